This design comes from an exercise in tuning for small area on the open sky130 flow, not from production work. The RTL was checked by simulation tests, not by an equivalence proof against the original design. Order is by start time. A run may have started before the one above it ended, and the first run may already hold edits. Not every run is shown, and edits may drop behaviour that the tests do not exercise. Power figures rest on the tool's default switching activity, not on a simulated workload.

--- design.v ---
module top_module (
  in_clk,
  in_restart,
  in_inserted_5,
  in_inserted_1,
  in_inserted_05,
  in_inserted_025,
  in_sel_a,
  in_sel_b,
  in_sel_c,
  in_sel_d,
  in_next,
  in_finish,
  out_change,
  out_stock_a,
  out_stock_b,
  out_stock_c,
  out_stock_d,
  out_csel_a,
  out_csel_b,
  out_csel_c,
  out_csel_d,
  out_change_1,
  out_change_05,
  out_change_025,
  out_spit_a,
  out_spit_b,
  out_spit_c,
  out_spit_d,
  out_state,
  out_sol_ok
);
wire [1:0] cmd;
input wire in_clk;
input wire in_restart;
input wire in_inserted_5;
input wire in_inserted_1;
input wire in_inserted_05;
input wire in_inserted_025;
input wire in_sel_a;
input wire in_sel_b;
input wire in_sel_c;
input wire in_sel_d;
input wire in_next;
input wire in_finish;
output wire signed [15:0] out_change;
output wire out_stock_a;
output wire out_stock_b;
output wire out_stock_c;
output wire out_stock_d;
output wire out_csel_a;
output wire out_csel_b;
output wire out_csel_c;
output wire out_csel_d;
output wire [7:0] out_change_1;
output wire out_change_05;
output wire out_change_025;
output wire out_spit_a;
output wire out_spit_b;
output wire out_spit_c;
output wire out_spit_d;
output wire [1:0] out_state;
output wire out_sol_ok;
main_FSM main_FSM_dut (
  .in_clk (in_clk ),
  .in_restart (in_restart ),
  .in_next ( in_next ),
  .in_finish ( in_finish ),
  .out_state (out_state ),
  .out_cmd  ( cmd)
);
dp dp_dut (
  .in_clk (in_clk ),
  .in_restart ( in_restart ),
  .in_cmd (cmd ),
  .in_inserted_5 (in_inserted_5 ),
  .in_inserted_1 (in_inserted_1 ),
  .in_inserted_05 (in_inserted_05 ),
  .in_inserted_025 (in_inserted_025 ),
  .in_sel_a (in_sel_a ),
  .in_sel_b (in_sel_b ),
  .in_sel_c (in_sel_c ),
  .in_sel_d (in_sel_d ),
  .out_change (out_change ),
  .out_stock_a (out_stock_a ),
  .out_stock_b (out_stock_b ),
  .out_stock_c (out_stock_c ),
  .out_stock_d (out_stock_d ),
  .out_csel_a (out_csel_a ),
  .out_csel_b (out_csel_b ),
  .out_csel_c (out_csel_c ),
  .out_csel_d (out_csel_d ),
  .out_change_1 (out_change_1 ),
  .out_change_05 (out_change_05 ),
  .out_change_025 (out_change_025 ),
  .out_spit_a (out_spit_a ),
  .out_spit_b (out_spit_b ),
  .out_spit_c (out_spit_c ),
  .out_spit_d (out_spit_d),
  .out_sol_ok (out_sol_ok)
);
endmodule  
module main_FSM (in_clk, in_restart, in_next, in_finish, out_state, out_cmd);
  parameter SIZE = 2;
  parameter IDLE = 2'b00, START = 2'b01, SITEM = 2'b10, SMONEY = 2'b11;
  parameter SITEM_CMD = 2'b00, SMONEY_CMD = 2'b01, CLEAR_CMD = 2'b10, START_CMD = 2'b11;
  input wire in_clk, in_next, in_finish, in_restart;
  output wire [SIZE-1:0] out_state;
  output reg [1:0] out_cmd;
  wire [SIZE-1:0] temp_out_state;
  reg [SIZE-1:0] next_out_state;
  assign temp_out_state = fsm_function(out_state, in_next);
  function [SIZE-1:0] fsm_function;
  input  [SIZE-1:0] out_state;
  input in_next;
  case(out_state)
    IDLE: begin
      fsm_function = START;
    end
    START: begin
      if(in_next) begin
        fsm_function = SITEM;
      end else if (in_finish) begin
        fsm_function = SMONEY;
      end else begin
        fsm_function = START;
      end
    end
    SITEM: begin
        fsm_function = START;
    end
    SMONEY: begin
        fsm_function = START;
    end
    default: fsm_function = IDLE;
    endcase
  endfunction
  always @ (posedge in_clk)
  begin : FSM_SEQ
    if (in_restart) begin
      next_out_state <= IDLE;
    end else begin
      next_out_state <= temp_out_state;
    end
  end
  assign out_state = next_out_state;
  always @ (*)
  begin : OUTPUT_LOGIC
    case(next_out_state)
    IDLE:    out_cmd = CLEAR_CMD;
    START:   out_cmd = START_CMD;
    SITEM:   out_cmd = SITEM_CMD;
    SMONEY:  out_cmd = SMONEY_CMD;
    default: out_cmd = CLEAR_CMD;
    endcase
  end  
endmodule   
module dp (
in_clk,        in_restart,    in_cmd, 
in_sel_a,      in_sel_b,      in_sel_c,      in_sel_d,
in_inserted_5, in_inserted_1, in_inserted_05, in_inserted_025,
out_stock_a,   out_stock_b,   out_stock_c,   out_stock_d, 
out_csel_a,    out_csel_b,    out_csel_c,    out_csel_d,
out_spit_a,    out_spit_b,    out_spit_c,    out_spit_d,
out_change,
out_change_1, out_change_05, out_change_025, out_sol_ok
);
parameter SITEM_CMD = 2'b00, SMONEY_CMD = 2'b01, CLEAR_CMD = 2'b10, START_CMD = 2'b11;
parameter ITEM_PRICE_A = 16'b1110, ITEM_PRICE_B = 16'b1100, ITEM_PRICE_C = 16'b1010, ITEM_PRICE_D = 16'b1000;
parameter DOLLAR_1_NUM = 8'b10, DOLLAR_05_NUM = 8'b10, DOLLAR_025_NUM = 8'b00;
input wire in_clk, in_restart;
input wire [1:0] in_cmd;
input wire in_inserted_5;
input wire in_inserted_1;
input wire in_inserted_05;
input wire in_inserted_025;
input wire in_sel_a;
input wire in_sel_b;
input wire in_sel_c;
input wire in_sel_d;
output wire signed [15:0] out_change;
output wire out_stock_a;
output wire out_stock_b;
output wire out_stock_c;
output wire out_stock_d;
output reg out_csel_a;
output reg out_csel_b;
output reg out_csel_c;
output reg out_csel_d;
output reg [7:0] out_change_1;
output reg out_change_05;
output reg out_change_025;
output reg out_spit_a;
output reg out_spit_b;
output reg out_spit_c;
output reg out_spit_d;
output wire out_sol_ok;
reg [7:0] item_a_num;
reg [7:0] item_b_num;
reg [7:0] item_c_num;
reg [7:0] item_d_num;
wire  [15:0] total_price;
reg  [15:0] inserted_money;
reg [7:0] dollar_1_num;
reg [7:0] dollar_05_num;
reg [7:0] dollar_025_num;
wire [7:0] out_change_1_sol1;
wire out_change_05_sol1;
wire out_change_025_sol1;
assign out_stock_a = (item_a_num == 0) ? 0 : 1;
assign out_stock_b = (item_b_num == 0) ? 0 : 1;
assign out_stock_c = (item_c_num == 0) ? 0 : 1;
assign out_stock_d = (item_d_num == 0) ? 0 : 1;
assign total_price = (in_cmd == CLEAR_CMD)?0:((out_csel_a ? ITEM_PRICE_A:0)+(out_csel_b ? ITEM_PRICE_B:0)+(out_csel_c ? ITEM_PRICE_C:0)+(out_csel_d ? ITEM_PRICE_D:0));
assign out_change = (in_cmd == CLEAR_CMD)?0:(inserted_money - total_price);
assign out_change_1_sol1 = out_change[15] ? 0:out_change[15:3];
assign out_change_05_sol1 = out_change[15] ? 0:out_change[2];
assign out_change_025_sol1 = out_change[15] ? 0:out_change[1];
assign out_sol_ok = (dollar_1_num>=out_change_1_sol1)&&(dollar_05_num>=out_change_05_sol1)&&(dollar_025_num>=out_change_025_sol1);
always @ (posedge in_clk)
begin
   if (in_restart) begin
   end else if (in_cmd == CLEAR_CMD) begin
      out_csel_a <= 0;
      out_csel_b <= 0;
      out_csel_c <= 0;
      out_csel_d <= 0;
      item_a_num <= 1;
      item_b_num <= 4;
      item_c_num <= 4;
      item_d_num <= 4;
      out_spit_a <= 0;
      out_spit_b <= 0;
      out_spit_c <= 0;
      out_spit_d <= 0;
      inserted_money <= 0;
      dollar_1_num <= DOLLAR_1_NUM;
      dollar_05_num <= DOLLAR_05_NUM;
      dollar_025_num <= DOLLAR_025_NUM;
   end else if (in_cmd == START_CMD) begin
      if (in_sel_a)
         out_csel_a <= (!out_stock_a) ? 0 : !out_csel_a;
      else
         out_csel_a <= out_csel_a;   
      if (in_sel_b)
         out_csel_b <= (!out_stock_b) ? 0 : !out_csel_b;
      else
         out_csel_b <= out_csel_b;  
      if (in_sel_c)
         out_csel_c <= (!out_stock_c) ? 0 : !out_csel_c;
      else
         out_csel_c <= out_csel_c;  
      if (in_sel_d)
         out_csel_d <= (!out_stock_d) ? 0 : !out_csel_d;
      else
         out_csel_d <= out_csel_d; 
      inserted_money <= inserted_money + (in_inserted_5 << 3) + (in_inserted_5<<5) + 
                        (in_inserted_1<<3) + 
                        (in_inserted_05<<2) + 
                        (in_inserted_025<<1);
      dollar_1_num <= dollar_1_num + in_inserted_1;
      dollar_05_num <= dollar_05_num + in_inserted_05;
      dollar_025_num <= dollar_025_num + in_inserted_025;
      out_change_1 <= 0;
      out_change_05 <= 0;
      out_change_025 <= 0;
      out_spit_a <= 0;
      out_spit_b <= 0;
      out_spit_c <= 0;
      out_spit_d <= 0;
   end else if (in_cmd == SITEM_CMD) begin
      if((inserted_money>=total_price)&&(out_sol_ok)) begin
         inserted_money <= inserted_money - total_price;
         out_spit_a <= out_csel_a;
         out_spit_b <= out_csel_b;
         out_spit_c <= out_csel_c;
         out_spit_d <= out_csel_d;
         out_csel_a <= 0;
         out_csel_b <= 0;
         out_csel_c <= 0;
         out_csel_d <= 0;
         item_a_num <= item_a_num - out_csel_a;
         item_b_num <= item_b_num - out_csel_b;
         item_c_num <= item_c_num - out_csel_c;
         item_d_num <= item_d_num - out_csel_d;
      end
   end else if (in_cmd == SMONEY_CMD) begin
      if((inserted_money>=total_price)&&(out_sol_ok)) begin
         inserted_money <= 0;
         out_spit_a <= out_csel_a;
         out_spit_b <= out_csel_b;
         out_spit_c <= out_csel_c;
         out_spit_d <= out_csel_d;
         out_csel_a <= 0;
         out_csel_b <= 0;
         out_csel_c <= 0;
         out_csel_d <= 0;
         item_a_num <= item_a_num - out_csel_a;
         item_b_num <= item_b_num - out_csel_b;
         item_c_num <= item_c_num - out_csel_c;
         item_d_num <= item_d_num - out_csel_d;
         out_change_1 <= out_sol_ok?out_change_1_sol1:inserted_money[15:3];
         out_change_05 <= out_sol_ok?out_change_05_sol1:inserted_money[2];
         out_change_025 <= out_sol_ok?out_change_025_sol1:inserted_money[1];
         dollar_1_num <= dollar_1_num - (out_sol_ok?out_change_1_sol1:inserted_money[15:3]);
         dollar_05_num <= dollar_05_num - (out_sol_ok?out_change_05_sol1:inserted_money[2]);
         dollar_025_num <= dollar_025_num - (out_sol_ok?out_change_025_sol1:inserted_money[1]);
      end
      else begin
         inserted_money <= 0;
         out_csel_a <= 0;
         out_csel_b <= 0;
         out_csel_c <= 0;
         out_csel_d <= 0;
         out_change_1 <= inserted_money[15:3];
         out_change_05 <= inserted_money[2];
         out_change_025 <= inserted_money[1];
         dollar_1_num <= dollar_1_num - inserted_money[15:3];
         dollar_05_num <= dollar_05_num - inserted_money[2];
         dollar_025_num <= dollar_025_num -   inserted_money[1];
      end
   end
   end
endmodule  
--- constraint.sdc ---
create_clock -name core_clock -period 10.0 [get_ports {in_clk}]
set_input_delay 2.0000 -clock core_clock [delete_from_list [all_inputs] [get_ports {in_clk}]]
set_output_delay 2.0000 -clock core_clock [all_outputs]
set_load 0.01 [all_outputs]
--- config.mk ---
export PLATFORM = sky130hd
export DESIGN_NAME = top_module
export DESIGN_NICKNAME = top_module
export VERILOG_FILES = /design/flow/design.v
export SDC_FILE = /design/flow/constraint.sdc
export NUM_CORES = 4
export LEC_CHECK = 0
export CAP_MARGIN = 20
export CORE_MARGIN = 2
export CORE_UTILIZATION = 40
export SLEW_MARGIN = 20
--- run.sh ---
#!/bin/bash
# synth_recipe.tcl (not shown) runs the flow's synth.tcl, then flattens the netlist and writes it again
# the make line also repeats each setting of config.mk as NAME=value (left out here)
make -C /OpenROAD-flow-scripts/flow DESIGN_CONFIG=/design/flow/config.mk WORK_HOME=/design/flow/orfs CLKGATE_MAP_FILE= SYNTH_SCRIPT=/design/flow/synth_recipe.tcl finish
==> flow_metrics.tcl, run 1 <==
set metrics [dict create \
    routed-via-count 4973 \
    ys_ff_latch 92 \
    io_pins 53 \
    cts_sinks 92 \
    pwr-share-comb_pct 53.7 \
    htreeDepth 3 \
    syn_to_final_growth_pct 15.1 \
    path_clk_slew_ns 0.07 \
    power.switching_mw 0.837 \
    grt.total_usage_pct 18.5 \
    whs_ns 0.623 \
    fmax_ghz 0.116 \
    fin_skew_ns 0.00844 \
    critPathMaxStageDelay_ns 0.74 \
    clock_path_buffers 2 \
    gp_congestion 0.846 \
    crit_type "reg2reg" \
    die_height_um 132 \
    seq_area_sq_um 2740 \
    fin_util_pct 47.3 \
    swShare_pct 41.4 \
    p_seq_share_pct 30.1 \
    crit_top_cell "ha_1" \
    initial_utilization_pct 41.1 \
    grt_max_degree 43 \
    numCtsBuffers 9 \
    numPortBuffers 52 \
    clockPowerShare_pct 16.2 \
    synth_warnings 2 \
    cp-start-kind "flop" \
    maxCapViolations 0 \
    rows 46 \
    period_share_pct 86.5 \
    fp.dieArea_sq_um 17500 \
    ir_drop_mv 0.117 \
    detail-route-antenna-nets 0 \
    synth_edf_count 90 \
    internal_power_mw 1.18 \
    place_hpwl_mm 11.4 \
    grt_first_pass_wirelength_mm 25.6 \
    post_cts_buffers 0 \
    synthCells 655 \
    detail_route.vias_per_cell 5.41 \
    dpl_cell_area_sq_um 7290 \
    antenna_found_initial 0 \
    first_global_vias 4985 \
    setup_viol_count_final 0 \
    stdcell_count 920 \
    power_density_nw_per_um2 267 \
    hp-class "reg2reg" \
    worst-path-buf-inv 2 \
    design_area_sq_um 7560 \
    nets 777 \
    synthArstFlopShare_pct 0 \
    yosysTopAreaCellShare_pct 41.1 \
    core_sq_um 16000 \
    cp_data_required_time_ns 10.11 \
    cts_root_buf "clkbuf_16" \
    yosys-top-cells-count "nor2_1 (112), edfxtp_1 (90), ha_1 (57)" \
    slew_headroom_pct 41.8 \
    rsz0062_at_grt "false" \
    nFillCells 1506 \
    end_kind "flop" \
    multi_input_area_sq_um 3610 \
    syn_nets 732 \
    drive_gt1_share_pct 7.53 \
    drt-wirelength-per-cell_um 17.0 \
    critPathTopFamily "compound AO/OA/AOI/OAI gates" \
    antenna_cells 0 \
    postCtsHoldBufs 0 \
    synth_flop_cell "edfxtp_1" \
    synth.most_common_cell "nor2_1" \
    die_w_um 132 \
    finalSetupTns_ns 0 \
    final.setup.worst_slack_ns 1.35 \
    yosysTopAreaCell "edfxtp_1" \
    p_leak_nw 2.95 \
    cts-resized-gates 0 \
    hold_violations 0 \
    drc 0 \
    synth_cell_type_count 64 \
    placed_cells 905 \
    synthTopCellsByArea "edfxtp_1 (41%), ha_1 (11%), nor2_1 (6.4%), xnor2_1 (4.9%), xor2_1 (4.1%)" \
    status "no timing/DRC/antenna violations" \
    drt_wl_total_mm 15.7 \
    yosysSeqAreaShare_pct 41.7 \
    tightest_slew_ns 0.862 \
    p_total_mw 2.02 \
    syn_area_sq_um 6570 \
    worstPathMaxFanout 34 \
    drt_iter0_markers 339 \
    dp_slack_ns 1.36 \
    slowest_stage "a311o_2" \
    cts_tree "done" \
    clock_latency_ns 0.36 \
    syn_area_per_cell_sq_um 10.0 \
    finalMaxSlewViolations 0 \
    worst_ep_arrival_time_ns 8.76 \
    overflow 0 \
    first_pass_iters 4 \
    post-route-min-period_ns 8.65 \
]
==> cell usage in the layout (no fill, tap or decap), types with 9 or more instances in the layout <==
cell type | netlist | layout
and2_1 | 9 | 9
o21ai_0 | 11 | 11
nand3_1 | 11 | 11
xnor2_1 | 37 | 37
nor2_1 | 112 | 109
nand2_1 | 45 | 45
xor2_1 | 31 | 31
ha_1 | 57 | 57
nor3_1 | 25 | 25
o22ai_1 | 9 | 9
a21o_1 | 21 | 21
a21oi_1 | 23 | 23
inv_1 | 24 | 24
clkdlybuf4s50_1 | 0 | 52
clkbuf_16 | 0 | 9
edfxtp_1 | 90 | 90
==> power by group through the flow <==
stage               Sequential (mW)  Clock (mW)  Combinational [mW]
floorplan                     0.592           0               0.853
global placement              0.613           0                1.05
detailed placement            0.615           0                1.08
CTS                           0.608       0.340                1.09
global route                  0.619       0.353                1.22
finish                        0.608       0.328                1.09
==> metal layers <==
| metal | part of all wire (%) | up-vias | global-route usage (%) | wire (um) |
|---|---|---|---|---|
| li1 | - | 2424 | - | - |
| met4 | 2.0 | 0 | 5.91 | 320 |
| met2 | 46 | 116 | 29.3 | 7220 |
| met5 | 0 | - | 0 | 0 |
| met3 | 5.2 | 22 | 4.73 | 816 |
| met1 | 47 | 2411 | 24.9 | 7300 |
==> worst paths after layout <==
path | start | end | slack, ns | depth (start not counted)
min | dp_dut.item_b_num[5]$_SDFFCE_PP0P_ | dp_dut.item_b_num[5]$_SDFFCE_PP0P_ | 0.62 | 2
max reg2reg | dp_dut.out_csel_b$_SDFFCE_PP0P_ | dp_dut.dollar_1_num[7]$_SDFFCE_PP0P_ | 1.35 | 31
min reg2reg | dp_dut.item_b_num[5]$_SDFFCE_PP0P_ | dp_dut.item_b_num[5]$_SDFFCE_PP0P_ | 0.62 | 2
max | dp_dut.out_csel_b$_SDFFCE_PP0P_ | dp_dut.dollar_1_num[7]$_SDFFCE_PP0P_ | 1.35 | 31
==> layout make-up <==
cell class / count / share of cell area, %
inverter: 24 / 1.19
sequential: 92 / 36.3
multi-input combinational: 513 / 47.7
tap: 216 / 3.57
clock buffer: 9 / 2.98
timing repair buffer: 60 / 7.67
clock inverter: 6 / 0.612
==> sequential cells by signal (all words and copies together) (netlist names) <==
register and flops:
dp_dut.out_csel_b 1, dp_dut.item_c_num 8, dp_dut.out_csel_c 1, dp_dut.out_change_05 1, dp_dut.out_spit_b 1, main_FSM_dut.next_out_state 2
dp_dut.out_spit_c 1, dp_dut.item_d_num 8, dp_dut.item_a_num 8, dp_dut.dollar_025_num 8, dp_dut.out_csel_a 1, dp_dut.out_change_1 8
dp_dut.dollar_1_num 8, dp_dut.out_spit_a 1, dp_dut.out_csel_d 1, dp_dut.inserted_money 16, dp_dut.item_b_num 8, dp_dut.out_change_025 1
dp_dut.out_spit_d 1, dp_dut.dollar_05_num 8
==> worst reg2reg max path: cells and delay by family (launching register included) <==
| family | cells | cell delay, ns |
|---|---|---|
| AO/OA/AOI/OAI | 9 | 2.91 |
| XOR/XNOR | 3 | 0.49 |
| adder cells (fa/ha/maj) | 8 | 2.88 |
| buffers and inverters | 2 | 0.09 |
| flip-flops | 1 | 0.50 |
| multiplexers | 1 | 0.43 |
| AND/OR/NAND/NOR | 8 | 1.09 |
==> cells by family (layout without fill, tap and decap cells) <==
family                   count (synthesis)  count (layout)  synth area share [%]
AND/OR/NAND/NOR                        259             259                  18.9
flip-flops                              92              92                  41.7
XOR/XNOR                                69              69                  9.31
buffers and inverters                   50              99                  3.58
adder cells (fa/ha/maj)                 65              65                  13.3
AO/OA/AOI/OAI                          116             116                  12.4
multiplexers                             4               4                 0.800
==> run 2: changes to the inputs <==
==> design.v (replaced) <==
module top_module (
  in_clk, in_restart,
  in_inserted_5, in_inserted_1, in_inserted_05, in_inserted_025,
  in_sel_a, in_sel_b, in_sel_c, in_sel_d,
  in_next, in_finish,
  out_change,
  out_stock_a, out_stock_b, out_stock_c, out_stock_d,
  out_csel_a, out_csel_b, out_csel_c, out_csel_d,
  out_change_1, out_change_05, out_change_025,
  out_spit_a, out_spit_b, out_spit_c, out_spit_d,
  out_state, out_sol_ok
);
input wire in_clk;
input wire in_restart;
input wire in_inserted_5;
input wire in_inserted_1;
input wire in_inserted_05;
input wire in_inserted_025;
input wire in_sel_a;
input wire in_sel_b;
input wire in_sel_c;
input wire in_sel_d;
input wire in_next;
input wire in_finish;
output wire signed [15:0] out_change;
output wire out_stock_a;
output wire out_stock_b;
output wire out_stock_c;
output wire out_stock_d;
output wire out_csel_a;
output wire out_csel_b;
output wire out_csel_c;
output wire out_csel_d;
output wire [7:0] out_change_1;
output wire out_change_05;
output wire out_change_025;
output wire out_spit_a;
output wire out_spit_b;
output wire out_spit_c;
output wire out_spit_d;
output wire [1:0] out_state;
output wire out_sol_ok;
main_FSM main_FSM_dut (
  .in_clk (in_clk),
  .in_restart (in_restart),
  .in_next (in_next),
  .in_finish (in_finish),
  .out_state (out_state)
);
dp dp_dut (
  .in_clk (in_clk),
  .in_restart (in_restart),
  .in_state (out_state),
  .in_inserted_5 (in_inserted_5),
  .in_inserted_1 (in_inserted_1),
  .in_inserted_05 (in_inserted_05),
  .in_inserted_025 (in_inserted_025),
  .in_sel_a (in_sel_a),
  .in_sel_b (in_sel_b),
  .in_sel_c (in_sel_c),
  .in_sel_d (in_sel_d),
  .out_change (out_change),
  .out_stock_a (out_stock_a),
  .out_stock_b (out_stock_b),
  .out_stock_c (out_stock_c),
  .out_stock_d (out_stock_d),
  .out_csel_a (out_csel_a),
  .out_csel_b (out_csel_b),
  .out_csel_c (out_csel_c),
  .out_csel_d (out_csel_d),
  .out_change_1 (out_change_1),
  .out_change_05 (out_change_05),
  .out_change_025 (out_change_025),
  .out_spit_a (out_spit_a),
  .out_spit_b (out_spit_b),
  .out_spit_c (out_spit_c),
  .out_spit_d (out_spit_d),
  .out_sol_ok (out_sol_ok)
);
endmodule
module main_FSM (in_clk, in_restart, in_next, in_finish, out_state);
  input wire in_clk, in_restart, in_next, in_finish;
  output reg [1:0] out_state;
  wire st_start = ~out_state[1] & out_state[0];
  always @(posedge in_clk) begin
    out_state[0] <= ~(in_restart | (st_start & in_next));
    out_state[1] <= ~in_restart & st_start & (in_next | in_finish);
  end
endmodule
module dp (
  in_clk, in_restart, in_state,
  in_sel_a, in_sel_b, in_sel_c, in_sel_d,
  in_inserted_5, in_inserted_1, in_inserted_05, in_inserted_025,
  out_stock_a, out_stock_b, out_stock_c, out_stock_d,
  out_csel_a, out_csel_b, out_csel_c, out_csel_d,
  out_spit_a, out_spit_b, out_spit_c, out_spit_d,
  out_change, out_change_1, out_change_05, out_change_025, out_sol_ok
);
  input wire in_clk, in_restart;
  input wire [1:0] in_state;
  input wire in_sel_a, in_sel_b, in_sel_c, in_sel_d;
  input wire in_inserted_5, in_inserted_1, in_inserted_05, in_inserted_025;
  output wire out_stock_a, out_stock_b, out_stock_c, out_stock_d;
  output reg out_csel_a, out_csel_b, out_csel_c, out_csel_d;
  output reg out_spit_a, out_spit_b, out_spit_c, out_spit_d;
  output wire signed [15:0] out_change;
  output reg [7:0] out_change_1;
  output reg out_change_05, out_change_025;
  output wire out_sol_ok;
  wire idle   = ~in_state[1] & ~in_state[0];
  wire start  = ~in_state[1] &  in_state[0];
  wire sitem  =  in_state[1] & ~in_state[0];
  wire smoney =  in_state[1] &  in_state[0];
  reg       item_a;
  reg [2:0] item_b, item_c, item_d;
  reg [14:0] money;
  reg [7:0] dollar_1_num, dollar_05_num, dollar_025_num;
  assign out_stock_a = item_a;
  assign out_stock_b = item_b[2];
  assign out_stock_c = item_c[2];
  assign out_stock_d = item_d[2];
  wire [4:0] price = (out_csel_a ? 5'd7 : 5'd0) + (out_csel_b ? 5'd6 : 5'd0) +
                     (out_csel_c ? 5'd5 : 5'd0) + (out_csel_d ? 5'd4 : 5'd0);
  wire        borrow;
  wire [14:0] change;
  assign {borrow, change} = {1'b0, money} - {11'd0, price};
  assign out_change = {change, 1'b0};
  assign out_sol_ok = change[14] |
                      ((dollar_1_num >= change[9:2]) &
                       ((|dollar_05_num) | ~change[1]) &
                       ((|dollar_025_num) | ~change[0]));
  wire buy = in_state[1] & ~borrow & out_sol_ok;
  wire [9:0] pay = ~smoney ? 10'd0 :
                   buy ? (change[14] ? 10'd0 : change[9:0]) : money[9:0];
  wire [4:0] coins = {in_inserted_5, 1'b0, in_inserted_5, 2'b00} +
                     {2'b00, in_inserted_1, in_inserted_05, in_inserted_025};
  wire [4:0] coins_g = start ? coins : 5'd0;
  always @(posedge in_clk) begin
    if (in_restart)
      money <= {10'd0, price};
    else if (idle | smoney)
      money <= 15'd0;
    else if (sitem & buy)
      money <= change;
    else
      money <= money + {10'd0, coins_g};
    if (idle) begin
      dollar_1_num   <= 8'd2;
      dollar_05_num  <= 8'd2;
      dollar_025_num <= 8'd0;
    end else begin
      dollar_1_num   <= dollar_1_num + (start ? {7'd0, in_inserted_1} : ~{pay[9:2]}) + {7'd0, ~start};
      dollar_05_num  <= dollar_05_num + {{7{pay[1]}}, pay[1] | (start & in_inserted_05)};
      dollar_025_num <= dollar_025_num + {{7{pay[0]}}, pay[0] | (start & in_inserted_025)};
    end
    if (~in_restart) begin
      if (idle | smoney | buy) begin
        out_csel_a <= 1'b0; out_csel_b <= 1'b0; out_csel_c <= 1'b0; out_csel_d <= 1'b0;
      end else if (start) begin
        if (in_sel_a) out_csel_a <= out_stock_a & ~out_csel_a;
        if (in_sel_b) out_csel_b <= out_stock_b & ~out_csel_b;
        if (in_sel_c) out_csel_c <= out_stock_c & ~out_csel_c;
        if (in_sel_d) out_csel_d <= out_stock_d & ~out_csel_d;
      end
      out_spit_a <= buy & out_csel_a;
      out_spit_b <= buy & out_csel_b;
      out_spit_c <= buy & out_csel_c;
      out_spit_d <= buy & out_csel_d;
      if (idle) begin
        item_a <= 1'b1; item_b <= 3'b101; item_c <= 3'b101; item_d <= 3'b101;
      end else if (buy) begin
        if (out_csel_a) item_a <= 1'b0;
        if (out_csel_b) item_b <= {item_b[1] | item_b[0], item_b[0], item_b[0] & ~item_b[1]};
        if (out_csel_c) item_c <= {item_c[1] | item_c[0], item_c[0], item_c[0] & ~item_c[1]};
        if (out_csel_d) item_d <= {item_d[1] | item_d[0], item_d[0], item_d[0] & ~item_d[1]};
      end
      if (in_state[0])
        {out_change_1, out_change_05, out_change_025} <= pay;
    end
  end
endmodule
==> run 2 against run 1 <==
  * Cell count shrank 20%
  * Register-to-register slack gained 0.82 ns
  * Core utilization increased by 1.5 points
  * Still clean
  * Non-clock buffer count down 7
  * Worst hold slack worse by 0.085 ns
  * Fmax is 8.3% higher
  * Flip-flop and latch count down 23
  * Critical path depth down 9
  * Power shrank 26%
  * Global-route usage rose by 0.74 points
  * Wire length decreased by 23%
==> flow_metrics.tcl, run 2 <==
set metrics [dict create \
    end_kind "output pin" \
    cts_root_buf "clkbuf_16" \
    whs_ns 0.537 \
    clock_path_buffers 2 \
    synth_fa_ha_area_share_pct 15.0 \
    drc 0 \
    cp_data_required_time_ns 8.00 \
    regMostFlops "dp_dut.money" \
    synth_compound_area_share_pct 17.9 \
    first_global_vias 3826 \
    overflow 0 \
    maxCapViolations 0 \
    fin_skew_ns 0.0101 \
    antenna_cells 0 \
    gp_congestion 0.871 \
    synthCells 517 \
    nets 629 \
    slowest_stage "fa_1" \
    fp.dieArea_sq_um 13300 \
    yosysSeqAreaShare_pct 33.6 \
    synth_warnings 2 \
    first_pass_iters 4 \
    finalMaxSlewViolations 0 \
    synth.most_common_cell "ha_1" \
    detail_route.vias_per_cell 5.30 \
    numPortBuffers 51 \
    syn_to_final_growth_pct 18.9 \
    finalSetupTns_ns 0 \
    synthMuxAreaShare_pct 1.62 \
    postCtsHoldBufs 0 \
    drive_gt1_share_pct 10.4 \
    hp-class "reg2reg" \
    grt_first_pass_wirelength_mm 19.6 \
    yosysTopAreaCell "edfxtp_1" \
    post-route-min-period_ns 7.99 \
    mostFrequentLayoutCells "clkdlybuf4s50_1 (51), ha_1 (45), nor2_1 (44)" \
    synth_cell_type_count 80 \
    syn_area_per_cell_sq_um 9.56 \
    synth_xor_area_share_pct 6.50 \
    synth_flop_cell "dfxtp_1" \
    ir_drop_mv 0.0880 \
    place_hpwl_mm 9.20 \
    path_clk_slew_ns 0.06 \
    tightest_slew_ns 1.06 \
    die_height_um 115 \
    cp-start-kind "flop" \
    synth_edf_count 28 \
    routed-via-count 3901 \
    crit_path_cell_trace "inv_1, fa_1, inv_1, fa_1, ha_1, inv_1, fa_1, ha_1, a21o_1, nand2_1, nand2_1, nor2_1, xor2_1, inv_1, ha_1, nand2_1, o21ai_0, and2_1, a221oi_4, a21o_2, nand2_1, clkdlybuf4s50_1" \
    synth_top_family_by_area "simple AND/OR/NAND/NOR gates" \
    p_leak_nw 2.43 \
    drt_iter0_markers 256 \
    worst_ep_arrival_time_ns 5.99 \
    rsz0062_at_grt "false" \
    fmax_ghz 0.125 \
    period_share_pct 79.9 \
    cts-resized-gates 0 \
    critPathMaxStageDelay_ns 0.54 \
    worst-path-buf-inv 5 \
    synthArstFlopShare_pct 0 \
    rows 40 \
    antenna_found_initial 0 \
    hold_violations 0 \
    status "no timing/DRC/antenna violations" \
    cts_sinks 69 \
    drt-wirelength-per-cell_um 16.4 \
    synthTopCellsByArea "edfxtp_1 (17%), dfxtp_1 (17%), ha_1 (11%), fa_1 (3.6%), xnor2_1 (3.5%)" \
    yosys-top-cells-count "ha_1 (45), nor2_1 (44), dfxtp_1 (41)" \
    synthSimpleGateAreaFrac_pct 20.2 \
    post_cts_buffers 0 \
    crit_type "reg2out" \
    critPathTopFamily "adder cells" \
    slew_headroom_pct 28.8 \
    syn_area_sq_um 4940 \
    grt_max_degree 47 \
    clock_latency_ns 0.35 \
    drt_wl_total_mm 12.0 \
    detail-route-antenna-nets 0 \
    cts_tree "done" \
    final_common_cell "clkdlybuf4s50_1" \
    largest_register_ffs 15 \
    yosysTopAreaCellShare_pct 17.0 \
    numCtsBuffers 9 \
    grt.total_usage_pct 19.2 \
    power_density_nw_per_um2 256 \
    setup_viol_count_final 0 \
    worstPathMaxFanout 6 \
    io_pins 53 \
    ys_ff_latch 69 \
    initial_utilization_pct 41.0 \
    core_sq_um 12100 \
    syn_nets 583 \
    htreeDepth 3 \
    die_w_um 115 \
]
run 2: changes by cell type in the layout (fill, tap and decap cells not counted), moves of 9 or more:
cell,previous run,this run
nor2b_1,5,14
inv_1,24,36
nand2_1,45,25
xnor2_1,37,20
dfxtp_1,2,41
edfxtp_1,90,28
xor2_1,31,13
ha_1,57,45
nor2_1,109,44
run 2: worst paths after layout:
| kind | endpoint | depth (start not counted) | slack, ns | start |
|---|---|---|---|---|
| worst max register to register | dp_dut.dollar_05_num[7]$_SDFF_PP0_ | 33 | 2.17 | dp_dut.out_csel_b$_SDFFCE_PP0P_ |
| worst min register to register | dp_dut.item_b[2]$_SDFFCE_PP1P_ | 1 | 0.54 | dp_dut.item_b[1]$_SDFFCE_PP0P_ |
| worst max-delay path | out_sol_ok | 22 | 2.01 | dp_dut.out_csel_b$_SDFFCE_PP0P_ |
| worst min-delay path | dp_dut.item_b[2]$_SDFFCE_PP1P_ | 1 | 0.54 | dp_dut.item_b[1]$_SDFFCE_PP0P_ |
run 2: cell families after synthesis:
kind of cell             count (synthesis)
AND/OR/NAND/NOR                        177
buffers and inverters                   56
adder cells (fa/ha/maj)                 54
multiplexers                             8
AO/OA/AOI/OAI                          117
XOR/XNOR                                35
flip-flops                              69
other                                    1
run 2: power by group:
part / total [mW] / leakage, nW / internal [mW] / switching [mW]
sequential: 0.361 / 0.602 / 0.329 / 0.0325
combinational: 0.817 / 1.68 / 0.365 / 0.452
clock: 0.327 / 0.146 / 0.194 / 0.134
run 2: layout make-up:
type	instances	area [sq um]
Clock buffer	9	225
Clock inverter	7	73.8
Fill cell	1147	6180
Inverter	38	148
Multi-Input combinational cell	392	3030
Sequential cell	69	1660
Tap cell	168	210
Timing Repair Buffer	53	526
run 2: routing by layer:
metal  vias up  track usage, %  part of all wire, %  routed length [um]
met5         -               0                    0                   0
met4         0            7.87                  1.7                 202
met3        13            3.74                  5.4                 646
met2        89            29.7                   46                5550
met1      1869            26.4                   47                5640
li1       1930               -                    -                   -
run 2: metrics by stage:
stage          util [%]  std cells  worst slack, ns  cell area [sq um]  power (mW)
6_report           48.7        736             2.01               5880        1.51
3_3_place_gp       46.3        720             2.43               5580        1.17
4_1_cts            48.7        736             1.97               5880        1.52
5_1_grt            48.7        736             1.56               5880        1.62
3_5_place_dp       46.3        720             2.15               5580        1.18
2_1_floorplan         -        517             2.84               4940       0.900
==> run 3: changes to the inputs <==
--- a/config.mk
+++ b/config.mk
@@ -8,4 +8,7 @@
 export CAP_MARGIN = 20
 export CORE_MARGIN = 2
 export CORE_UTILIZATION = 40
+export CTS_BUF_LIST = sky130_fd_sc_hd__clkbuf_8
+export CTS_CLUSTER_DIAMETER = 500
+export CTS_CLUSTER_SIZE = 100
 export SLEW_MARGIN = 20
==> run 3 against run 2 <==
  * Worst hold slack improved by 0.0073 ns
  * Critical path type unchanged
  * Clock-buffer cell count did not move
  * Sequential power is essentially flat
  * Core utilization shrank 0.84 points
  * Largest power group unchanged
  * Highest routed layer unchanged
==> flow_metrics.tcl, run 3 <==
set metrics [dict create \
    status "no timing/DRC/antenna violations" \
    drc 0 \
    period_share_pct 80.1 \
    die_w_um 115 \
    fp.dieArea_sq_um 13300 \
    synth_edf_count 28 \
    gp_congestion 0.871 \
    synthArstFlopShare_pct 0 \
    synth_warnings 2 \
    cts_tree "done" \
    clock_latency_ns 0.37 \
    whs_ns 0.545 \
    place_hpwl_mm 9.20 \
    synth_cell_type_count 80 \
    initial_utilization_pct 41.0 \
    drt-wirelength-per-cell_um 16.3 \
    yosysTopAreaCellShare_pct 17.0 \
    syn_to_final_growth_pct 16.8 \
    fin_skew_ns 0.0109 \
    rows 40 \
    core_sq_um 12100 \
    first_pass_iters 4 \
    cts-resized-gates 0 \
    synthCells 517 \
    postCtsHoldBufs 0 \
    io_pins 53 \
    setup_viol_count_final 0 \
    design_area_sq_um 5780 \
    synth_flop_cell "dfxtp_1" \
    antenna_cells 0 \
    cts_sinks 69 \
    power_density_nw_per_um2 245 \
    hold_violations 0 \
    tightest_slew_ns 1.06 \
    drt_wl_total_mm 12.0 \
    die_height_um 115 \
    grt_first_pass_wirelength_mm 19.6 \
    hp-class "reg2reg" \
    regMostFlops "dp_dut.money" \
    crit_type "reg2out" \
    antenna_found_initial 0 \
    grt.total_usage_pct 19.1 \
    rsz0062_at_grt "false" \
    syn_nets 583 \
    synth.most_common_cell "ha_1" \
    path_clk_slew_ns 0.08 \
    ir_drop_mv 0.0886 \
    drive_gt1_share_pct 10.4 \
    largest_register_ffs 15 \
    htreeDepth 3 \
    maxCapViolations 0 \
    worst_ep_arrival_time_ns 6.01 \
    yosys-top-cells-count "ha_1 (45), nor2_1 (44), dfxtp_1 (41)" \
    stdcell_count 736 \
    cp-start-kind "flop" \
    routed-via-count 3891 \
    syn_area_per_cell_sq_um 9.56 \
    ys_ff_latch 69 \
    clock_path_buffers 2 \
    numCtsBuffers 9 \
    synthTopCellsByArea "edfxtp_1 (17%), dfxtp_1 (17%), ha_1 (11%), fa_1 (3.6%), xnor2_1 (3.5%)" \
    p_leak_nw 2.38 \
    end_kind "output pin" \
    syn_area_sq_um 4940 \
    post_cts_buffers 0 \
    detail-route-antenna-nets 0 \
    finalSetupTns_ns 0 \
    yosysSeqAreaShare_pct 33.6 \
    dpl_cell_area_sq_um 5580 \
    final_common_cell "clkdlybuf4s50_1" \
    finalMaxSlewViolations 0 \
    first_global_vias 3831 \
    nets 629 \
    post-route-min-period_ns 8.01 \
    slew_headroom_pct 29.2 \
    grt_max_degree 47 \
    placed_cells 720 \
    numPortBuffers 51 \
    drt_iter0_markers 224 \
    yosysTopAreaCell "edfxtp_1" \
    fmax_ghz 0.125 \
    cts_root_buf "clkbuf_8" \
    mostFrequentLayoutCells "clkdlybuf4s50_1 (51), ha_1 (45), nor2_1 (44)" \
    cp_data_required_time_ns 8.00 \
    worstPathMaxFanout 6 \
    overflow 0 \
    detail_route.vias_per_cell 5.29 \
]
[run 3: cell counts after synthesis]
No cell type changed its count.
[run 3: per-stage QoR]
stage	total power, mW	setup slack [ns]	utilization (%)
finish	1.42	1.99	47.9
detailed placement	1.18	2.15	46.3
global placement	1.17	2.43	46.3
global route	1.52	1.55	47.9
floorplan	0.900	2.84	-
CTS	1.43	1.93	47.9
[run 3: report_power, final]
| part | total, mW | switching (mW) | internal, mW |
|---|---|---|---|
| combinational | 0.817 | 0.452 | 0.365 |
| clock | 0.237 | 0.121 | 0.116 |
| sequential | 0.361 | 0.0327 | 0.328 |
[run 3: cells by family after synthesis]
group	Yosys count	share of synthesized area [%]
buffers and inverters	56	5.04
and+or+nand+nor	177	20.2
adders and majority gates	54	15.0
muxes	8	1.62
AOI/OAI and AO/OA	117	17.9
DFF	69	33.6
other	1	0.0758
xor gates and xnor gates	35	6.50
[run 3: routing by layer]
| metal | share of wire [%] | up-vias | track usage (%) |
|---|---|---|---|
| met4 | 1.8 | 0 | 8.43 |
| met2 | 46 | 73 | 29.8 |
| met5 | 0 | - | 0 |
| li1 | - | 1932 | - |
| met1 | 49 | 1872 | 26.3 |
| met3 | 3.8 | 14 | 2.79 |
[run 3: area by class of cell]
type / count / area [sq um]
Clock inverter: 7 / 73.8
Sequential cell: 69 / 1660
Multi-Input combinational cell: 392 / 3030
Tap cell: 168 / 210
Timing Repair Buffer: 53 / 526
Inverter: 38 / 148
Clock buffer: 9 / 124
Fill cell: 1162 / 6280
[run 3: worst paths after layout]
kind                                   startpoint                            endpoint  slack, ns  cells after the start
hold reg to reg    dp_dut.item_b[1]$_SDFFCE_PP0P_      dp_dut.item_b[2]$_SDFFCE_PP1P_       0.54                      1
setup reg to reg  dp_dut.out_csel_b$_SDFFCE_PP0P_  dp_dut.dollar_05_num[7]$_SDFF_PP0_       2.19                     33
setup / recovery  dp_dut.out_csel_b$_SDFFCE_PP0P_                          out_sol_ok       1.99                     22
hold / removal     dp_dut.item_b[1]$_SDFFCE_PP0P_      dp_dut.item_b[2]$_SDFFCE_PP1P_       0.54                      1
[run 3: critical path, stage by stage, from the launching register on]
cell	delay [ns]
edfxtp_1	0.40
inv_1	0.09
fa_1	0.54
inv_1	0.05
fa_1	0.51
ha_1	0.14
inv_1	0.04
fa_1	0.48
ha_1	0.36
a21o_1	0.19
nand2_1	0.14
nand2_1	0.13
nor2_1	0.15
xor2_1	0.34
inv_1	0.11
ha_1	0.28
nand2_1	0.06
o21ai_0	0.11
and2_1	0.21
a221oi_4	0.42
a21o_2	0.26
nand2_1	0.10
clkdlybuf4s50_1	0.51
==> run 4: changes to the inputs <==
--- a/config.mk
+++ b/config.mk
@@ -7,8 +7,8 @@
 export LEC_CHECK = 0
 export CAP_MARGIN = 20
 export CORE_MARGIN = 2
-export CORE_UTILIZATION = 40
-export CTS_BUF_LIST = sky130_fd_sc_hd__clkbuf_8
+export CORE_UTILIZATION = 60
+export CTS_BUF_LIST = sky130_fd_sc_hd__clkbuf_16
 export CTS_CLUSTER_DIAMETER = 500
 export CTS_CLUSTER_SIZE = 100
 export SLEW_MARGIN = 20
==> run 4 against run 3 <==
  * Combinational power fell by 0.5%
  * Clock power rose by 43%
  * Power rose by 7.0%
  * Global-route usage rose by 8.1 points
  * Sequential share of layout area fell by 0.16 points
  * Worst hold slack got worse by 0.014 ns
  * Synthesized area did not move
  * Cell count fell by 8.7%
  * Still clean
  * Final area rose by 0.56%
  * Clock skew fell by 0.0053 ns
  * Non-clock buffer count fell by 1
  * Fmax rose by 0.80%
==> flow_metrics.tcl, run 4 <==
set metrics [dict create \
    worst_ep_arrival_time_ns 5.94 \
    cts-resized-gates 0 \
    initial_utilization_pct 61.1 \
    whs_ns 0.531 \
    postCtsHoldBufs 0 \
    crit_type "reg2out" \
    period_share_pct 79.4 \
    synth.most_common_cell "ha_1" \
    io_pins 53 \
    numPortBuffers 51 \
    yosysTopAreaCellShare_pct 17.0 \
    drive_gt1_share_pct 9.88 \
    place_hpwl_mm 8.84 \
    min_from "dp_dut.item_c[1]$_SDFFCE_PP0P_" \
    min_to "dp_dut.item_c[2]$_SDFFCE_PP1P_" \
    regMostFlops "dp_dut.money" \
    worstPathMaxFanout 6 \
    cts_root_buf "clkbuf_16" \
    finalSetupTns_ns 0 \
    ys_ff_latch 69 \
    design_area_sq_um 5810 \
    fp.dieArea_sq_um 8980 \
    tightest_slew_ns 1.08 \
    cts_sinks 69 \
    cp-start-kind "flop" \
    gp_congestion 0.925 \
    reg2reg_depth 31 \
    routed-via-count 3923 \
    nets 628 \
    fin_skew_ns 0.00562 \
    synthTopCellsByArea "edfxtp_1 (17%), dfxtp_1 (17%), ha_1 (11%), fa_1 (3.6%), xnor2_1 (3.5%)" \
    post-route-min-period_ns 7.94 \
    p_leak_nw 2.43 \
    fmax_ghz 0.126 \
    drt_wl_total_mm 11.6 \
    synth_flop_cell "dfxtp_1" \
    ir_drop_mv 0.136 \
    die_height_um 94.8 \
    synth_warnings 2 \
    antenna_found_initial 0 \
    path_clk_slew_ns 0.06 \
    final_common_cell "clkdlybuf4s50_1" \
    clock_path_buffers 2 \
    maxCapViolations 0 \
    post_cts_buffers 0 \
    stdcell_count 672 \
    slew_headroom_pct 27.8 \
    syn_to_final_growth_pct 17.5 \
    overflow 0 \
    yosysSeqAreaShare_pct 33.6 \
    first_global_vias 3709 \
    r2r_setup_slack_ns 2.17 \
    mostFrequentLayoutCells "clkdlybuf4s50_1 (51), ha_1 (45), nor2_1 (44)" \
    synthCells 517 \
    detail-route-antenna-nets 0 \
    end_kind "output pin" \
    drt-wirelength-per-cell_um 17.2 \
    drt_iter0_markers 239 \
    numCtsBuffers 9 \
    setup_viol_count_final 0 \
    first_pass_iters 4 \
    core_sq_um 8090 \
    cp_data_required_time_ns 8.00 \
    htreeDepth 3 \
    hold_violations 0 \
    grt_first_pass_wirelength_mm 18.7 \
    finalMaxSlewViolations 0 \
    largest_register_ffs 15 \
    yosysTopAreaCell "edfxtp_1" \
    antenna_cells 0 \
    placed_cells 656 \
    drc 0 \
    power_density_nw_per_um2 261 \
    syn_nets 583 \
    r2r-end "dp_dut.dollar_05_num[7]$_SDFF_PP0_" \
    synthArstFlopShare_pct 0 \
    detail_route.vias_per_cell 5.84 \
    syn_area_per_cell_sq_um 9.56 \
    cts_tree "done" \
    dpl_cell_area_sq_um 5490 \
    syn_area_sq_um 4940 \
    min_delay_path_depth 1 \
    synth_edf_count 28 \
    rows 33 \
    rsz0062_at_grt "false" \
    hp-class "reg2reg" \
    worst_r2r_startpoint "dp_dut.out_csel_b$_SDFFCE_PP0P_" \
    grt_max_degree 47 \
    nFillCells 646 \
    p_total_mw 1.51 \
    clock_latency_ns 0.33 \
    status "no timing/DRC/antenna violations" \
    synth_cell_type_count 80 \
    yosys-top-cells-count "ha_1 (45), nor2_1 (44), dfxtp_1 (41)" \
    die_w_um 94.8 \
    grt.total_usage_pct 27.2 \
]
==> run 4: cell counts after synthesis <==
Identical to the previous run, type by type.
==> run 4: per-stage QoR <==
stage | util, % | setup WS [ns]
final | 71.8 | 2.06
after global routing | 71.8 | 1.67
after CTS | 71.8 | 2.06
after detailed placement | 67.9 | 2.30
after global placement | 67.9 | 2.47
after floorplan | - | 2.84
==> run 4: worst max-delay path, cell delays in order, from the launching register on <==
cell	delay [ns]
edfxtp_1	0.38
inv_1	0.09
fa_1	0.54
inv_1	0.05
fa_1	0.51
ha_1	0.14
inv_1	0.04
fa_1	0.46
ha_1	0.35
a21oi_1	0.30
nor2_1	0.13
nor3_1	0.24
xnor2_1	0.30
ha_1	0.34
a21oi_1	0.13
o21ai_0	0.13
and2_1	0.21
a221oi_4	0.42
a21o_2	0.26
nand2_1	0.09
clkdlybuf4s50_1	0.51
==> run 4: layout make-up <==
cell class              instances  area [sq um]  share of cell area, %
clock buffers                   9           225                   3.88
clock inverters                 7          91.3                   1.57
inverters                      38           148                   2.54
multi-input cells             392          3030                   52.2
flip-flops and latches         69          1660                   28.6
well taps                     105           131                   2.26
repair buffers                 52           518                   8.92
==> run 4: how the worst max path moves through the flow <==
stage	startpoint	to	slack, ns	depth (start not counted)
floorplan	dp_dut.out_csel_b$_SDFFCE_PP0P_	dp_dut.dollar_05_num[7]$_SDFF_PP0_	2.84	33
global placement	dp_dut.out_csel_b$_SDFFCE_PP0P_	dp_dut.dollar_05_num[7]$_SDFF_PP0_	2.47	33
detailed placement	dp_dut.out_csel_c$_SDFFCE_PP0P_	dp_dut.dollar_05_num[7]$_SDFF_PP0_	2.30	33
CTS	dp_dut.out_csel_b$_SDFFCE_PP0P_	out_sol_ok	2.06	20
global route	dp_dut.out_csel_b$_SDFFCE_PP0P_	dp_dut.dollar_05_num[7]$_SDFF_PP0_	1.67	31
finish	dp_dut.out_csel_b$_SDFFCE_PP0P_	out_sol_ok	2.06	20
==> run 4: kinds of logic after synthesis <==
| group | count (synthesis) | synth area share, % |
|---|---|---|
| buf+inv | 56 | 5.04 |
| flops | 69 | 33.6 |
| fa+ha+maj | 54 | 15.0 |
| compound gates | 117 | 17.9 |
| simple gates | 177 | 20.2 |
| mux | 8 | 1.62 |
| other cells | 1 | 0.0758 |
| xor+xnor | 35 | 6.50 |
==> run 4: metal layers <==
| layer | share of wire (%) | up-vias | GRT usage, % |
|---|---|---|---|
| li1 | - | 1926 | - |
| met1 | 45 | 1870 | 38.0 |
| met2 | 48 | 107 | 43.0 |
| met3 | 5.7 | 20 | 4.71 |
| met4 | 2.2 | 0 | 8.82 |
| met5 | 0 | - | 0 |
==> run 4: power breakdown <==
| part | total (mW) | internal [mW] | switching, mW |
|---|---|---|---|
| Combinational | 0.813 | 0.365 | 0.448 |
| Sequential | 0.361 | 0.329 | 0.0318 |
| Clock | 0.340 | 0.217 | 0.123 |
==> run 5: changes to the inputs <==
--- a/design.v
+++ b/design.v
@@ -101,8 +101,8 @@
   input wire in_sel_a, in_sel_b, in_sel_c, in_sel_d;
   input wire in_inserted_5, in_inserted_1, in_inserted_05, in_inserted_025;
   output wire out_stock_a, out_stock_b, out_stock_c, out_stock_d;
-  output reg out_csel_a, out_csel_b, out_csel_c, out_csel_d;
-  output reg out_spit_a, out_spit_b, out_spit_c, out_spit_d;
+  output wire out_csel_a, out_csel_b, out_csel_c, out_csel_d;
+  output wire out_spit_a, out_spit_b, out_spit_c, out_spit_d;
   output wire signed [15:0] out_change;
   output reg [7:0] out_change_1;
   output reg out_change_05, out_change_025;
@@ -114,6 +114,11 @@
   reg       item_a;
   reg [2:0] item_b, item_c, item_d;
   reg [14:0] money;
+  reg [3:0] sel;
+  reg       bought;
+  assign {out_csel_a, out_csel_b, out_csel_c, out_csel_d} = sel & {4{~bought}};
+  assign {out_spit_a, out_spit_b, out_spit_c, out_spit_d} = sel & {4{bought}};
+  wire [3:0] in_sel = {in_sel_a, in_sel_b, in_sel_c, in_sel_d};
   reg [7:0] dollar_1_num, dollar_05_num, dollar_025_num;
   assign out_stock_a = item_a;
   assign out_stock_b = item_b[2];
@@ -154,18 +159,13 @@
       dollar_025_num <= dollar_025_num + {{7{pay[0]}}, pay[0] | (start & in_inserted_025)};
     end
     if (~in_restart) begin
-      if (idle | smoney | buy) begin
-        out_csel_a <= 1'b0; out_csel_b <= 1'b0; out_csel_c <= 1'b0; out_csel_d <= 1'b0;
+      bought <= buy;
+      if (idle | (smoney & ~buy)) begin
+        sel <= 4'd0;
       end else if (start) begin
-        if (in_sel_a) out_csel_a <= out_stock_a & ~out_csel_a;
-        if (in_sel_b) out_csel_b <= out_stock_b & ~out_csel_b;
-        if (in_sel_c) out_csel_c <= out_stock_c & ~out_csel_c;
-        if (in_sel_d) out_csel_d <= out_stock_d & ~out_csel_d;
+        sel <= ({out_csel_a, out_csel_b, out_csel_c, out_csel_d} ^ in_sel) &
+               (~in_sel | {out_stock_a, out_stock_b, out_stock_c, out_stock_d});
       end
-      out_spit_a <= buy & out_csel_a;
-      out_spit_b <= buy & out_csel_b;
-      out_spit_c <= buy & out_csel_c;
-      out_spit_d <= buy & out_csel_d;
       if (idle) begin
         item_a <= 1'b1; item_b <= 3'b101; item_c <= 3'b101; item_d <= 3'b101;
       end else if (buy) begin
==> config.mk (replaced) <==
export PLATFORM = sky130hd
export DESIGN_NAME = top_module
export DESIGN_NICKNAME = top_module
export VERILOG_FILES = /design/flow/design.v
export SDC_FILE = /design/flow/constraint.sdc
export NUM_CORES = 4
export LEC_CHECK = 0
export ABC_AREA = 1
export CAP_MARGIN = 20
export CORE_MARGIN = 2
export CORE_UTILIZATION = 40
export CTS_BUF_LIST = sky130_fd_sc_hd__clkbuf_8
export SLEW_MARGIN = 20
==> run 5 against run 4 <==
  * Via count is 0.61% higher
  * Synthesized area is 7.5% lower
  * Global-route usage is 8.5 points lower
  * Fmax is 8.4% higher
==> flow_metrics.tcl, run 5 <==
set metrics [dict create \
    rsz0062_at_grt "false" \
    yosysTopAreaCellShare_pct 17.9 \
    slew_headroom_pct 35.5 \
    drt-wirelength-per-cell_um 14.3 \
    p_seq_share_pct 26.3 \
    gp_congestion 0.883 \
    final_common_cell "inv_1" \
    synth_edf_count 25 \
    postCtsHoldBufs 0 \
    grt_first_pass_wirelength_mm 18.6 \
    detail_route.vias_per_cell 5.00 \
    post-route-min-period_ns 7.33 \
    slowest_stage "clkdlybuf4s50_1" \
    synthTopCellsByArea "dfxtp_1 (18%), edfxtp_1 (16%), ha_1 (12%), inv_1 (8.4%), nand2_1 (8.0%)" \
    initial_utilization_pct 40.6 \
    synth_warnings 2 \
    worst_ep_arrival_time_ns 5.33 \
    antenna_found_initial 0 \
    first_pass_iters 7 \
    yosys-top-cells-count "inv_1 (102), nand2_1 (98), nor2_1 (65)" \
    tightest_slew_ns 0.967 \
    antenna_cells 0 \
    ys_ff_latch 66 \
    yosysSeqAreaShare_pct 34.3 \
    grt.total_usage_pct 18.8 \
    nFillCells 1087 \
    numCtsBuffers 9 \
    swShare_pct 40.7 \
    detail-route-antenna-nets 0 \
    drt_iter0_markers 188 \
    power_density_nw_per_um2 231 \
    critPathMaxStageDelay_ns 0.55 \
    ir_drop_mv 0.131 \
    setup_viol_count_final 0 \
    finalSetupTns_ns 0 \
    fmax_ghz 0.136 \
    finalMaxSlewViolations 0 \
    regMostFlops "dp_dut.money" \
    fp.dieArea_sq_um 12300 \
    die_height_um 111 \
    htreeDepth 3 \
    routed-via-count 3947 \
    synthArstFlopShare_pct 0 \
    p_total_mw 1.26 \
    worstPathMaxFanout 5 \
    mostFrequentLayoutCells "inv_1 (103), nand2_1 (98), nor2_1 (65)" \
    crit_type "reg2out" \
    place_hpwl_mm 8.70 \
    drt_wl_total_mm 11.3 \
    drive_gt1_share_pct 8.05 \
    crit_path_cell_trace "inv_1, nand2_1, inv_1, fa_1, fa_1, ha_1, inv_1, fa_1, ha_1, a21o_1, a31oi_1, nor2_1, nor2_4, nand3_1, xor2_1, ha_1, nand2_1, inv_1, nand2_1, nand2_2, nand2_2, nand2_4, clkdlybuf4s50_1" \
    syn_nets 653 \
    synth.most_common_cell "inv_1" \
    status "no timing/DRC/antenna violations" \
    crit_top_cell "inv_1" \
    end_kind "output pin" \
    clockPowerShare_pct 21.9 \
    largest_register_ffs 15 \
    p_leak_nw 2.67 \
    grt_max_degree 30 \
    cp_data_required_time_ns 8.00 \
    yosysTopAreaCell "dfxtp_1" \
    pwr-share-comb_pct 51.9 \
    post_cts_buffers 0 \
    internal_power_mw 0.747 \
    synthCells 587 \
    seq_area_sq_um 1570 \
    first_global_vias 3892 \
    cts-resized-gates 0 \
    drc 0 \
    synth_flop_cell "dfxtp_1" \
    clock_latency_ns 0.35 \
    syn_area_per_cell_sq_um 7.79 \
    numPortBuffers 51 \
    syn_to_final_growth_pct 19.4 \
    power.switching_mw 0.512 \
    path_clk_slew_ns 0.07 \
    core_sq_um 11300 \
    syn_area_sq_um 4580 \
    rows 39 \
    hp-class "reg2reg" \
    nets 707 \
    clock_path_buffers 2 \
    die_w_um 111 \
    cts_tree "done" \
    io_pins 53 \
    cts_root_buf "clkbuf_8" \
    fin_skew_ns 0.0120 \
    overflow 0 \
    multi_input_area_sq_um 2550 \
    synth_cell_type_count 42 \
    cts_sinks 66 \
    cp-start-kind "flop" \
    hold_violations 0 \
    maxCapViolations 0 \
    period_share_pct 73.3 \
]
-- run 5: cell count changes after synthesis, moves of 14 or more --
cell     previous run  this run
nor3_1             19         3
nand3_1             6        31
o21ai_0            11        34
xnor2_1            20         0
inv_1              36       102
nor2b_1            14         0
nand2_1            25        98
a21o_1             17         3
nor2_1             44        65
a21oi_1            26        41
-- run 5: area by class of cell --
| type | count | share of cell area [%] |
|---|---|---|
| inverters | 108 | 7.47 |
| repair buffers | 52 | 9.48 |
| well taps | 143 | 3.28 |
| clock buffers | 9 | 2.27 |
| flip-flops and latches | 66 | 28.8 |
| clock inverters | 7 | 2.11 |
| multi-input cells | 404 | 46.6 |
-- run 5: cells by family after synthesis --
family,after synthesis,synth area share [%]
and+or+nand+nor,231,23.3
AOI/OAI and AO/OA,98,12.2
xor gates and xnor gates,20,3.83
other,1,0.0820
buffers and inverters,117,10.0
adders and majority gates,54,16.2
DFF,66,34.3
-- run 5: through the flow --
stage | instance area (sq um) | instances | hold WS [ns] | utilization [%] | setup slack, ns
5_1_grt | 5460 | 789 | 0.573 | 48.5 | 2.34
3_3_place_gp | 5220 | 773 | 0.509 | 46.3 | 3.16
6_report | 5460 | 789 | 0.531 | 48.5 | 2.67
2_1_floorplan | 4580 | 587 | 0.494 | - | 3.65
3_5_place_dp | 5220 | 773 | 0.513 | 46.3 | 3.05
4_1_cts | 5460 | 789 | 0.526 | 48.5 | 2.67
-- run 5: path summary, 6_finish.rpt --
| kind | endpoint | depth (start not counted) | slack (ns) | start |
|---|---|---|---|---|
| max | out_sol_ok | 23 | 2.67 | dp_dut.bought$_DFFE_PN_ |
| min | dp_dut.item_b[2]$_SDFFCE_PP1P_ | 2 | 0.53 | dp_dut.item_b[0]$_SDFFCE_PP1P_ |
| max reg2reg | dp_dut.dollar_1_num[7]$_SDFF_PP0_ | 39 | 3.05 | dp_dut.bought$_DFFE_PN_ |
| min reg2reg | dp_dut.item_b[2]$_SDFFCE_PP1P_ | 2 | 0.53 | dp_dut.item_b[0]$_SDFFCE_PP1P_ |
-- run 5: power groups by stage --
stage / logic (mW) / registers [mW] / clock network [mW]
global route: 0.728 / 0.334 / 0.294
detailed placement: 0.646 / 0.337 / 0
CTS: 0.652 / 0.331 / 0.283
finish: 0.653 / 0.331 / 0.275
global placement: 0.638 / 0.336 / 0
floorplan: 0.420 / 0.331 / 0
-- run 5: layer usage --
| layer | part of all wire, % | track usage, % | vias up |
|---|---|---|---|
| met2 | 45 | 30.7 | 113 |
| met1 | 48 | 25.3 | 1813 |
| met5 | 0 | 0 | - |
| met4 | 1.6 | 5.75 | 0 |
| met3 | 4.7 | 3.55 | 18 |
| li1 | - | - | 2003 |
-- run 5: critical path, delay by kind of cell (launching register included) --
kind	cells	cell delay [ns]
adder cells (fa/ha/maj)	6	2.20
buffers and inverters	5	0.95
AND/OR/NAND/NOR	9	0.82
flip-flops	1	0.46
AO/OA/AOI/OAI	2	0.37
XOR/XNOR	1	0.20
==> run 6: changes to the inputs <==
==> flow/run.sh (new file) <==
#!/bin/bash
# Own layout flow: the standard ORFS flow (standard.sh) with
#  - synthesis: the standard flow's script, but ABC maps with the area script in
#    flow/area.abc and Yosys's adder cells are not used (ADDER_MAP_FILE empty),
#    so ABC optimises the arithmetic too; registers are unchanged;
#  - port buffers of type buf_1;
#  - a clock tree of small clock buffers, without dummy loads.
set -euo pipefail
W=$PWD
{
  echo 'proc abc {args} {'
  echo '  set i [lsearch -exact $args -script]'
  echo '  if {$i >= 0} { lset args [expr {$i + 1}] $::env(AREA_ABC_SCRIPT) }'
  echo '  yosys abc {*}$args'
  echo '}'
  cat "$W/synth_recipe.tcl"
} > "$W/area_synth.tcl"
sed -e "s|SYNTH_SCRIPT=[^ ]*|SYNTH_SCRIPT=$W/area_synth.tcl ADDER_MAP_FILE=|" "$W/standard.sh" > "$W/area_standard.sh"
grep -q "area_synth.tcl ADDER_MAP_FILE=" "$W/area_standard.sh"
export AREA_ABC_SCRIPT="$W/flow/area.abc"
export BUFFER_PORTS_ARGS="-buffer_cell sky130_fd_sc_hd__buf_1"
export CTS_ARGS="-sink_clustering_enable -repair_clock_nets -buf_list sky130_fd_sc_hd__clkbuf_8 -dont_use_dummy_load"
bash "$W/area_standard.sh" > "$W/flow.log" 2>&1
==> flow/area.abc (new file) <==
strash
&get -n
&deepsyn -T 20
&put
dch -f
&get -n
&nf -R 1000
&put
topo
==> standard.sh (new file) <==
#!/bin/bash
# synth_recipe.tcl (not shown) runs the flow's synth.tcl, then flattens the netlist and writes it again
# the make line also repeats each setting of config.mk as NAME=value (left out here)
make -C /OpenROAD-flow-scripts/flow DESIGN_CONFIG=/design/flow/config.mk WORK_HOME=/design/flow/orfs CLKGATE_MAP_FILE= SYNTH_SCRIPT=/design/flow/synth_recipe.tcl "${@:-finish}"
==> config.mk (replaced) <==
export PLATFORM = sky130hd
export DESIGN_NAME = top_module
export DESIGN_NICKNAME = top_module
export VERILOG_FILES = /design/flow/design.v
export SDC_FILE = /design/flow/constraint.sdc
export NUM_CORES = 4
export LEC_CHECK = 0
export CAP_MARGIN = 20
export CORE_MARGIN = 2
export CORE_UTILIZATION = 60
export SLEW_MARGIN = 20
removed: run.sh
==> run 6 against run 5 <==
  * Combinational power is 54% lower
  * Register-to-register slack worse by 1.4 ns
  * Synthesized area decreased by 20%
  * Clock-buffer cell count unchanged
  * Fmax is 12% lower
  * Wire length down 24%
  * Global-route usage rose by 8.4 points
  * Synthesized cell count decreased by 25%
  * Die area down 45%
  * Clock skew increased by 0.0060 ns
  * Worst setup slack got worse by 0.99 ns
  * Power is 37% lower
  * Largest cell class unchanged
  * Largest power group is now sequential cells
==> flow_metrics.tcl, run 6 <==
set metrics [dict create \
    status "no timing/DRC/antenna violations" \
    synthArstFlopShare_pct 0 \
    fin_skew_ns 0.0181 \
    ys_ff_latch 66 \
    gp_congestion 0.887 \
    worstPathMaxFanout 16 \
    core_sq_um 5920 \
    setup_viol_count_final 0 \
    grt_first_pass_wirelength_mm 13.8 \
    cts_sinks 66 \
    numPortBuffers 51 \
    rows 28 \
    overflow 0 \
    synth_warnings 2 \
    syn_area_sq_um 3660 \
    end_kind "flop" \
    regMostFlops "dp_dut.money" \
    detail-route-antenna-nets 0 \
    antenna_found_initial 0 \
    r2r-end "dp_dut.dollar_05_num[7]$_SDFF_PP0_" \
    fmax_ghz 0.120 \
    clock_latency_ns 0.34 \
    final.setup.worst_slack_ns 1.69 \
    syn_area_per_cell_sq_um 8.27 \
    post-route-min-period_ns 8.31 \
    yosys-top-cells-count "nand2_1 (54), a21oi_1 (53), nor2_1 (43)" \
    numCtsBuffers 9 \
    drt-wirelength-per-cell_um 14.8 \
    path_clk_slew_ns 0.06 \
    die_w_um 82.1 \
    synthTopCellsByArea "dfxtp_1 (22%), edfxtp_1 (20%), a21oi_1 (7.2%), xnor2_1 (6.5%), nand2_1 (5.5%)" \
    ir_drop_mv 0.113 \
    slew_headroom_pct 52.4 \
    r2r_setup_slack_ns 1.69 \
    postCtsHoldBufs 0 \
    syn_to_final_growth_pct 11.9 \
    yosysTopAreaCellShare_pct 22.4 \
    largest_register_ffs 15 \
    yosysSeqAreaShare_pct 42.9 \
    nets 520 \
    cts-resized-gates 0 \
    whs_ns 0.507 \
    rsz0062_at_grt "false" \
    cp_data_required_time_ns 10.26 \
    finalSetupTns_ns 0 \
    synth_edf_count 25 \
    die_height_um 82.1 \
    syn_nets 455 \
    detail_route.vias_per_cell 5.66 \
    clock_path_buffers 2 \
    synth.most_common_cell "nand2_1" \
    crit_type "reg2reg" \
    finalMaxSlewViolations 0 \
    grt.total_usage_pct 27.2 \
    drive_gt1_share_pct 2.77 \
    cts_root_buf "clkbuf_8" \
    grt_max_degree 26 \
    initial_utilization_pct 61.9 \
    slowest_stage "a32o_1" \
    drt_iter0_markers 158 \
    final_common_cell "nand2_1" \
    cp-start-kind "flop" \
    reg2reg_depth 35 \
    first_global_vias 3033 \
    yosysTopAreaCell "dfxtp_1" \
    placed_cells 572 \
    place_hpwl_mm 6.39 \
    htreeDepth 3 \
    hold_violations 0 \
    synth_cell_type_count 40 \
    cts_tree "done" \
    synth_flop_cell "dfxtp_1" \
    p_leak_nw 1.46 \
    post_cts_buffers 0 \
    crit_end "dp_dut.dollar_05_num[7]$_SDFF_PP0_" \
    fp.dieArea_sq_um 6750 \
    power_density_nw_per_um2 194 \
    maxCapViolations 0 \
    dp_slack_ns 1.58 \
    worstSetupStartpoint "dp_dut.bought$_DFFE_PN_" \
    antenna_cells 0 \
    worst_r2r_startpoint "dp_dut.bought$_DFFE_PN_" \
    hp-class "reg2reg" \
    stdcell_count 581 \
    worst_ep_arrival_time_ns 8.58 \
    first_pass_iters 4 \
    tightest_slew_ns 0.712 \
    critPathMaxStageDelay_ns 0.65 \
    synthCells 443 \
    period_share_pct 83.1 \
    drc 0 \
    drt_wl_total_mm 8.58 \
    mostFrequentLayoutCells "nand2_1 (54), a21oi_1 (53), buf_1 (51)" \
    routed-via-count 3289 \
    io_pins 53 \
]
## run 6: changes by cell type after synthesis, sizes merged, moves of 10 or more
cell    before  now
nand3       34   18
nand2      111   54
ha          45    0
a21oi       42   53
inv        108    0
nor2        69   43
nand2b       0   10
xnor2        0   27
clkinv       0   28
## run 6: power breakdown
group          switching, mW  total (mW)  internal [mW]
combinational          0.188       0.299          0.112
clock                 0.0874       0.167         0.0801
sequential            0.0241       0.330          0.306
## run 6: logic make-up (layout without fill, tap and decap cells)
family	after synthesis	count (layout)	synth area share [%]
mux	1	1	0.273
other cells	1	1	0.102
fa+ha+maj	7	7	1.91
xor+xnor	42	42	10.0
flops	66	66	42.9
compound gates	125	125	19.9
simple gates	172	172	21.8
buf+inv	29	92	3.07
## run 6: worst min-delay path by stage
| stage | start | cells after the start | to |
|---|---|---|---|
| finish | dp_dut.dollar_025_num[7]$_SDFF_PP0_ | 1 | dp_dut.dollar_025_num[7]$_SDFF_PP0_ |
| CTS | dp_dut.dollar_025_num[7]$_SDFF_PP0_ | 1 | dp_dut.dollar_025_num[7]$_SDFF_PP0_ |
| global route | dp_dut.dollar_025_num[7]$_SDFF_PP0_ | 1 | dp_dut.dollar_025_num[7]$_SDFF_PP0_ |
| floorplan | dp_dut.dollar_025_num[7]$_SDFF_PP0_ | 1 | dp_dut.dollar_025_num[7]$_SDFF_PP0_ |
| detailed placement | dp_dut.dollar_025_num[7]$_SDFF_PP0_ | 1 | dp_dut.dollar_025_num[7]$_SDFF_PP0_ |
| global placement | dp_dut.dollar_025_num[7]$_SDFF_PP0_ | 1 | dp_dut.dollar_025_num[7]$_SDFF_PP0_ |
## run 6: stage by stage
step                total power, mW  cell area [sq um]  utilization (%)
global route                  0.850               4100             69.2
floorplan                     0.549               3660                -
CTS                           0.799               4100             69.2
detailed placement            0.633               3970             67.1
finish                        0.797               4100             69.2
global placement              0.627               3970             67.1
## run 6: layout make-up
type | count | area, sq um
inverters | 28 | 105
clock buffers | 9 | 124
multi-input cells | 348 | 1980
flip-flops and latches | 66 | 1570
well taps | 75 | 93.8
repair buffers | 55 | 221
fillers | 525 | 1820
## run 6: metal layers
metal	vias up	global-route usage [%]	wire (um)	part of all wire, %
met5	-	0	0	0
met4	0	10.0	134	1.6
met3	10	4.24	543	6.3
met2	86	47.4	4130	48
met1	1508	33.9	3770	44
li1	1685	-	-	-
## run 6: critical path, delay by kind of cell (launching register included)
kind / cells / cell delay (ns)
simple gates: 19 / 4.24
flops: 1 / 0.48
fa+ha+maj: 4 / 1.43
buf+inv: 1 / 0.19
compound gates: 11 / 1.88
==> run 7: changes to the inputs <==
--- a/flow/run.sh
+++ b/flow/run.sh
@@ -19,5 +19,5 @@
 grep -q "area_synth.tcl ADDER_MAP_FILE=" "$W/area_standard.sh"
 export AREA_ABC_SCRIPT="$W/flow/area.abc"
 export BUFFER_PORTS_ARGS="-buffer_cell sky130_fd_sc_hd__buf_1"
-export CTS_ARGS="-sink_clustering_enable -repair_clock_nets -buf_list sky130_fd_sc_hd__clkbuf_8 -dont_use_dummy_load"
+export CTS_ARGS="-sink_clustering_enable -repair_clock_nets -buf_list sky130_fd_sc_hd__clkbuf_4 -dont_use_dummy_load"
 bash "$W/area_standard.sh" > "$W/flow.log" 2>&1
--- a/config.mk
+++ b/config.mk
@@ -7,5 +7,5 @@
 export LEC_CHECK = 0
 export CAP_MARGIN = 20
 export CORE_MARGIN = 2
-export CORE_UTILIZATION = 60
+export CORE_UTILIZATION = 75
 export SLEW_MARGIN = 20
==> run 7 against run 6 <==
  * Combinational power rose by 2%
  * Worst setup slack improved by 0.079 ns
  * Critical path depth fell by 1
  * Flip-flop and latch count did not move
  * Synthesized area did not move
  * Synthesized cell count did not move
  * Clock skew fell by 0.0011 ns
  * Global-route usage rose by 7.3 points
  * Cell count fell by 1.4%
  * Critical path type unchanged
  * Highest routed layer unchanged
==> flow_metrics.tcl, run 7 <==
set metrics [dict create \
    p_total_mw 0.761 \
    first_global_vias 3167 \
    numPortBuffers 51 \
    dp_slack_ns 1.62 \
    grt_max_degree 26 \
    initial_utilization_pct 77.6 \
    routed-via-count 3475 \
    cts-resized-gates 0 \
    nFillCells 296 \
    final.setup.worst_slack_ns 1.77 \
    yosys-top-cells-count "nand2_1 (54), a21oi_1 (53), nor2_1 (43)" \
    syn_area_sq_um 3660 \
    clockPowerShare_pct 16.4 \
    drt-wirelength-per-cell_um 15.6 \
    numCtsBuffers 9 \
    end_kind "flop" \
    synth.most_common_cell "nand2_1" \
    synth_edf_count 25 \
    internal_power_mw 0.459 \
    die_w_um 73.9 \
    cp_data_required_time_ns 10.30 \
    grt.total_usage_pct 34.5 \
    p_leak_nw 1.43 \
    status "no timing/DRC/antenna violations" \
    power_density_nw_per_um2 189 \
    synth_cell_type_count 40 \
    io_pins 53 \
    cp-start-kind "flop" \
    power.switching_mw 0.303 \
    dpl_cell_area_sq_um 3960 \
    finalMaxSlewViolations 0 \
    mostFrequentLayoutCells "nand2_1 (54), a21oi_1 (53), buf_1 (51)" \
    hold_violations 0 \
    htreeDepth 3 \
    fp.dieArea_sq_um 5460 \
    slowest_stage "nor2_1" \
    post_cts_buffers 0 \
    finalSetupTns_ns 0 \
    postCtsHoldBufs 0 \
    maxCapViolations 0 \
    nets 520 \
    fin_skew_ns 0.0170 \
    synth_warnings 2 \
    syn_area_per_cell_sq_um 8.27 \
    yosysSeqAreaShare_pct 42.9 \
    ir_drop_mv 0.142 \
    grt_first_pass_wirelength_mm 14.3 \
    die_height_um 73.9 \
    synthCells 443 \
    p_seq_share_pct 43.5 \
    drt_wl_total_mm 8.92 \
    period_share_pct 82.3 \
    cts_sinks 66 \
    drc 0 \
    tightest_slew_ns 0.744 \
    crit_type "reg2reg" \
    critPathMaxStageDelay_ns 0.62 \
    design_area_sq_um 4040 \
    rows 25 \
    worst_r2r_startpoint "dp_dut.bought$_DFFE_PN_" \
    worstPathMaxFanout 16 \
    yosysTopAreaCellShare_pct 22.4 \
    overflow 0 \
    yosysTopAreaCell "dfxtp_1" \
    hp-class "reg2reg" \
    clock_path_buffers 2 \
    min_from "dp_dut.dollar_025_num[7]$_SDFF_PP0_" \
    worstSetupStartpoint "dp_dut.bought$_DFFE_PN_" \
    syn_to_final_growth_pct 10.1 \
    synth_flop_cell "dfxtp_1" \
    fmax_ghz 0.121 \
    placed_cells 564 \
    synthTopCellsByArea "dfxtp_1 (22%), edfxtp_1 (20%), a21oi_1 (7.2%), xnor2_1 (6.5%), nand2_1 (5.5%)" \
    synthArstFlopShare_pct 0 \
    cts_root_buf "clkbuf_4" \
    gp_congestion 0.903 \
    drive_gt1_share_pct 2.96 \
    cts_tree "done" \
    stdcell_count 573 \
    post-route-min-period_ns 8.23 \
    slew_headroom_pct 50.2 \
    ys_ff_latch 66 \
    setup_viol_count_final 0 \
    rsz0062_at_grt "false" \
    first_pass_iters 7 \
    swShare_pct 39.7 \
    core_sq_um 4720 \
    pwr-share-comb_pct 40.2 \
    final_common_cell "nand2_1" \
    path_clk_slew_ns 0.09 \
    antenna_found_initial 0 \
    place_hpwl_mm 6.45 \
    detail-route-antenna-nets 0 \
    detail_route.vias_per_cell 6.06 \
    syn_nets 455 \
    largest_register_ffs 15 \
    antenna_cells 0 \
    worst_ep_arrival_time_ns 8.54 \
    clock_latency_ns 0.41 \
    regMostFlops "dp_dut.money" \
    drt_iter0_markers 268 \
]
==> run 7: cell type report <==
type | instances | area (sq um) | share of cell area [%]
Tap cell | 67 | 83.8 | 2.08
Sequential cell | 66 | 1570 | 38.9
Multi-Input combinational cell | 348 | 1990 | 49.2
Timing Repair Buffer | 55 | 221 | 5.49
Clock buffer | 9 | 67.6 | 1.67
Inverter | 28 | 105 | 2.60
==> run 7: stage by stage <==
stage	hold slack (ns)	util [%]
floorplan	0.464	-
global placement	0.491	83.9
detailed placement	0.498	83.9
CTS	0.518	85.3
global route	0.533	85.4
finish	0.518	85.4
==> run 7: worst max-delay path, delay by kind of cell, from the launching register on <==
family | cells | cell delay, ns
fa+ha+maj | 4 | 1.45
buf+inv | 1 | 0.18
simple gates | 19 | 4.43
compound gates | 10 | 1.60
flops | 1 | 0.46
==> run 7: metal layers <==
metal | vias to the layer above | wire length [um] | global-route usage, %
met2 | 204 | 4090 | 53.2
met5 | - | 0 | 0
met4 | 0 | 216 | 15.2
met3 | 28 | 852 | 5.90
met1 | 1563 | 3760 | 47.6
li1 | 1680 | - | -
==> run 7: worst paths after layout <==
kind / depth (start not counted) / endpoint / slack (ns)
setup / recovery: 34 / dp_dut.dollar_025_num[7]$_SDFF_PP0_ / 1.77
hold / removal: 1 / dp_dut.dollar_025_num[7]$_SDFF_PP0_ / 0.52
setup reg to reg: 34 / dp_dut.dollar_025_num[7]$_SDFF_PP0_ / 1.77
hold reg to reg: 1 / dp_dut.dollar_025_num[7]$_SDFF_PP0_ / 0.52
==> run 7: cell families after synthesis <==
logic type,synth area share (%)
buf+inv,3.07
compound gates,19.9
flops,42.9
simple gates,21.8
xor+xnor,10.0
mux,0.273
fa+ha+maj,1.91
other cells,0.102
==> run 7: power by group through the flow <==
stage	clock network [mW]	logic (mW)	registers [mW]
6_report	0.125	0.306	0.331
3_3_place_gp	0	0.288	0.334
5_1_grt	0.133	0.339	0.334
3_5_place_dp	0	0.296	0.336
4_1_cts	0.124	0.299	0.330
2_1_floorplan	0	0.218	0.331
==> run 8: changes to the inputs <==
--- a/design.v
+++ b/design.v
@@ -129,8 +129,8 @@
   wire        borrow;
   wire [14:0] change;
   assign {borrow, change} = {1'b0, money} - {11'd0, price};
-  assign out_change = {change, 1'b0};
-  assign out_sol_ok = change[14] |
+  assign out_change = idle ? 16'd0 : {change, 1'b0};
+  assign out_sol_ok = idle | change[14] |
                       ((dollar_1_num >= change[9:2]) &
                        ((|dollar_05_num) | ~change[1]) &
                        ((|dollar_025_num) | ~change[0]));
@@ -141,9 +141,7 @@
                      {2'b00, in_inserted_1, in_inserted_05, in_inserted_025};
   wire [4:0] coins_g = start ? coins : 5'd0;
   always @(posedge in_clk) begin
-    if (in_restart)
-      money <= {10'd0, price};
-    else if (idle | smoney)
+    if (idle | smoney)
       money <= 15'd0;
     else if (sitem & buy)
       money <= change;
==> flow/area.abc (replaced) <==
strash
&get -n
&deepsyn -T 60
&put
dch -f
&get -n
&nf -R 1000
&put
topo
==> run 8 against run 7 <==
  * Still clean
  * Sequential share of layout area is 1.2 points higher
  * Flip-flop and latch count is the same
  * First-iteration DRC count increased by 24%
  * Critical path depth up 5
  * Largest power group is now combinational logic
==> flow_metrics.tcl, run 8 <==
set metrics [dict create \
    ir_drop_mv 0.142 \
    initial_utilization_pct 77.0 \
    regMostFlops "dp_dut.money" \
    postCtsHoldBufs 0 \
    end_kind "flop" \
    reg2reg_depth 39 \
    core_sq_um 4660 \
    min_to "dp_dut.dollar_025_num[7]$_SDFF_PP0_" \
    cts_sinks 66 \
    drt_wl_total_mm 8.36 \
    slowest_stage "edfxtp_1" \
    maxCapViolations 0 \
    synth_edf_count 25 \
    antenna_cells 0 \
    dpl_cell_area_sq_um 3850 \
    mostFrequentLayoutCells "buf_1 (51), nor2_1 (45), dfxtp_1 (41)" \
    drc 0 \
    place_hpwl_mm 6.03 \
    cp_data_required_time_ns 10.33 \
    fmax_ghz 0.119 \
    synthCells 420 \
    min_from "dp_dut.dollar_025_num[7]$_SDFF_PP0_" \
    period_share_pct 83.7 \
    cts_root_buf "clkbuf_4" \
    finalMaxSlewViolations 0 \
    grt.total_usage_pct 33.8 \
    placed_cells 525 \
    synth_cell_type_count 45 \
    grt_max_degree 28 \
    synthArstFlopShare_pct 0 \
    routed-via-count 3333 \
    worst_r2r_startpoint "dp_dut.sel[1]$_SDFFCE_PP0P_" \
    synth.most_common_cell "nor2_1" \
    fin_skew_ns 0.0259 \
    syn_area_sq_um 3590 \
    yosysSeqAreaShare_pct 43.8 \
    first_global_vias 3145 \
    syn_to_final_growth_pct 9.09 \
    numCtsBuffers 9 \
    cts_tree "done" \
    critPathMaxStageDelay_ns 0.48 \
    first_pass_iters 7 \
    tightest_slew_ns 0.906 \
    rsz0062_at_grt "false" \
    hp-class "reg2reg" \
    overflow 0 \
    p_leak_nw 1.45 \
    worstPathMaxFanout 10 \
    post_cts_buffers 0 \
    drive_gt1_share_pct 2.08 \
    post-route-min-period_ns 8.37 \
    io_pins 53 \
    die_w_um 73.2 \
    yosysTopAreaCell "dfxtp_1" \
    stdcell_count 534 \
    worst-path-buf-inv 2 \
    slew_headroom_pct 39.5 \
    setup_viol_count_final 0 \
    grt_first_pass_wirelength_mm 13.9 \
    status "no timing/DRC/antenna violations" \
    power_density_nw_per_um2 258 \
    yosysTopAreaCellShare_pct 22.9 \
    detail_route.vias_per_cell 6.24 \
    ys_ff_latch 66 \
    finalSetupTns_ns 0 \
    r2r_setup_slack_ns 1.63 \
    synthTopCellsByArea "dfxtp_1 (23%), edfxtp_1 (21%), xnor2_1 (6.3%), nor2_1 (4.7%), a21oi_1 (4.5%)" \
    yosys-top-cells-count "nor2_1 (45), dfxtp_1 (41), nand2_1 (39)" \
    rows 25 \
    r2r-end "dp_dut.dollar_1_num[7]$_SDFF_PP0_" \
    gp_congestion 0.906 \
    fin_util_pct 84.1 \
    antenna_found_initial 0 \
    nets 494 \
    clock_path_buffers 2 \
    hold_violations 0 \
    die_height_um 73.2 \
    critPathTopFamily "simple AND/OR/NAND/NOR gates" \
    crit_type "reg2reg" \
    htreeDepth 3 \
    worst_ep_arrival_time_ns 8.70 \
    cts-resized-gates 0 \
    design_area_sq_um 3920 \
    clock_latency_ns 0.41 \
    path_clk_slew_ns 0.10 \
    syn_area_per_cell_sq_um 8.55 \
    synth_flop_cell "dfxtp_1" \
    drt_iter0_markers 333 \
    crit_cells 39 \
    drt-wirelength-per-cell_um 15.7 \
    largest_register_ffs 15 \
    numPortBuffers 51 \
    min_delay_path_depth 1 \
    syn_nets 432 \
    cp-start-kind "flop" \
    final_common_cell "buf_1" \
    detail-route-antenna-nets 0 \
    synth_warnings 2 \
    fp.dieArea_sq_um 5360 \
]
[run 8: cell types whose count changed after synthesis, sizes merged, moves of 7 or more]
cell   before  now
a21o       12    4
a21oi      53   32
and3        3   10
nand2      54   39
o21a        3   11
o22ai       2   15
[run 8: through the flow]
| stage | hold WS [ns] | power [mW] | worst slack (ns) |
|---|---|---|---|
| floorplan | 0.417 | 0.758 | 2.78 |
| global placement | 0.434 | 0.868 | 2.34 |
| detailed placement | 0.457 | 0.885 | 1.84 |
| CTS | 0.472 | 1.00 | 1.78 |
| global route | 0.497 | 1.08 | 0.658 |
| finish | 0.470 | 1.01 | 1.63 |
[run 8: worst register-to-register path, delay by kind of cell, from the launching register on]
kind / cells / cell delay [ns]
flops: 1 / 0.48
compound gates: 14 / 2.54
fa+ha+maj: 2 / 0.78
simple gates: 14 / 2.98
mux: 1 / 0.22
xor+xnor: 6 / 1.12
buf+inv: 2 / 0.19
[run 8: how the worst max path moves through the flow]
stage	startpoint	end	slack (ns)
global placement	dp_dut.sel[1]$_SDFFCE_PP0P_	dp_dut.dollar_1_num[7]$_SDFF_PP0_	2.34
detailed placement	dp_dut.sel[1]$_SDFFCE_PP0P_	dp_dut.dollar_1_num[7]$_SDFF_PP0_	1.84
CTS	dp_dut.sel[1]$_SDFFCE_PP0P_	dp_dut.dollar_1_num[7]$_SDFF_PP0_	1.78
floorplan	dp_dut.sel[1]$_SDFFCE_PP0P_	dp_dut.dollar_1_num[7]$_SDFF_PP0_	2.78
finish	dp_dut.sel[1]$_SDFFCE_PP0P_	dp_dut.dollar_1_num[7]$_SDFF_PP0_	1.63
global route	dp_dut.sel[1]$_SDFFCE_PP0P_	dp_dut.dollar_1_num[7]$_SDFF_PP0_	0.66
[run 8: cells by family (layout without fill, tap and decap cells)]
logic type	after synthesis	after routing	share of synthesized area, %
adders and majority gates	3	3	0.836
xor gates and xnor gates	38	38	9.27
AOI/OAI and AO/OA	119	119	20.4
other	1	1	0.104
buffers and inverters	29	89	3.14
DFF	66	66	43.8
muxes	4	4	1.12
and+or+nand+nor	160	160	21.4
[run 8: final cells by class]
cell class,count,area (sq um)
flip-flops and latches,66,1570
multi-input cells,325,1910
fillers,290,743
inverters,28,105
repair buffers,52,199
well taps,54,67.6
clock buffers,9,67.6
[run 8: report_power, final]
group,internal [mW],total [mW],switching [mW]
clock network,0.0417,0.122,0.0804
logic,0.202,0.512,0.309
registers,0.323,0.378,0.0542
[run 8: per-layer routing]
layer	vias to the layer above	wire length (um)	GRT usage, %
met1	1530	3390	40.8
met5	-	0	0
met3	38	559	5.94
met4	0	306	21.6
met2	146	4100	55.5
li1	1619	-	-
==> run 9: changes to the inputs <==
--- a/config.mk
+++ b/config.mk
@@ -7,5 +7,5 @@
 export LEC_CHECK = 0
 export CAP_MARGIN = 20
 export CORE_MARGIN = 2
-export CORE_UTILIZATION = 75
+export CORE_UTILIZATION = 85
 export SLEW_MARGIN = 20
==> run 9 against run 8 <==
  * The run now fails in global placement without I/O (3_1_place_gp_skip_io)
  * Synthesized cell count stayed put
  * Synthesized area stayed put
==> flow_metrics.tcl, run 9 <==
set metrics [dict create \
    synth_compound_area_share_pct 20.4 \
    rows 23 \
    lastStage "global placement without I/O (3_1_place_gp_skip_io)" \
    syn_area_sq_um 3590 \
    synthTopCellsByArea "dfxtp_1 (23%), edfxtp_1 (21%), xnor2_1 (6.3%), nor2_1 (4.7%), a21oi_1 (4.5%)" \
    synthArstFlopShare_pct 0 \
    status "aborted with a tool error" \
    synth_warnings 2 \
    synth_fa_ha_area_share_pct 0.836 \
    synth_cell_type_count 45 \
    synthSimpleGateAreaFrac_pct 21.4 \
    syn_nets 432 \
    synthCells 420 \
    yosysTopAreaCellShare_pct 22.9 \
    syn_area_per_cell_sq_um 8.55 \
    yosysTopAreaCell "dfxtp_1" \
    synth_xor_area_share_pct 9.27 \
    die_w_um 69.0 \
    die_height_um 69.0 \
    yosysSeqAreaShare_pct 43.8 \
    synth_top_family_by_area "simple AND/OR/NAND/NOR gates" \
    firstError "[ERROR GPL-0301] Utilization 100.518 % exceeds 100%." \
    yosys-top-cells-count "nor2_1 (45), dfxtp_1 (41), nand2_1 (39)" \
    ys_ff_latch 66 \
    initial_utilization_pct 89.1 \
    synth.most_common_cell "nor2_1" \
    synth_flop_cell "dfxtp_1" \
    synthMuxAreaShare_pct 1.11 \
    synth_edf_count 25 \
]
[run 9: cell counts after synthesis]
Identical to the previous run, type by type.
[run 9: cell families after synthesis]
logic type,Yosys count
simple gates,160
fa+ha+maj,3
buf+inv,29
compound gates,119
mux,4
xor+xnor,38
flops,66
other cells,1
==> run 10: changes to the inputs <==
--- a/config.mk
+++ b/config.mk
@@ -7,5 +7,6 @@
 export LEC_CHECK = 0
 export CAP_MARGIN = 20
 export CORE_MARGIN = 2
-export CORE_UTILIZATION = 85
+export CORE_UTILIZATION = 75
+export GPL_TIMING_DRIVEN = 0
 export SLEW_MARGIN = 20
==> run 10 against run 9 <==
  * The run now finishes clean
  * Synthesized area is the same
  * Synthesized cell count is the same
==> flow_metrics.tcl, run 10 <==
set metrics [dict create \
    status "no timing/DRC/antenna violations" \
    grt_max_degree 28 \
    detail_route.vias_per_cell 6.20 \
    cts-resized-gates 0 \
    slew_headroom_pct 29.4 \
    synthCells 420 \
    hp-class "reg2reg" \
    p_seq_share_pct 37.1 \
    rows 25 \
    synthTopCellsByArea "dfxtp_1 (23%), edfxtp_1 (21%), xnor2_1 (6.3%), nor2_1 (4.7%), a21oi_1 (4.5%)" \
    fin_skew_ns 0.0137 \
    first_global_vias 3059 \
    mostFrequentLayoutCells "buf_1 (51), nor2_1 (45), dfxtp_1 (41)" \
    drt_wl_total_mm 7.92 \
    io_pins 53 \
    hold_violations 0 \
    syn_area_sq_um 3590 \
    core_sq_um 4660 \
    cp-start-kind "flop" \
    p_leak_nw 1.45 \
    clockPowerShare_pct 12.1 \
    synthArstFlopShare_pct 0 \
    ir_drop_mv 0.134 \
    drt_iter0_markers 256 \
    post-route-min-period_ns 8.78 \
    swShare_pct 44.0 \
    met2_usage_pct 56.0 \
    fp.dieArea_sq_um 5360 \
    rsz0062_at_grt "false" \
    power.switching_mw 0.445 \
    synth_edf_count 25 \
    crit_type "reg2reg" \
    grt_most_used_layer "met2" \
    synth_cell_type_count 45 \
    met3_usage_pct 5.25 \
    drive_gt1_share_pct 2.08 \
    grtUsageMet1_pct 36.7 \
    pwr-share-comb_pct 50.8 \
    detail-route-antenna-nets 0 \
    die_height_um 73.2 \
    cp_data_required_time_ns 10.31 \
    antenna_cells 0 \
    antenna_found_initial 0 \
    multi_input_area_sq_um 1910 \
    syn_area_per_cell_sq_um 8.55 \
    htreeDepth 3 \
    drt-wirelength-per-cell_um 14.8 \
    postCtsHoldBufs 0 \
    end_kind "flop" \
    largest_register_ffs 15 \
    final_common_cell "buf_1" \
    grt.total_usage_pct 31.6 \
    syn_to_final_growth_pct 9.09 \
    power_density_nw_per_um2 258 \
    clock_latency_ns 0.39 \
    path_clk_slew_ns 0.09 \
    grt_first_pass_wirelength_mm 13.0 \
    overflow 0 \
    gp_congestion 0.922 \
    slowest_stage "edfxtp_1" \
    numPortBuffers 51 \
    tightest_slew_ns 1.06 \
    yosysTopAreaCellShare_pct 22.9 \
    yosys-top-cells-count "nor2_1 (45), dfxtp_1 (41), nand2_1 (39)" \
    seq_area_sq_um 1570 \
    synth_warnings 2 \
    yosysSeqAreaShare_pct 43.8 \
    place_hpwl_mm 5.77 \
    critPathMaxStageDelay_ns 0.49 \
    nFillCells 310 \
    cts_root_buf "clkbuf_4" \
    nets 494 \
    period_share_pct 87.8 \
    synth.most_common_cell "nor2_1" \
    cts_sinks 66 \
    finalSetupTns_ns 0 \
    syn_nets 432 \
    stdcell_count 534 \
    worstPathMaxFanout 10 \
    maxCapViolations 0 \
    fmax_ghz 0.114 \
    numCtsBuffers 9 \
    yosysTopAreaCell "dfxtp_1" \
    clock_path_buffers 2 \
    regMostFlops "dp_dut.money" \
    cts_tree "done" \
    setup_viol_count_final 0 \
    placed_cells 525 \
    r2r_setup_slack_ns 1.22 \
    routed-via-count 3310 \
    synth_flop_cell "dfxtp_1" \
    post_cts_buffers 0 \
    die_w_um 73.2 \
    worst_ep_arrival_time_ns 9.09 \
    initial_utilization_pct 77.0 \
    drc 0 \
    finalMaxSlewViolations 0 \
    first_pass_iters 5 \
    ys_ff_latch 66 \
    internal_power_mw 0.567 \
]
==> run 10: cell counts after synthesis <==
Identical to the previous run, type by type.
==> run 10: through the flow <==
step	setup WS (ns)	hold WS (ns)	utilization [%]	total power, mW	area (sq um)
after floorplan	2.78	0.417	-	0.758	3590
after global placement	1.87	0.435	82.6	0.860	3850
after detailed placement	1.42	0.442	82.6	0.885	3850
after CTS	1.38	0.454	84.1	1.01	3920
after global routing	0.536	0.469	84.1	1.08	3920
final	1.22	0.450	84.1	1.01	3920
==> run 10: worst max-delay path: cells and delay by family, from the launching register on <==
family	cells	cell delay, ns
AND/OR/NAND/NOR	14	3.29
XOR/XNOR	6	1.07
flip-flops	1	0.49
AO/OA/AOI/OAI	14	2.58
multiplexers	1	0.17
buffers and inverters	2	0.31
adder cells (fa/ha/maj)	2	0.79
==> run 10: power by group through the flow <==
| stage | sequential (mW) | combinational, mW | clock (mW) |
|---|---|---|---|
| after CTS | 0.374 | 0.509 | 0.123 |
| after global placement | 0.376 | 0.483 | 0 |
| final | 0.375 | 0.514 | 0.123 |
| after floorplan | 0.369 | 0.389 | 0 |
| after detailed placement | 0.380 | 0.505 | 0 |
| after global routing | 0.382 | 0.571 | 0.131 |
==> run 10: final cells by class <==
| cell class | instances | area share [%] |
|---|---|---|
| tap | 54 | 1.72 |
| clock buffer | 9 | 1.72 |
| timing repair buffer | 51 | 4.89 |
| sequential | 66 | 40.1 |
| buffer | 1 | 0.192 |
| multi-input combinational | 325 | 48.7 |
| inverter | 28 | 2.68 |
==> run 10: final timing paths <==
check                                                    startpoint                                  end  cells past startpoint
worst min register to register  dp_dut.dollar_025_num[7]$_SDFF_PP0_  dp_dut.dollar_025_num[7]$_SDFF_PP0_                      1
worst min-delay path            dp_dut.dollar_025_num[7]$_SDFF_PP0_  dp_dut.dollar_025_num[7]$_SDFF_PP0_                      1
worst max-delay path                    dp_dut.sel[1]$_SDFFCE_PP0P_    dp_dut.dollar_1_num[7]$_SDFF_PP0_                     39
worst max register to register          dp_dut.sel[1]$_SDFFCE_PP0P_    dp_dut.dollar_1_num[7]$_SDFF_PP0_                     39
==> run 10: cells by family after synthesis <==
logic type	after synthesis	synth area share (%)
fa+ha+maj	3	0.836
flops	66	43.8
mux	4	1.12
compound gates	119	20.4
other cells	1	0.104
simple gates	160	21.4
buf+inv	29	3.14
xor+xnor	38	9.27
==> run 10: routing by layer <==
layer	vias to the layer above	wire length, um
met4	0	201
li1	1629	-
met3	29	414
met2	129	3970
met5	-	0
met1	1523	3340
==> run 11: changes to the inputs <==
==> flow/area.abc (replaced) <==
strash
&get -n
&deepsyn -T 30
&dch -f
&nf -R 2000
&st
&dch -f
&nf -R 2000
&put
topo
--- a/config.mk
+++ b/config.mk
@@ -8,5 +8,4 @@
 export CAP_MARGIN = 20
 export CORE_MARGIN = 2
 export CORE_UTILIZATION = 75
-export GPL_TIMING_DRIVEN = 0
 export SLEW_MARGIN = 20
==> run 11 against run 10 <==
  * Worst hold slack improved by 0.040 ns
  * Combinational power increased by 8.2%
  * Wire length increased by 6.5%
  * Worst setup slack improved by 0.32 ns
==> flow_metrics.tcl, run 11 <==
set metrics [dict create \
    status "no timing/DRC/antenna violations" \
    crit_top_cell "nor2_1" \
    syn_area_sq_um 3550 \
    ir_drop_mv 0.223 \
    mostFrequentLayoutCells "nor2_1 (58), buf_1 (51), nand2_1 (44)" \
    syn_to_final_growth_pct 9.42 \
    drc 0 \
    hp-class "reg2reg" \
    antenna_cells 0 \
    cts-resized-gates 0 \
    drt_wl_total_mm 8.43 \
    yosysTopAreaCellShare_pct 23.1 \
    postCtsHoldBufs 0 \
    largest_register_ffs 15 \
    dpl_cell_area_sq_um 3810 \
    first_pass_iters 5 \
    gp_congestion 0.873 \
    io_pins 53 \
    drive_gt1_share_pct 2.29 \
    worst-path-buf-inv 2 \
    power.switching_mw 0.480 \
    worst_ep_arrival_time_ns 8.77 \
    grt_max_degree 27 \
    worstSetupStartpoint "dp_dut.bought$_DFFE_PN_" \
    maxCapViolations 0 \
    cp-start-kind "flop" \
    grt.total_usage_pct 33.6 \
    fin_util_pct 83.8 \
    post_cts_buffers 0 \
    critPathTopFamily "simple AND/OR/NAND/NOR gates" \
    first_global_vias 3010 \
    crit_cells 36 \
    synth_warnings 2 \
    post-route-min-period_ns 8.45 \
    initial_utilization_pct 76.6 \
    die_height_um 72.8 \
    fmax_ghz 0.118 \
    crit_end "dp_dut.dollar_1_num[7]$_SDFF_PP0_" \
    synth_flop_cell "dfxtp_1" \
    power_density_nw_per_um2 272 \
    ys_ff_latch 66 \
    min_delay_path_depth 2 \
    hold_violations 0 \
    die_w_um 72.8 \
    r2r-end "dp_dut.dollar_1_num[7]$_SDFF_PP0_" \
    grt_first_pass_wirelength_mm 13.6 \
    setup_viol_count_final 0 \
    synthTopCellsByArea "dfxtp_1 (23%), edfxtp_1 (21%), xnor2_1 (6.4%), nor2_1 (6.1%), o21ai_0 (4.9%)" \
    numPortBuffers 51 \
    regMostFlops "dp_dut.money" \
    synthCells 420 \
    drt-wirelength-per-cell_um 15.8 \
    swShare_pct 45.5 \
    path_clk_slew_ns 0.09 \
    worst_r2r_startpoint "dp_dut.bought$_DFFE_PN_" \
    synthArstFlopShare_pct 0 \
    r2r_setup_slack_ns 1.55 \
    synth.most_common_cell "nor2_1" \
    clockPowerShare_pct 11.6 \
    overflow 0 \
    period_share_pct 84.5 \
    design_area_sq_um 3880 \
    cts_sinks 66 \
    core_sq_um 4630 \
    syn_area_per_cell_sq_um 8.44 \
    synth_edf_count 25 \
    yosysTopAreaCell "dfxtp_1" \
    end_kind "flop" \
    yosysSeqAreaShare_pct 44.3 \
    syn_nets 432 \
    slowest_stage "edfxtp_1" \
    worstPathMaxFanout 10 \
    routed-via-count 3330 \
    drt_iter0_markers 325 \
    rsz0062_at_grt "false" \
    cp_data_required_time_ns 10.32 \
    pwr-share-comb_pct 52.6 \
    antenna_found_initial 0 \
    cts_tree "done" \
    nets 495 \
    critPathMaxStageDelay_ns 0.53 \
    detail-route-antenna-nets 0 \
    p_leak_nw 1.43 \
    fp.dieArea_sq_um 5290 \
    finalMaxSlewViolations 0 \
    fin_skew_ns 0.0291 \
    clock_latency_ns 0.42 \
    synth_cell_type_count 41 \
    clock_path_buffers 2 \
    reg2reg_depth 36 \
    place_hpwl_mm 6.07 \
    p_seq_share_pct 35.7 \
    cts_root_buf "clkbuf_4" \
    yosys-top-cells-count "nor2_1 (58), nand2_1 (44), dfxtp_1 (41)" \
    detail_route.vias_per_cell 6.22 \
    crit_type "reg2reg" \
    final_common_cell "nor2_1" \
    finalSetupTns_ns 0 \
    tightest_slew_ns 0.894 \
    slew_headroom_pct 40.1 \
    rows 25 \
    numCtsBuffers 9 \
    htreeDepth 3 \
    internal_power_mw 0.576 \
]
[run 11: cell type report]
type / count / area (sq um)
Multi-Input combinational cell: 326 / 1870
Fill cell: 304 / 749
Inverter: 27 / 101
Clock buffer: 9 / 67.6
Tap cell: 54 / 67.6
Sequential cell: 66 / 1570
Timing Repair Buffer: 53 / 206
[run 11: layer usage]
| metal | wire length (um) | global-route usage (%) | vias to the layer above |
|---|---|---|---|
| met4 | 255 | 18.5 | 0 |
| met5 | 0 | 0 | - |
| met1 | 3490 | 41.7 | 1512 |
| met2 | 4000 | 54.0 | 173 |
| li1 | - | - | 1615 |
| met3 | 694 | 7.60 | 30 |
[run 11: how the worst min path moves through the flow]
stage                                       start                                  to  slack (ns)
2_1_floorplan  dp_dut.dollar_05_num[4]$_SDFF_PP0_  dp_dut.dollar_05_num[4]$_SDFF_PP0_        0.46
3_3_place_gp   dp_dut.dollar_05_num[7]$_SDFF_PP0_  dp_dut.dollar_05_num[7]$_SDFF_PP0_        0.47
3_5_place_dp   dp_dut.dollar_05_num[7]$_SDFF_PP0_  dp_dut.dollar_05_num[7]$_SDFF_PP0_        0.48
4_1_cts        dp_dut.dollar_05_num[7]$_SDFF_PP0_  dp_dut.dollar_05_num[7]$_SDFF_PP0_        0.49
5_1_grt        dp_dut.dollar_05_num[7]$_SDFF_PP0_  dp_dut.dollar_05_num[7]$_SDFF_PP0_        0.52
6_report       dp_dut.dollar_05_num[7]$_SDFF_PP0_  dp_dut.dollar_05_num[7]$_SDFF_PP0_        0.49
[run 11: power groups by stage]
stage	Sequential [mW]	Combinational [mW]	Clock, mW
floorplan	0.369	0.415	0
global placement	0.378	0.527	0
detailed placement	0.381	0.545	0
CTS	0.375	0.549	0.124
global route	0.382	0.613	0.132
finish	0.377	0.556	0.123
[run 11: cells by family (layout without fill, tap and decap cells)]
| logic type | count (synthesis) | in the layout | synth area share (%) |
|---|---|---|---|
| AOI/OAI and AO/OA | 115 | 115 | 19.8 |
| xor gates and xnor gates | 39 | 39 | 9.63 |
| adders and majority gates | 3 | 3 | 0.847 |
| buffers and inverters | 28 | 89 | 3.07 |
| DFF | 66 | 66 | 44.3 |
| muxes | 4 | 4 | 1.13 |
| other | 1 | 1 | 0.106 |
| and+or+nand+nor | 164 | 164 | 21.1 |
[run 11: through the flow]
| step | std cells | power [mW] | hold WS, ns | worst slack [ns] |
|---|---|---|---|---|
| 6_report | 535 | 1.06 | 0.491 | 1.55 |
| 5_1_grt | 535 | 1.13 | 0.518 | 0.902 |
| 4_1_cts | 535 | 1.05 | 0.492 | 1.72 |
| 2_1_floorplan | 420 | 0.785 | 0.455 | 2.79 |
| 3_3_place_gp | 526 | 0.906 | 0.466 | 2.37 |
| 3_5_place_dp | 526 | 0.926 | 0.476 | 1.83 |
[run 11: worst min-delay path: cells and delay by family (launching register included)]
kind                      cells  cell delay [ns]
and+or+nand+nor               1             0.07
xor gates and xnor gates      1             0.06
DFF                           1             0.32

## port drivers added, routing unchanged
The results above use ideal ports. As a check the final layouts listed here were re-extracted and re-timed, cells and wires unchanged.
Step 1 (the two cells are an assumption about what drives the block):
set clk [get_ports {in_clk}]
set_driving_cell -lib_cell sky130_fd_sc_hd__clkbuf_16 $clk
set_driving_cell -lib_cell sky130_fd_sc_hd__buf_2 [delete_from_list [all_inputs] $clk]
Step 2 also shifts input and output timing later by t, the mid clock arrival at the registers, as if the neighbouring blocks saw the same clock.
Three values: ideal, step 1, step 2; two values: the first two.
run | t, ns | setup slack, ns | worst setup path after step 2 | clock arrival spread, ns | worst register clock-pin slew, ns
run 1 | 0.396 | 1.345 / 1.345 / 1.345 | register to register | 0.009 / 0.009 | 0.07 / 0.07
run 2 | 0.386 | 2.010 / 1.973 / 2.169 | register to register | 0.010 / 0.010 | 0.06 / 0.06
run 3 | 0.402 | 1.992 / 1.959 / 2.190 | register to register | 0.011 / 0.011 | 0.08 / 0.08
run 4 | 0.366 | 2.055 / 2.017 / 2.166 | register to register | 0.006 / 0.005 | 0.06 / 0.06
run 5 | 0.381 | 2.673 / 2.638 / 3.019 | register to output | 0.012 / 0.012 | 0.08 / 0.08
run 6 | 0.361 | 1.686 / 1.686 / 1.686 | register to register | 0.018 / 0.018 | 0.07 / 0.07
run 7 | 0.435 | 1.766 / 1.766 / 1.766 | register to register | 0.017 / 0.017 | 0.10 / 0.10
run 8 | 0.430 | 1.629 / 1.629 / 1.629 | register to register | 0.026 / 0.026 | 0.11 / 0.11
run 10 | 0.413 | 1.224 / 1.224 / 1.224 | register to register | 0.014 / 0.014 | 0.10 / 0.10
run 11 | 0.435 | 1.548 / 1.548 / 1.548 | register to register | 0.029 / 0.030 | 0.11 / 0.11
After both steps every run listed still meets setup and hold.
